This design comes from an exercise in tuning for small area on the open sky130 flow, not from production work.
Only simulation tests tie the RTL to the original design; equivalence was not proved.
The runs stand in the order in which they began. Some may have run side by side, so a run need not build on the results above it, and the first need not be the original design.
Some runs may be left out. An edit can pass the tests and still lose a function that they never use.
No activity file was given, so power comes from the tool's default toggle rates.

==> flow/run.sh <==
#!/bin/bash
# synth_recipe.tcl (not shown) runs the flow's synth.tcl, then flattens the netlist and writes it again
# the make line also repeats each setting of config.mk as NAME=value (left out here)
make -C /OpenROAD-flow-scripts/flow DESIGN_CONFIG=/design/flow/config.mk WORK_HOME=/design/flow/orfs CLKGATE_MAP_FILE= SYNTH_SCRIPT=/design/flow/synth_recipe.tcl finish
==> flow/config.mk <==
export PLATFORM = sky130hd
export DESIGN_NAME = parking_management_system
export DESIGN_NICKNAME = parking_management_system
export VERILOG_FILES = /design/flow/design.v
export SDC_FILE = /design/flow/constraint.sdc
export NUM_CORES = 4
export LEC_CHECK = 0
export CAP_MARGIN = 20
export CORE_MARGIN = 2
export CORE_UTILIZATION = 40
export SLEW_MARGIN = 20
==> flow/constraint.sdc <==
create_clock -name core_clock -period 5.0 [get_ports {clk}]
set_input_delay 1.0000 -clock core_clock [delete_from_list [all_inputs] [get_ports {clk}]]
set_output_delay 1.0000 -clock core_clock [all_outputs]
set_load 0.01 [all_outputs]
==> flow/design.v <==
module parking_management_system (
    input wire clk,
    input wire reset,
    input wire car_entered,
    input wire car_exited,
    input wire is_uni_car_entered,
    input wire is_uni_car_exited,
    output reg [9:0] uni_parked_car,
    output reg [9:0] parked_car,
    output reg [9:0] uni_vacated_space,
    output reg [9:0] vacated_space,
    output reg uni_is_vacated_space,
    output reg is_vacated_space
);
    parameter MAX_PARKING_SPACE = 700;
    parameter MAX_UNI_SPACE = 500;
    parameter CLK_FREQ = 1;
    reg [31:0] elapsed_time_cycles;
    reg [9:0] NON_UNI_SPACE;
    reg [3:0] time_threshold;
    always @(posedge clk or posedge reset) begin
        if (reset) begin
            elapsed_time_cycles <= 0;
            time_threshold <= 0;
            uni_parked_car <= 0;
            parked_car <= 0;
            uni_vacated_space <= MAX_UNI_SPACE;
            vacated_space <= 200;
            NON_UNI_SPACE <= 200;
            uni_is_vacated_space <= 1;
            is_vacated_space <= 1;
        end else begin
            if (elapsed_time_cycles <= CLK_FREQ * 300 * 60) begin
                elapsed_time_cycles <= elapsed_time_cycles + 1;
            end
            if (elapsed_time_cycles > CLK_FREQ * 300 * 60) begin
                time_threshold <= 4'd4;  
            end else if (elapsed_time_cycles > CLK_FREQ * 240 * 60) begin
                time_threshold <= 4'd3;  
            end else if (elapsed_time_cycles > CLK_FREQ * 180 * 60) begin
                time_threshold <= 4'd2;  
            end else if (elapsed_time_cycles > CLK_FREQ * 120 * 60) begin
                time_threshold <= 4'd1;  
            end else begin
                time_threshold <= 4'd0;  
            end
            if (car_entered && is_uni_car_entered) begin
                if (uni_parked_car < MAX_UNI_SPACE && uni_parked_car + parked_car < MAX_PARKING_SPACE) begin
                    uni_parked_car <= uni_parked_car + 1;
                    uni_vacated_space <= uni_vacated_space - 1;
                    uni_is_vacated_space <= 1;
                end else begin
                    uni_is_vacated_space <= 0;
                end
                if (parked_car < NON_UNI_SPACE && uni_parked_car + parked_car < MAX_PARKING_SPACE) begin
                    is_vacated_space <= 1;
                end else begin
                    is_vacated_space <= 0;
                end
            end else if (car_exited && is_uni_car_exited) begin
                if (uni_parked_car > 0) begin
                    uni_parked_car <= uni_parked_car - 1;
                    uni_vacated_space <= uni_vacated_space + 1;
                    uni_is_vacated_space <= 1;
                end
            end else if (car_entered && !is_uni_car_entered) begin
                if (time_threshold == 4'd0) begin
                    NON_UNI_SPACE <= 200;
                end else if (time_threshold == 4'd1) begin
                    NON_UNI_SPACE <= 250;
                end else if (time_threshold == 4'd2) begin
                    NON_UNI_SPACE <= 300;
                end else if (time_threshold == 4'd3) begin
                    NON_UNI_SPACE <= 350;
                end else if (time_threshold == 4'd4) begin
                    NON_UNI_SPACE <= 500;
                end
                if (parked_car + uni_parked_car < MAX_PARKING_SPACE && parked_car < NON_UNI_SPACE) begin
                    parked_car <= parked_car + 1;
                    vacated_space <= vacated_space - 1;
                    if (uni_parked_car < MAX_UNI_SPACE && uni_parked_car + parked_car < MAX_PARKING_SPACE) begin
                        uni_is_vacated_space <= 1;
                    end else begin
                        uni_is_vacated_space <= 0;
                    end
                    if (parked_car < NON_UNI_SPACE && uni_parked_car + parked_car < MAX_PARKING_SPACE) begin
                        is_vacated_space <= 1;
                    end else begin
                        is_vacated_space <= 0;
                    end
                end
            end else if (car_exited && !is_uni_car_exited) begin
                if (parked_car > 0) begin
                    parked_car <= parked_car - 1;
                    vacated_space <= vacated_space + 1;
                    is_vacated_space <= 1;
                end
            end
        end
    end
endmodule
==> reports/summary.txt, run 1 <==
Share of layout cells above drive strength 1 = 0.132
Max-slew violation count = 0
Yosys reg bits = 84
Final ANT Viol Nets = 0
Slew HR = 0.306
Syn Area/Cell = 10.3 um^2
Final instance area = 0.00627 mm^2
Sum Neg Setup Slack = 0 ns
Clock transition at path regs = 0.07 ns
Vias in the first global route = 3892
Critical Path RT = 5.23 ns
CTS root buf = clkbuf_16
Routed WL = 11100 um
Arrival @ worst endpoint = 3.85 ns
Hold WS = 0.377 ns
Initial Utilization = 0.409
R2R Setup Slk = 1.38 ns
Leading cell type in the layout, fill and taps excluded = dfrtp_1
Largest net degree at the start of global routing = 61
Worst vdd ir = 0.347 mV
Grt ovf = 0
PwrDens = 670 mW/mm^2
Hold Vio Cnt, Final = 0
Port Buffers = 47
Critical-path maximum fanout = 18
Async set-reset flop share out of synthesis = 1.00
CTS tree = built
Outcome = no timing/DRC/antenna violations
Die width = 120 um
DRC viols = 0
Post-CTS setup buffers = 0
Clk_skew = 0.00902 ns
GP Congestion = 0.866
Clock latency (worst-skew pair) = 0.35 ns
Die Area = 0.0144 mm^2
Cell Area, Synth = 0.00539 mm^2
Vias = 3881
Yosys warning count = 1
Initial antenna violation count = 0
Global-route wire length before repair = 19000 um
Hold Crit Endpoint = elapsed_time_cycles[17]
RSZ-0062 raised after global routing = false
DP Area = 0.00596 mm^2
Clock Path Buffers = 2
Ports = 48
Ys flop type = dfrtp_1
Crit path time final = 3.62 ns
Most frequent cells in the layout = dfrtp_1 (70), ha_1 (50), clkdlybuf4s50_1 (47), xnor2_1 (36), nor2_1 (30)
Reg2reg end = parked_car[8]
Synth Instances = 526
Die H = 120 um
Cts bufs inserted = 9
Routed len/inst = 15.0 um
Crit start category = register
Critical Path Sink Type = register
Antenna Cells = 0
Leakage = 0.00282 uW
Worst hold start = elapsed_time_cycles[17]
Reg2reg start = uni_parked_car[3]
Post-cts resize count = 0
Total Routing Usage GR = 0.165
Max_cap viols = 0
Setup Viol. Count Final = 0
Crit share post-route = 0.723
Worst min-delay path category = register to register
CORE AREA = 0.0132 mm^2
Worst Hold Depth = 0
Sequential-to-total area share from yosys stat = 0.393
Net count, final = 617
Area grow syn2layout = 16.3%
Post-DP HPWL = 7900 um
CP Class = register to register
Post-synth cell types = 61
Hold-fix buffers at CTS = 0
Initial DRC count = 187
Design Power = 4200 uW
FMAX = 277 MHz
FF-to-FF path depth = 9
Std-Cell Rows = 42
Via density per instance = 5.26
DRT Pass-1 Iters = 4
Actual slew at the worst max-slew pin = 1.04 ns
Post-synth EDFFs = 0
H-tree depth = 3
Clk sinks = 84
## worst max path at each step
stage | slack [ns] | startpoint | to | cells after the start
floorplan | 1.33 | is_uni_car_entered | vacated_space[9] | 12
CTS | 1.36 | uni_parked_car[3] | parked_car[8] | 9
global route | 1.15 | uni_parked_car[3] | parked_car[8] | 9
finish | 1.38 | uni_parked_car[3] | parked_car[8] | 9
detailed placement | 1.05 | car_entered | vacated_space[9] | 12
global placement | 1.16 | is_uni_car_entered | vacated_space[9] | 12
## kinds of logic (layout without fill, tap and decap cells)
logic type / count (synthesis) / in the layout / share of synthesized area
buf+inv: 60 / 96 / 0.0482
compound gates: 115 / 115 / 0.147
fa+ha+maj: 54 / 54 / 0.131
xor+xnor: 55 / 55 / 0.0893
simple gates: 124 / 124 / 0.117
mux: 34 / 34 / 0.0752
flops: 84 / 84 / 0.393
## layout make-up
class / count / area [um^2]
Multi-Input combinational cell: 382 / 3010
Sequential cell: 84 / 2120
Timing Repair Buffer: 51 / 500
Fill cell: 1220 / 6920
Inverter: 29 / 111
Clock buffer: 9 / 225
Tap cell: 176 / 220
Clock inverter: 7 / 81.3
## power breakdown
part | switching [uW] | internal [uW] | total [uW]
logic | 1100 | 1210 | 2310
clock network | 297 | 394 | 691
registers | 285 | 911 | 1200
total | 1680 | 2520 | 4200
## synth_stat cells, drive strengths merged, types with 2 or more instances
cell / number / area (um^2)
a211oi: 4 / 35.0
nor4: 11 / 68.8
dfstp: 14 / 368
o41ai: 3 / 26.3
o311ai: 2 / 17.5
xnor2: 36 / 315
xor2: 19 / 166
nor2b: 3 / 18.8
o22a: 3 / 26.3
and3: 5 / 31.3
o21bai: 4 / 33.8
dfrtp: 70 / 1750
o21a: 3 / 22.5
a22o: 2 / 17.5
or3: 3 / 18.8
or4: 3 / 22.5
or2: 4 / 25.0
fa: 4 / 80.1
nor3: 8 / 40.0
nand4: 5 / 31.3
o21ai: 26 / 130
clkbuf: 28 / 105
mux2: 31 / 375
inv: 29 / 109
o32ai: 2 / 25.0
ha: 50 / 626
nand2: 28 / 105
nand2b: 5 / 31.3
a21o: 13 / 97.6
nand3: 12 / 60.1
o211ai: 4 / 35.0
a21oi: 30 / 154
a31oi: 11 / 81.3
nor2: 31 / 124
buf: 3 / 46.3
mux2i: 3 / 30.0
## metrics by stage
stage          setup WS [ns]  utilization  instances
5_1_grt                 1.15        0.476        738
6_report                1.38        0.476        738
2_1_floorplan           1.33            -        526
3_5_place_dp            1.05        0.452        722
3_3_place_gp            1.16        0.452        722
4_1_cts                 1.36        0.475        738
## flip-flops by register name, summed over array words and instances (netlist names)
name / flops
uni_parked_car: 10
uni_is_vacated_space: 1
NON_UNI_SPACE: 7
uni_vacated_space: 10
is_vacated_space: 1
elapsed_time_cycles: 32
time_threshold: 3
parked_car: 10
vacated_space: 10
## worst max-delay path, cell delays in order, from the launching register on
cell	delay [ns]
dfrtp_1	0.46
ha_1	0.38
a211oi_2	0.25
o221ai_2	0.19
a31oi_2	0.28
xnor2_1	0.11
o32ai_2	0.39
a21oi_2	0.16
o21bai_2	0.83
mux2_2	0.42
## routing by layer
layer | up-vias | GRT usage | routed length, um
li1 | 1943 | - | -
met1 | 1872 | 0.215 | 5390
met2 | 57 | 0.258 | 5050
met3 | 9 | 0.0561 | 530
met4 | 0 | 0.0478 | 122
met5 | - | 0 | 0
==> inputs of run 2 (changes only) <==
==> flow/design.v (replaced) <==
module parking_management_system (
    input wire clk,
    input wire reset,
    input wire car_entered,
    input wire car_exited,
    input wire is_uni_car_entered,
    input wire is_uni_car_exited,
    output wire [9:0] uni_parked_car,
    output wire [9:0] parked_car,
    output wire [9:0] uni_vacated_space,
    output wire [9:0] vacated_space,
    output reg uni_is_vacated_space,
    output reg is_vacated_space
);
    reg [8:0] uni_cnt;
    reg [8:0] cnt;
    reg [11:0] lfsr;
    reg [2:0] stage;
    reg [2:0] quota;
    localparam [11:0] LFSR_RESET = 12'b011110001110;
    wire term = lfsr[11:7] == 5'b11100 && lfsr[5:0] == 6'b011101;
    wire fb = lfsr[11] ^ lfsr[5] ^ lfsr[3] ^ lfsr[0];
    wire [11:0] lfsr_next = {lfsr[10:9], lfsr[8] | term, lfsr[7:0], fb};
    wire uni_in   = car_entered & is_uni_car_entered;
    wire uni_out  = car_exited & is_uni_car_exited & ~uni_in;
    wire nuni_in  = car_entered & ~is_uni_car_entered & ~(car_exited & is_uni_car_exited);
    wire nuni_out = ~car_entered & car_exited & ~is_uni_car_exited;
    wire [9:0] total = uni_cnt + cnt;
    wire room = total < 10'd700;
    wire uni_full = uni_cnt == 9'd500;
    reg [8:0] quota_val;
    always @(*) begin
        case (quota)
            3'd2: quota_val = 9'd250;
            3'd3: quota_val = 9'd300;
            3'd4: quota_val = 9'd350;
            3'd5: quota_val = 9'd500;
            default: quota_val = 9'd200;
        endcase
    end
    wire below_quota = cnt < quota_val;
    wire uni_inc = uni_in & ~uni_full & room;
    wire uni_dec = uni_out & (uni_cnt != 9'd0);
    wire inc = nuni_in & room & below_quota;
    wire dec = nuni_out & (cnt != 9'd0);
    wire [9:0] uni_c, c;
    assign uni_c[0] = uni_inc | uni_dec;
    assign c[0] = inc | dec;
    genvar i;
    generate for (i = 0; i < 9; i = i + 1) begin : g
        assign uni_c[i+1] = uni_c[i] & (uni_cnt[i] ^ uni_dec);
        assign c[i+1] = c[i] & (cnt[i] ^ dec);
    end endgenerate
    wire [8:0] uni_tog = uni_c[8:0];
    wire [8:0] tog = c[8:0];
    always @(posedge clk or posedge reset) begin
        if (reset) begin
            uni_cnt <= 9'd0;
            cnt <= 9'd0;
            uni_is_vacated_space <= 1'b1;
            is_vacated_space <= 1'b1;
            lfsr <= LFSR_RESET;
            stage <= 3'd0;
            quota <= 3'd0;
        end else begin
            lfsr <= lfsr_next;
            if (term && stage != 3'd5)
                stage <= stage + 3'd1;
            if (nuni_in)
                quota <= stage;
            uni_cnt <= uni_cnt ^ uni_tog;
            cnt <= cnt ^ tog;
            if (uni_in) begin
                uni_is_vacated_space <= ~uni_full & room;
                is_vacated_space <= below_quota & room;
            end else if (uni_dec) begin
                uni_is_vacated_space <= 1'b1;
            end else if (inc) begin
                uni_is_vacated_space <= ~uni_full;
                is_vacated_space <= 1'b1;
            end else if (dec) begin
                is_vacated_space <= 1'b1;
            end
        end
    end
    assign uni_parked_car = {1'b0, uni_cnt};
    assign parked_car = {1'b0, cnt};
    assign uni_vacated_space = 10'd500 - {1'b0, uni_cnt};
    assign vacated_space = 10'd200 - {1'b0, cnt};
endmodule
==> reports/summary.txt, run 2 <==
Leading cell type in the layout, fill and taps excluded = clkdlybuf4s50_1
Net count, final = 352 (-43%)
Setup ws final = 1.62 ns (+0.239 ns)
Leakage = 0.00134 uW (-52%)
Routing usage on met3 = 0.0362 (-0.0199)
FF-to-FF path depth = 9 (unchanged)
Port Buffers = 45 (-4.3%)
Register area = 962 um^2 (-55%)
Vias = 2176 (-44%)
Critical Path RT = 4.00 ns (-1.23 ns)
Cts bufs inserted = 5 (-4)
Reg2reg end = cnt[4]
Top cells by area, synth = dfrtp_1 (26%), xnor2_1 (9.3%), ha_1 (8.7%)
Die H = 86.8 um (-28%)
Max stage delay on crit path = 0.55 ns (-0.28 ns)
Hold Vio Cnt, Final = 0 (unchanged)
Area of the multi-input gates = 0.00166 mm^2 (-45%)
Most frequent cells in the layout = clkdlybuf4s50_1 (45), xnor2_1 (29), dfrtp_1 (29), nand2_1 (26), nor2_1 (20)
Initial Utilization = 0.408 (-0.000928)
Ys flop type = dfrtp_1
PwrDens = 583 mW/mm^2 (-13%)
GP Congestion = 0.870 (+0.45%)
Largest net degree at the start of global routing = 39 (-36%)
Worst hold start = lfsr[6]
Setup Viol. Count Final = 0 (unchanged)
Clock transition at path regs = 0.08 ns (about the same)
Std-Cell Rows = 30 (-29%)
Met2 usage = 0.251 (-0.00695)
Die width = 86.8 um (-28%)
Grt met1 use = 0.255 (+0.0391)
Ports = 48 (unchanged)
Max-slew violation count = 0 (unchanged)
Largest Register = lfsr
Die Area = 0.00753 mm^2 (-48%)
Post-synth cell types = 57 (-6.6%)
Global-route wire length before repair = 10200 um (-46%)
Crit path time final = 3.38 ns (-0.239 ns)
Clk sinks = 38 (-55%)
Slew HR = 0.511 (+0.206)
Hold Crit Endpoint = lfsr[7]
Post-CTS setup buffers = 0 (unchanged)
Worst min-delay path category = register to register
Post-cts resize count = 0 (unchanged)
Syn Area/Cell = 9.42 um^2 (-8.1%)
Synth Instances = 291 (-45%)
Total Routing Usage GR = 0.171 (+0.00697)
Fillers = 642 (-47%)
Clk_skew = 0.00949 ns (+0.000469 ns)
Routed len/inst = 15.1 um (+0.37%)
CTS root buf = clkbuf_8
Crit-path cells = inv_1 -> ha_1 -> inv_1 -> o21ai_0 -> and2_1 -> nor2_1 -> xnor2_1 -> clkdlybuf4s50_1
Leading area contributor after synthesis = dfrtp_1
Crit start category = register
H-tree depth = 2 (-1)
Hold-fix buffers at CTS = 0 (unchanged)
Worst vdd ir = 0.426 mV (+22%)
Final ANT Viol Nets = 0 (unchanged)
Clock Path Buffers = 2 (unchanged)
Yosys warning count = 1 (unchanged)
FMAX = 296 MHz (+7.1%)
Outcome = no timing/DRC/antenna violations
CP Class = register to primary output
Critical Path Sink Type = primary output
Clock latency (worst-skew pair) = 0.29 ns (-0.06 ns)
Post-synth top area share = 0.265 (-0.0600)
Pre-CTS WS = 1.80 ns (+0.755 ns)
Cell Area, Synth = 0.00274 mm^2 (-49%)
Sequential-to-total area share from yosys stat = 0.351 (-0.0420)
Critical-path maximum fanout = 7 (-11)
Synth top cells by count = dfrtp_1 (29), xnor2_1 (29), nand2_1 (26), nor2_1 (20), ha_1 (19)
DRT Pass-1 Iters = 4 (unchanged)
Routed WL = 6160 um (-45%)
CORE AREA = 0.00672 mm^2 (-49%)
Vias in the first global route = 1999 (-49%)
Reg2reg start = cnt[4]
CTS tree = built
Initial DRC count = 146 (-22%)
Largest register FFs = 12 (-63%)
Crit share post-route = 0.675 (-0.0478)
RSZ-0062 raised after global routing = false
Async set-reset flop share out of synthesis = 1.00 (unchanged)
Slowest cell on the critical path = clkdlybuf4s50_1
Grt ovf = 0 (unchanged)
Arrival @ worst endpoint = 2.38 ns (-1.47 ns)
Area grow syn2layout = 20.9%
Via density per instance = 5.33 (+1.4%)
Busiest grt layer = met1
Max_cap viols = 0 (unchanged)
Share of layout cells above drive strength 1 = 0.110 (-0.0219)
Biggest regs = lfsr x12, cnt x9, uni_cnt x9
Yosys reg bits = 38 (-55%)
Antenna Cells = 0 (unchanged)
Initial antenna violation count = 0 (unchanged)
DRC viols = 0 (unchanged)
Worst Hold Depth = 0 (unchanged)
Post-synth EDFFs = 0 (unchanged)
Sum Neg Setup Slack = 0 ns (unchanged)
Post-DP HPWL = 4640 um (-41%)
Most frequent CP cell = inv_1
Actual slew at the worst max-slew pin = 0.733 ns (-0.308 ns)
R2R Setup Slk = 1.90 ns (+0.52 ns)
## run 2: critical path, delay by kind of cell (launching register included)
family | cells | cell delay (ns)
flip-flops | 1 | 0.47
AO/OA/AOI/OAI | 1 | 0.23
buffers and inverters | 3 | 0.75
adder cells (fa/ha/maj) | 1 | 0.24
XOR/XNOR | 1 | 0.12
AND/OR/NAND/NOR | 2 | 0.27
## run 2: cell families after synthesis
| family | share of synthesized area |
|---|---|
| adders and majority gates | 0.0867 |
| xor gates and xnor gates | 0.141 |
| DFF | 0.351 |
| other | 0.00137 |
| buffers and inverters | 0.0466 |
| and+or+nand+nor | 0.194 |
| AOI/OAI and AO/OA | 0.172 |
| muxes | 0.00821 |
## run 2: final cells by class
class,instances,area share
flip-flops and latches,38,0.290
multi-input cells,225,0.499
well taps,80,0.0302
inverters,10,0.0113
clock buffers,6,0.0249
clock inverters,2,0.00377
repair buffers,47,0.140
## run 2: per-stage QoR
step | utilization | power [uW] | std cells | area [um^2] | hold WS, ns
floorplan | - | 1250 | 292 | 2750 | 0.333
global placement | 0.479 | 1710 | 400 | 3220 | 0.337
detailed placement | 0.479 | 1720 | 400 | 3220 | 0.346
CTS | 0.493 | 1950 | 408 | 3320 | 0.365
global route | 0.493 | 2080 | 408 | 3320 | 0.374
finish | 0.493 | 1930 | 408 | 3320 | 0.360
## run 2: per-layer routing
metal | part of all wire | wire (um) | vias up
li1 | - | - | 1099
met1 | 0.51 | 3120 | 1017
met2 | 0.43 | 2660 | 54
met3 | 0.049 | 302 | 6
met4 | 0.013 | 77 | 0
met5 | 0 | 0 | -
## run 2: worst max path at each step
stage                      from              endpoint  cells after the start
floorplan              quota[1]                cnt[7]                     12
global placement         cnt[4]            uni_cnt[5]                      9
detailed placement  car_entered            uni_cnt[6]                      8
CTS                  uni_cnt[0]  uni_vacated_space[8]                      7
global route             cnt[0]      vacated_space[8]                      8
finish                   cnt[0]      vacated_space[8]                      8
## run 2: power breakdown
part           switching (uW)  leakage, uW  internal (uW)  total [uW]
clock network             111    0.0000472            111         222
logic                     510     0.000826            616        1130
registers                 213     0.000466            371         584
total                     834      0.00134           1100        1930
==> inputs of run 3 (changes only) <==
==> flow/flow/run.sh (new file) <==
#!/bin/bash
# The standard layout (bash standard.sh), with every port buffered by the
# smallest buffer, sky130_fd_sc_hd__buf_1, instead of the one buffer_ports
# picks by default. The make output of the whole flow goes to standard.log
# here; ORFS keeps each step's own log under orfs/logs/.
set -euo pipefail
export BUFFER_PORTS_ARGS="-buffer_cell sky130_fd_sc_hd__buf_1"
bash standard.sh > standard.log 2>&1
==> flow/standard.sh (new file) <==
#!/bin/bash
# synth_recipe.tcl (not shown) runs the flow's synth.tcl, then flattens the netlist and writes it again
# the make line also repeats each setting of config.mk as NAME=value (left out here)
make -C /OpenROAD-flow-scripts/flow DESIGN_CONFIG=/design/flow/config.mk WORK_HOME=/design/flow/orfs CLKGATE_MAP_FILE= SYNTH_SCRIPT=/design/flow/synth_recipe.tcl "${@:-finish}"
removed: flow/run.sh
==> reports/summary.txt, run 3 <==
Biggest regs = lfsr x12, cnt x9, uni_cnt x9
Largest Register = lfsr
Ports = 48 (unchanged)
Crit path time final = 3.08 ns (-0.297 ns)
Worst min-delay path category = register to register
Mux contribution to synthesized area = 0.00822 (unchanged)
Critical Path RT = 5.17 ns (+1.17 ns)
DRT Pass-1 Iters = 4 (unchanged)
Initial Utilization = 0.408 (unchanged)
CP Class = register to register
Leakage = 0.00124 uW (-7.7%)
Area share of fa/ha/maj cells after synthesis = 0.0867 (unchanged)
Syn Area/Cell = 9.42 um^2 (unchanged)
Yosys reg bits = 38 (unchanged)
Top cells by area, synth = dfrtp_1 (26%), xnor2_1 (9.3%), ha_1 (8.7%)
Worst Hold Depth = 0 (unchanged)
Leading area contributor after synthesis = dfrtp_1
Post-synth top area share = 0.265 (unchanged)
Most frequent cells in the layout = buf_1 (45), xnor2_1 (29), dfrtp_1 (29), nand2_1 (26), nor2_1 (20)
Post-cts resize count = 0 (unchanged)
Area of the multi-input gates = 0.00166 mm^2 (+0.45%)
Critical Path Sink Type = register
Die Area = 0.00753 mm^2 (unchanged)
Hold Vio Cnt, Final = 0 (unchanged)
Largest register FFs = 12 (unchanged)
Std-Cell Rows = 30 (unchanged)
Die width = 86.8 um (unchanged)
Largest family of logic cells by synthesized area = simple AND/OR/NAND/NOR gates
Hold-fix buffers at CTS = 0 (unchanged)
Slowest cell on the critical path = a211o_1
Yosys warning count = 1 (unchanged)
Sum Neg Setup Slack = 0 ns (unchanged)
Via density per instance = 5.35 (+0.34%)
Clock latency (worst-skew pair) = 0.29 ns (about the same)
DP Area = 0.00293 mm^2 (-9.0%)
Fillers = 649 (+1.1%)
Crit-path cells = nor2b_1 -> and2_1 -> nor2_1 -> ha_1 -> nor3_1 -> nor2_1 -> a2111oi_0 -> o21bai_1 -> a211o_1 -> a21oi_1 -> a21oi_1 -> xnor2_1
Clk_skew = 0.00711 ns (-0.00239 ns)
Post-CTS setup buffers = 0 (unchanged)
Crit share post-route = 0.616 (-0.0593)
Worst vdd ir = 0.281 mV (-34%)
Actual slew at the worst max-slew pin = 0.718 ns (-0.0147 ns)
FF-to-FF path depth = 12 (+3)
Outcome = no timing/DRC/antenna violations
Routed len/inst = 14.9 um (-1.2%)
Post-synth cell types = 57 (unchanged)
Synth top cells by count = dfrtp_1 (29), xnor2_1 (29), nand2_1 (26), nor2_1 (20), ha_1 (19)
Register area = 962 um^2 (unchanged)
Crit start category = register
FMAX = 325 MHz (+9.6%)
Slew HR = 0.521 (+0.00982)
Max-slew violation count = 0 (unchanged)
Cell Area, Synth = 0.00274 mm^2 (unchanged)
Sequential-to-total area share from yosys stat = 0.351 (unchanged)
Post-synth EDFFs = 0 (unchanged)
CTS root buf = clkbuf_8
Synth Area in XOR/XNOR = 0.141 (unchanged)
Final instance area = 0.00308 mm^2 (-7.2%)
Total Routing Usage GR = 0.170 (-0.00156)
Clk sinks = 38 (unchanged)
Ys flop type = dfrtp_1
Setup Viol. Count Final = 0 (unchanged)
Compound-Gate Fraction of Synth Area = 0.172 (unchanged)
Vias in the first global route = 2059 (+3.0%)
GP Congestion = 0.837 (-3.8%)
Share of layout cells above drive strength 1 = 0.110 (+0.000336)
H-tree depth = 2 (unchanged)
Critical-path maximum fanout = 4 (-3)
Max stage delay on crit path = 0.41 ns (-0.14 ns)
Cts bufs inserted = 5 (unchanged)
Initial DRC count = 104 (-29%)
PwrDens = 582 mW/mm^2 (about the same)
Vias = 2178 (+0.092%)
Clock Path Buffers = 2 (unchanged)
Post-DP HPWL = 4520 um (-2.5%)
Max_cap viols = 0 (unchanged)
Simple-gate share of the synthesized area = 0.194 (unchanged)
Async set-reset flop share out of synthesis = 1.00 (unchanged)
Routed WL = 6060 um (-1.5%)
Initial antenna violation count = 0 (unchanged)
Area grow syn2layout = 12.2%
DRC viols = 0 (unchanged)
Clock transition at path regs = 0.08 ns (about the same)
CTS tree = built
Leading cell type in the layout, fill and taps excluded = buf_1
Antenna Cells = 0 (unchanged)
Global-route wire length before repair = 10100 um (-1.3%)
RSZ-0062 raised after global routing = false
Arrival @ worst endpoint = 3.25 ns (+0.87 ns)
Synth Instances = 291 (unchanged)
Largest net degree at the start of global routing = 39 (unchanged)
Port Buffers = 45 (unchanged)
Net count, final = 351 (-0.28%)
Final ANT Viol Nets = 0 (unchanged)
Die H = 86.8 um (unchanged)
Grt ovf = 0 (unchanged)
CORE AREA = 0.00672 mm^2 (unchanged)
-- run 3: power breakdown --
group,switching [uW],total (uW),internal (uW)
sequential,212,583,371
clock,113,313,200
combinational,510,897,386
total,835,1790,957
-- run 3: worst paths after layout --
check | to | slack, ns | from
setup / recovery | cnt[1] | 1.92 | quota[1]
hold / removal | lfsr[7] | 0.36 | lfsr[6]
setup reg to reg | cnt[1] | 1.92 | quota[1]
hold reg to reg | lfsr[7] | 0.36 | lfsr[6]
max in group asynchronous | lfsr[7] | 3.86 | reset
min in group asynchronous | lfsr[4] | 0.78 | reset
-- run 3: logic make-up (layout without fill, tap and decap cells) --
logic type / Yosys count / after routing
xor+xnor: 44 / 44
flops: 38 / 38
mux: 2 / 2
fa+ha+maj: 19 / 19
other cells: 1 / 2
compound gates: 57 / 57
simple gates: 101 / 101
buf+inv: 29 / 64
-- run 3: area by class of cell --
type	count	area share
clock buffers	5	0.0224
clock inverters	3	0.0224
inverters	10	0.0122
multi-input cells	225	0.540
flip-flops and latches	38	0.313
well taps	80	0.0325
repair buffers	46	0.0573
-- run 3: metal layers --
metal | part of all wire | track usage | wire [um]
met1 | 0.52 | 0.245 | 3140
met2 | 0.44 | 0.264 | 2690
met3 | 0.030 | 0.0295 | 181
met4 | 0.0097 | 0.0426 | 59
met5 | 0 | 0 | 0
-- run 3: through the flow --
stage,utilization,worst slack (ns),std cells,hold WS [ns],power [uW]
floorplan,-,2.27,292,0.333,1250
global placement,0.436,1.83,399,0.337,1470
detailed placement,0.436,1.81,399,0.339,1480
CTS,0.457,1.88,407,0.368,1810
global route,0.458,1.62,407,0.371,1940
finish,0.458,1.92,407,0.363,1790
-- run 3: worst max-delay path: cells and delay by family (launching register included) --
family                     cells  cell delay [ns]
AOI/OAI and AO/OA              5             1.39
DFF                            1             0.37
and+or+nand+nor                5             0.78
adders and majority gates      1             0.28
xor gates and xnor gates       1             0.14
==> inputs of run 4 (changes only) <==
==> flow/flow/run.sh (replaced) <==
#!/bin/bash
# The standard layout (bash standard.sh) with two changes:
#  - every port is buffered by the smallest buffer, sky130_fd_sc_hd__buf_1,
#    instead of the one buffer_ports picks by default;
#  - clock tree synthesis builds the tree from clkbuf_4 cells and adds no
#    dummy load cells.
# The make output of the whole flow goes to standard.log here; ORFS keeps each
# step's own log under orfs/logs/.
set -euo pipefail
export BUFFER_PORTS_ARGS="-buffer_cell sky130_fd_sc_hd__buf_1"
export CTS_ARGS="-sink_clustering_enable -repair_clock_nets -dont_use_dummy_load -buf_list sky130_fd_sc_hd__clkbuf_4"
bash standard.sh > standard.log 2>&1
==> reports/summary.txt, run 4 <==
Clock power share = 0.085 (-0.089)
Clock transition at path regs = 0.12 ns (+0.04 ns)
DR WL met3 = 223 um (+23%)
Synth top cells by count = dfrtp_1 (29), xnor2_1 (29), nand2_1 (26), nor2_1 (20), ha_1 (19)
Hold-fix buffers at CTS = 0 (unchanged)
Clk_skew = 0.0273 ns (+0.0202 ns)
Clock Path Buffers = 2 (unchanged)
PwrDens = 543 mW/mm^2 (-6.8%)
Worst vdd ir = 0.281 mV (about the same)
FMAX = 321 MHz (-1.0%)
Critical Path RT = 5.20 ns (+0.03 ns)
Die H = 86.8 um (unchanged)
Std-Cell Rows = 30 (unchanged)
Crit share post-route = 0.622 (+0.00643)
Leading cell type in the layout, fill and taps excluded = buf_1
Max_cap viols = 0 (unchanged)
Yosys warning count = 1 (unchanged)
Syn Area/Cell = 9.42 um^2 (unchanged)
CORE AREA = 0.00672 mm^2 (unchanged)
Post-synth EDFFs = 0 (unchanged)
H-tree depth = 2 (unchanged)
Largest net degree at the start of global routing = 39 (unchanged)
Cts bufs inserted = 5 (unchanged)
Max-slew violation count = 0 (unchanged)
Async set-reset flop share out of synthesis = 1.00 (unchanged)
CTS root buf = clkbuf_4
Biggest regs = lfsr x12, cnt x9, uni_cnt x9
Most frequent CP cell = nor2_1
Initial Utilization = 0.408 (unchanged)
Most frequent cells in the layout = buf_1 (45), xnor2_1 (29), dfrtp_1 (29), nand2_1 (26), nor2_1 (20)
CTS tree = built
Via density per instance = 5.34 (-0.14%)
Post-synth cell types = 57 (unchanged)
Largest Register = lfsr
Post-cts resize count = 0 (unchanged)
Die width = 86.8 um (unchanged)
Cell Area, Synth = 0.00274 mm^2 (unchanged)
Met2 routed WL = 2640 um (-1.7%)
Vias in the first global route = 2040 (-0.92%)
Grt ovf = 0 (unchanged)
Leakage = 0.00119 uW (-3.7%)
Final instance area = 0.00298 mm^2 (-3.3%)
Initial antenna violation count = 0 (unchanged)
Metal-1 WL = 3060 um (-2.4%)
Leading area contributor after synthesis = dfrtp_1
Final ANT Viol Nets = 0 (unchanged)
Outcome = no timing/DRC/antenna violations
Switch share = 0.502 (+0.0362)
Critical Path Sink Type = register
Crit start category = register
Worst min-delay path category = register to register
Setup ws final = 1.89 ns (-0.0321 ns)
Slowest cell on the critical path = a211o_1
Post-DP HPWL = 4520 um (unchanged)
Synth Instances = 291 (unchanged)
Setup Viol. Count Final = 0 (unchanged)
Register area = 962 um^2 (unchanged)
Hold Vio Cnt, Final = 0 (unchanged)
Vias = 2159 (-0.87%)
Crit-path cells = nor2b_1 -> and2_1 -> nor2_1 -> ha_1 -> nor3_1 -> nor2_1 -> a2111oi_0 -> o21bai_1 -> a211o_1 -> a211oi_4 -> o211ai_1 -> xnor2_1
Seq pwr share = 0.360 (+0.035)
Combinational Power Share = 0.555 (+0.055)
Share of layout cells above drive strength 1 = 0.102 (-0.00824)
Top sig layer = met4
Global-route wire length before repair = 9940 um (-1.2%)
Post-CTS setup buffers = 0 (unchanged)
NetSw = 811 uW (-2.9%)
GP Congestion = 0.837 (unchanged)
DRT Pass-1 Iters = 5 (+1)
Hold WS = 0.369 ns (+0.00601 ns)
Clk sinks = 38 (unchanged)
Sum Neg Setup Slack = 0 ns (unchanged)
Max stage delay on crit path = 0.41 ns (about the same)
Critical-path maximum fanout = 4 (unchanged)
Initial DRC count = 83 (-20%)
Area of the multi-input gates = 0.00166 mm^2 (unchanged)
Arrival @ worst endpoint = 3.31 ns (+0.06 ns)
Die Area = 0.00753 mm^2 (unchanged)
Net count, final = 351 (unchanged)
Ys flop type = dfrtp_1
Pre-CTS WS = 1.81 ns (unchanged)
Total Routing Usage GR = 0.168 (-0.00213)
Routed WL = 5980 um (-1.5%)
DRC viols = 0 (unchanged)
Antenna Cells = 0 (unchanged)
Crit path time final = 3.11 ns (+0.0321 ns)
CP Class = register to register
Yosys reg bits = 38 (unchanged)
Sequential-to-total area share from yosys stat = 0.351 (unchanged)
Actual slew at the worst max-slew pin = 0.715 ns (-0.00283 ns)
Top cells by area, synth = dfrtp_1 (26%), xnor2_1 (9.3%), ha_1 (8.7%)
DP Area = 0.00293 mm^2 (unchanged)
Fillers = 662 (+2.0%)
Routed len/inst = 14.8 um (-0.72%)
RSZ-0062 raised after global routing = false
Ports = 48 (unchanged)
Area grow syn2layout = 8.58%
Largest register FFs = 12 (unchanged)
Slew HR = 0.523 (+0.00189)
P_int = 804 uW (-16%)
Post-synth top area share = 0.265 (unchanged)
Port Buffers = 45 (unchanged)
Clock latency (worst-skew pair) = 0.35 ns (+0.06 ns)
-- run 4: path summary, 6_finish.rpt --
check                                end  depth (start not counted)      from  slack, ns
worst max-delay path              cnt[7]                         12  quota[1]       1.89
worst min-delay path            lfsr[10]                          0   lfsr[9]       0.37
worst max register to register    cnt[7]                         12  quota[1]       1.89
worst min register to register  lfsr[10]                          0   lfsr[9]       0.37
max in group asynchronous        lfsr[7]                          3     reset       3.90
min in group asynchronous        lfsr[4]                          3     reset       0.71
-- run 4: critical path: cells and delay by family (launching register included) --
| family | cells | cell delay [ns] |
|---|---|---|
| compound gates | 5 | 1.38 |
| xor+xnor | 1 | 0.14 |
| fa+ha+maj | 1 | 0.28 |
| flops | 1 | 0.39 |
| simple gates | 5 | 0.79 |
-- run 4: layout make-up --
class	instances	area share
multi-input cells	225	0.559
clock buffers	5	0.0126
flip-flops and latches	38	0.323
inverters	10	0.0126
repair buffers	46	0.0593
well taps	80	0.0336
-- run 4: kinds of logic (layout without fill, tap and decap cells) --
| kind of cell | after synthesis | count (layout) | share of synthesized area |
|---|---|---|---|
| xor+xnor | 44 | 44 | 0.141 |
| other cells | 1 | 2 | 0.00137 |
| fa+ha+maj | 19 | 19 | 0.0867 |
| compound gates | 57 | 57 | 0.172 |
| simple gates | 101 | 101 | 0.194 |
| buf+inv | 29 | 61 | 0.0466 |
| flops | 38 | 38 | 0.351 |
| mux | 2 | 2 | 0.00821 |
-- run 4: metal layers --
metal,track usage,up-vias
met2,0.257,53
met4,0.0554,0
met3,0.0210,4
met1,0.244,1011
met5,0,-
li1,-,1091
-- run 4: through the flow --
stage | total power (uW) | std cells | utilization
2_1_floorplan | 1250 | 292 | -
6_report | 1620 | 404 | 0.443
3_3_place_gp | 1470 | 399 | 0.436
3_5_place_dp | 1480 | 399 | 0.436
5_1_grt | 1760 | 404 | 0.443
4_1_cts | 1630 | 404 | 0.442
-- run 4: power groups by stage --
stage | Clock [uW] | Sequential [uW] | Combinational (uW)
final | 137 | 582 | 896
after global routing | 158 | 603 | 999
after CTS | 145 | 583 | 902
after detailed placement | 0 | 589 | 894
after global placement | 0 | 583 | 889
after floorplan | 0 | 471 | 779
==> inputs of run 5 (changes only) <==
--- a/flow/design.v
+++ b/flow/design.v
@@ -25,34 +25,44 @@
     wire uni_out  = car_exited & is_uni_car_exited & ~uni_in;
     wire nuni_in  = car_entered & ~is_uni_car_entered & ~(car_exited & is_uni_car_exited);
     wire nuni_out = ~car_entered & car_exited & ~is_uni_car_exited;
-    wire [9:0] total = uni_cnt + cnt;
-    wire room = total < 10'd700;
-    wire uni_full = uni_cnt == 9'd500;
-    reg [8:0] quota_val;
+    wire [9:0] ua = {1'b0, uni_cnt};
+    wire [9:0] pa = {1'b0, cnt};
+    localparam [9:0] K = 10'd700;
+    wire [9:0] cin;
+    assign cin[0] = 1'b0;
+    genvar j;
+    generate for (j = 1; j < 10; j = j + 1) begin : gk
+        assign cin[j] = K[j-1] ? (ua[j-1] & pa[j-1]) : (ua[j-1] | pa[j-1]);
+    end endgenerate
+    wire room = ~&(ua ^ pa ^ K ^ ~cin);
+    wire uni_full = &{uni_cnt[8:4], uni_cnt[2]};
+    reg at_quota;
     always @(*) begin
         case (quota)
-            3'd2: quota_val = 9'd250;
-            3'd3: quota_val = 9'd300;
-            3'd4: quota_val = 9'd350;
-            3'd5: quota_val = 9'd500;
-            default: quota_val = 9'd200;
+            3'd2: at_quota = &{cnt[7:3], cnt[1]};                    
+            3'd3: at_quota = &{cnt[8], cnt[5], cnt[3:2]};            
+            3'd4: at_quota = &{cnt[8], cnt[6], cnt[4:1]};            
+            3'd5: at_quota = &{cnt[8:4], cnt[2]};                    
+            default: at_quota = &{cnt[7:6], cnt[3]};                 
         endcase
     end
-    wire below_quota = cnt < quota_val;
+    wire below_quota = ~at_quota;
     wire uni_inc = uni_in & ~uni_full & room;
     wire uni_dec = uni_out & (uni_cnt != 9'd0);
     wire inc = nuni_in & room & below_quota;
     wire dec = nuni_out & (cnt != 9'd0);
-    wire [9:0] uni_c, c;
-    assign uni_c[0] = uni_inc | uni_dec;
-    assign c[0] = inc | dec;
+    wire [9:0] uni_up, uni_dn, up, dn;
+    assign uni_up[0] = uni_inc;
+    assign uni_dn[0] = uni_dec;
+    assign up[0] = inc;
+    assign dn[0] = dec;
     genvar i;
     generate for (i = 0; i < 9; i = i + 1) begin : g
-        assign uni_c[i+1] = uni_c[i] & (uni_cnt[i] ^ uni_dec);
-        assign c[i+1] = c[i] & (cnt[i] ^ dec);
+        assign uni_up[i+1] = uni_up[i] & uni_cnt[i];
+        assign uni_dn[i+1] = uni_dn[i] & ~uni_cnt[i];
+        assign up[i+1] = up[i] & cnt[i];
+        assign dn[i+1] = dn[i] & ~cnt[i];
     end endgenerate
-    wire [8:0] uni_tog = uni_c[8:0];
-    wire [8:0] tog = c[8:0];
     always @(posedge clk or posedge reset) begin
         if (reset) begin
             uni_cnt <= 9'd0;
@@ -68,8 +78,8 @@
                 stage <= stage + 3'd1;
             if (nuni_in)
                 quota <= stage;
-            uni_cnt <= uni_cnt ^ uni_tog;
-            cnt <= cnt ^ tog;
+            uni_cnt <= uni_cnt ^ uni_up[8:0] ^ uni_dn[8:0];
+            cnt <= cnt ^ up[8:0] ^ dn[8:0];
             if (uni_in) begin
                 uni_is_vacated_space <= ~uni_full & room;
                 is_vacated_space <= below_quota & room;
@@ -83,8 +93,17 @@
             end
         end
     end
-    assign uni_parked_car = {1'b0, uni_cnt};
-    assign parked_car = {1'b0, cnt};
-    assign uni_vacated_space = 10'd500 - {1'b0, uni_cnt};
-    assign vacated_space = 10'd200 - {1'b0, cnt};
+    localparam [9:0] UVK = 10'd500;
+    localparam [9:0] VK = 10'd200;
+    wire [10:0] ub, pb;
+    assign ub[0] = 1'b0;
+    assign pb[0] = 1'b0;
+    generate for (i = 0; i < 10; i = i + 1) begin : s
+        assign uni_vacated_space[i] = UVK[i] ^ ua[i] ^ ub[i];
+        assign ub[i+1] = UVK[i] ? (ua[i] & ub[i]) : (ua[i] | ub[i]);
+        assign vacated_space[i] = VK[i] ^ pa[i] ^ pb[i];
+        assign pb[i+1] = VK[i] ? (pa[i] & pb[i]) : (pa[i] | pb[i]);
+    end endgenerate
+    assign uni_parked_car = ua;
+    assign parked_car = pa;
 endmodule
==> flow/flow/run.sh (replaced) <==
#!/bin/bash
# The standard layout (bash standard.sh) with these changes:
#  - every port is buffered by the smallest buffer, sky130_fd_sc_hd__buf_1,
#    instead of the one buffer_ports picks by default;
#  - after the floorplan, flow/post_floorplan.tcl gives every combinational
#    cell its smallest drive strength (timing repair later sizes up
#    whatever needs it);
#  - clock tree synthesis builds the tree from clkbuf_4 cells and adds no
#    dummy load cells.
# The make output of the whole flow goes to standard.log here; ORFS keeps each
# step's own log under orfs/logs/.
set -euo pipefail
here=$(pwd)
export BUFFER_PORTS_ARGS="-buffer_cell sky130_fd_sc_hd__buf_1"
export CTS_ARGS="-sink_clustering_enable -repair_clock_nets -dont_use_dummy_load -buf_list sky130_fd_sc_hd__clkbuf_4"
export POST_FLOORPLAN_TCL="$here/flow/post_floorplan.tcl"
bash standard.sh > standard.log 2>&1
==> flow/flow/post_floorplan.tcl (new file) <==
# Give every combinational cell the smallest-area drive strength of its
# function (same cell name but for the _N suffix). Registers keep their cells.
set db [ord::get_db]
set block [ord::get_db_block]
set swapped 0
foreach inst [$block getInsts] {
  set m [$inst getMaster]
  set name [$m getName]
  if { [$m isSequential] } { continue }
  if { ![regexp {^(sky130_fd_sc_hd__[a-z0-9]+)_([0-9]+)$} $name -> base drv] } { continue }
  if { [string match "*tap*" $base] || [string match "*fill*" $base] || [string match "*decap*" $base] || [string match "*conb*" $base] } { continue }
  set best $name
  set best_area [expr { [$m getWidth] * [$m getHeight] }]
  foreach d {0 1 2 3 4 6 8 12 16} {
    set c [$db findMaster ${base}_$d]
    if { $c == "NULL" || $c == "" } { continue }
    set a [expr { [$c getWidth] * [$c getHeight] }]
    if { $a < $best_area } { set best ${base}_$d; set best_area $a }
  }
  if { $best != $name } {
    replace_cell [get_cells [$inst getName]] [get_lib_cells */$best]
    incr swapped
  }
}
puts "post_floorplan: gave $swapped cells a smaller drive strength"
==> reports/summary.txt, run 5 <==
DRC viols = 0 (unchanged)
Cts bufs inserted = 5 (unchanged)
RSZ-0062 raised after global routing = false
Worst vdd ir = 0.216 mV (-23%)
Arrival @ worst endpoint = 2.69 ns (-0.62 ns)
Synth top cells by count = ha_1 (43), inv_1 (31), dfrtp_1 (29), nand2_1 (18), xnor2_1 (17)
Initial antenna violation count = 0 (unchanged)
Seq pwr share = 0.365 (+0.005)
Die H = 81.3 um (-6.4%)
Post-cts resize count = 0 (unchanged)
PwrDens = 550 mW/mm^2 (+1.3%)
Largest Register = lfsr
CTS root buf = clkbuf_4
Sum Neg Setup Slack = 0 ns (unchanged)
Post-Place Cells = 343 (-14%)
CORE AREA = 0.00585 mm^2 (-13%)
Leakage = 0.00132 uW (+11%)
Ports = 48 (unchanged)
Leading area contributor after synthesis = dfrtp_1
Top cells by area, synth = dfrtp_1 (30%), ha_1 (23%), dfstp_2 (9.9%)
Post-CTS setup buffers = 0 (unchanged)
Cell Area, Synth = 0.00239 mm^2 (-13%)
Compound-Gate Fraction of Synth Area = 0.0398 (-0.132)
Synth Area in XOR/XNOR = 0.121 (-0.0195)
Net count, final = 324 (-7.7%)
Post-synth top area share = 0.304 (+0.0393)
Most frequent cell after synthesis = ha_1
Simple-gate share of the synthesized area = 0.144 (-0.0499)
Final instance area = 0.00264 mm^2 (-11%)
Max_cap viols = 0 (unchanged)
Async set-reset flop share out of synthesis = 1.00 (unchanged)
Via density per instance = 4.88 (-8.6%)
Largest register FFs = 12 (unchanged)
Crit path time final = 3.69 ns (+0.574 ns)
Actual slew at the worst max-slew pin = 0.620 ns (-0.0957 ns)
Final ANT Viol Nets = 0 (unchanged)
Post-synth cell types = 36 (-37%)
Mux contribution to synthesized area = 0.00419 (-0.00402)
Post-synth EDFFs = 0 (unchanged)
Clock latency (worst-skew pair) = 0.35 ns (about the same)
Combinational Power Share = 0.537 (-0.018)
P_int = 761 uW (-5.3%)
Clk sinks = 38 (unchanged)
Initial DRC count = 61 (-27%)
Setup Viol. Count Final = 0 (unchanged)
DRT Pass-1 Iters = 4 (-1)
Largest family of logic cells by synthesized area = adder cells
Total Routing Usage GR = 0.155 (-0.0130)
Ys flop type = dfrtp_1
Largest net degree at the start of global routing = 39 (unchanged)
Hold WS = 0.369 ns (+0.0000990 ns)
Hold Vio Cnt, Final = 0 (unchanged)
Yosys reg bits = 38 (unchanged)
Die width = 81.3 um (-6.4%)
FMAX = 271 MHz (-16%)
Port Buffers = 45 (unchanged)
Crit share post-route = 0.737 (+0.115)
Global-route wire length before repair = 7580 um (-24%)
Outcome = no timing/DRC/antenna violations
NetSw = 691 uW (-15%)
Fillers = 579 (-13%)
Critical Path Sink Type = primary output
Synth Instances = 225 (-23%)
Top sig layer = met4
Area share of fa/ha/maj cells after synthesis = 0.225 (+0.139)
Vias in the first global route = 1601 (-22%)
Routed WL = 4570 um (-24%)
Area grow syn2layout = 10.6%
Critical Path RT = 4.00 ns (-1.20 ns)
CP Class = register to primary output
Routed len/inst = 13.1 um (-11%)
GP Congestion = 0.802 (-4.2%)
Slew HR = 0.582 (+0.0584)
Switch share = 0.476 (-0.0263)
Syn Area/Cell = 10.6 um^2 (+13%)
Yosys warning count = 1 (unchanged)
Sequential-to-total area share from yosys stat = 0.403 (+0.0521)
Grt ovf = 0 (unchanged)
Clk_skew = 0.0107 ns (-0.0165 ns)
Die Area = 0.00660 mm^2 (-12%)
Critical-path maximum fanout = 6 (+2)
Hold-fix buffers at CTS = 0 (unchanged)
H-tree depth = 2 (unchanged)
Leading cell type in the layout, fill and taps excluded = buf_1
Clock transition at path regs = 0.11 ns (about the same)
Initial Utilization = 0.408 (about the same)
Post-Layout Cell Count = 348 (-14%)
CTS tree = built
Std-Cell Rows = 28 (-6.7%)
Post-DP HPWL = 3590 um (-20%)
Antenna Cells = 0 (unchanged)
Most frequent cells in the layout = buf_1 (45), ha_1 (43), inv_1 (31), dfrtp_1 (29), nand2_1 (18)
Max-slew violation count = 0 (unchanged)
Worst min-delay path category = register to register
Vias = 1699 (-21%)
Met2 routed WL = 2060 um (-22%)
Clock Path Buffers = 2 (unchanged)
DP Area = 0.00260 mm^2 (-11%)
DR WL met3 = 271 um (+22%)
Clock power share = 0.098 (+0.013)
Metal-1 WL = 2160 um (-30%)
Biggest regs = lfsr x12, cnt x9, uni_cnt x9
Design Power = 1450 uW (-10%)
Crit start category = register
Share of layout cells above drive strength 1 = 0.0586 (-0.0432)
==> run 5: cell types whose count changed after synthesis, sizes merged, moves of 10 or more <==
cell | previous run | this run
ha | 19 | 43
inv | 10 | 31
xnor2 | 29 | 17
clkbuf | 11 | 0
nor2 | 20 | 10
==> run 5: layer usage <==
| metal | vias up | GRT usage |
|---|---|---|
| met2 | 39 | 0.246 |
| met5 | - | 0 |
| met1 | 794 | 0.196 |
| li1 | 858 | - |
| met3 | 8 | 0.0478 |
| met4 | 0 | 0.0610 |
==> run 5: stage by stage <==
step	setup slack, ns	util
floorplan	1.68	-
global placement	1.44	0.445
global route	1.09	0.451
detailed placement	1.40	0.445
finish	1.31	0.451
CTS	1.24	0.451
==> run 5: path summary, 6_finish.rpt <==
check / slack (ns) / endpoint / start / cells after the start
worst max-delay path: 1.31 / uni_vacated_space[8] / uni_cnt[0] / 14
worst min-delay path: 0.37 / lfsr[7] / lfsr[6] / 0
worst max register to register: 1.41 / cnt[8] / cnt[6] / 16
worst min register to register: 0.37 / lfsr[7] / lfsr[6] / 0
max in group asynchronous: 3.92 / lfsr[9] / reset / 3
min in group asynchronous: 0.71 / uni_cnt[1] / reset / 3
==> run 5: kinds of logic (layout without fill, tap and decap cells) <==
| logic type | count (synthesis) | after routing |
|---|---|---|
| and+or+nand+nor | 62 | 62 |
| adders and majority gates | 43 | 43 |
| DFF | 38 | 38 |
| buffers and inverters | 35 | 82 |
| xor gates and xnor gates | 33 | 33 |
| AOI/OAI and AO/OA | 12 | 12 |
| other | 1 | 2 |
| muxes | 1 | 1 |
==> run 5: power by group through the flow <==
stage | Sequential, uW | Clock [uW] | Combinational [uW]
floorplan | 536 | 0 | 551
global placement | 535 | 0 | 782
detailed placement | 538 | 0 | 791
CTS | 533 | 151 | 797
global route | 554 | 163 | 898
finish | 530 | 142 | 780
==> run 5: layout make-up <==
cell class | instances | area, um^2 | share of cell area
Tap cell | 75 | 93.8 | 0.0355
Sequential cell | 38 | 962 | 0.364
Timing Repair Buffer | 46 | 176 | 0.0668
Clock buffer | 5 | 37.5 | 0.0142
Inverter | 31 | 116 | 0.0441
Multi-Input combinational cell | 153 | 1250 | 0.475
==> run 5: worst max-delay path, cell delays in order, from the launching register on <==
cell     delay, ns
dfrtp_1       0.45
inv_1         0.12
ha_1          0.18
inv_1         0.05
ha_1          0.16
inv_1         0.05
ha_1          0.13
inv_1         0.04
ha_1          0.17
ha_1          0.18
ha_1          0.18
ha_1          0.18
ha_1          0.26
inv_1         0.05
buf_1         0.14
==> inputs of run 6 (changes only) <==
--- a/flow/flow/run.sh
+++ b/flow/flow/run.sh
@@ -2,7 +2,8 @@
 # The standard layout (bash standard.sh) with these changes:
 #  - every port is buffered by the smallest buffer, sky130_fd_sc_hd__buf_1,
 #    instead of the one buffer_ports picks by default;
-#  - after the floorplan, flow/post_floorplan.tcl gives every combinational
+#  - after the floorplan, flow/post_floorplan.tcl re-maps the combinational
+#    logic for area (OpenROAD's restructure) and gives every combinational
 #    cell its smallest drive strength (timing repair later sizes up
 #    whatever needs it);
 #  - clock tree synthesis builds the tree from clkbuf_4 cells and adds no
--- a/flow/flow/post_floorplan.tcl
+++ b/flow/flow/post_floorplan.tcl
@@ -1,5 +1,18 @@
-# Give every combinational cell the smallest-area drive strength of its
-# function (same cell name but for the _N suffix). Registers keep their cells.
+# Area recovery after the floorplan, on the standard synthesis's netlist:
+#  1. restructure (OpenROAD's rmp, through ABC) re-maps the combinational
+#     logic between registers for area. Registers are left as they are.
+#  2. every combinational cell gets the smallest-area drive strength of its
+#     function (same cell name but for the _N suffix); timing repair later
+#     sizes up whatever needs it.
+set lib [lindex $::env(LIB_FILES) 0]
+set rs_dir $::env(RESULTS_DIR)/restructure
+file mkdir $rs_dir
+report_design_area
+restructure -liberty_file $lib -target area \
+  -tielo_port sky130_fd_sc_hd__conb_1/LO -tiehi_port sky130_fd_sc_hd__conb_1/HI \
+  -work_dir $rs_dir
+report_design_area
+
 set db [ord::get_db]
 set block [ord::get_db_block]
 set swapped 0
@@ -23,3 +36,4 @@
   }
 }
 puts "post_floorplan: gave $swapped cells a smaller drive strength"
+report_design_area
==> reports/summary.txt, run 6 <==
Leakage = 0.000911 uW (-31%)
H-tree depth = 2 (unchanged)
Global-route wire length before repair = 8340 um (+10%)
Critical-path maximum fanout = 8 (+2)
Port Buffers = 45 (unchanged)
FMAX = 290 MHz (+6.9%)
DRT Pass-1 Iters = 4 (unchanged)
Via density per instance = 5.10 (+4.6%)
Std-Cell Rows = 28 (unchanged)
Met2 routed WL = 2180 um (+5.7%)
Slowest cell on the critical path = dfrtp_1
PwrDens = 527 mW/mm^2 (-4.1%)
Share of layout cells above drive strength 1 = 0.0472 (-0.0114)
Ys flop type = dfrtp_1
Antenna Cells = 0 (unchanged)
Vias = 2006 (+18%)
Die width = 81.3 um (unchanged)
Die Area = 0.00660 mm^2 (unchanged)
Setup ws final = 1.55 ns (+0.238 ns)
Net count, final = 326 (+0.62%)
Clk sinks = 38 (unchanged)
Pre-CTS WS = 1.46 ns (+0.0581 ns)
Clk_skew = 0.0294 ns (+0.0187 ns)
CP Buf/Inv Count = 3 (-3)
Largest register FFs = 12 (unchanged)
Post-layout util = 0.410 (-0.0411)
Clock Path Buffers = 2 (unchanged)
Max_cap viols = 0 (unchanged)
Ports = 48 (unchanged)
Most frequent CP cell = nor2_1
Largest net degree at the start of global routing = 39 (unchanged)
Syn Area/Cell = 10.6 um^2 (unchanged)
GP Congestion = 0.873 (+8.9%)
Arrival @ worst endpoint = 3.64 ns (+0.95 ns)
Worst vdd ir = 0.193 mV (-11%)
Metal-1 WL = 2590 um (+20%)
Leading area contributor after synthesis = dfrtp_1
Initial DRC count = 109 (+79%)
DRC viols = 0 (unchanged)
CTS tree = built
Initial antenna violation count = 0 (unchanged)
Sequential-to-total area share from yosys stat = 0.403 (unchanged)
Clock latency (worst-skew pair) = 0.34 ns (about the same)
Critical Path Sink Type = register
Post-synth top area share = 0.304 (unchanged)
Slew HR = 0.434 (-0.148)
Cts bufs inserted = 5 (unchanged)
Most frequent cells in the layout = clkinv_1 (47), buf_1 (45), nor2_1 (45), nand2_1 (31), dfrtp_1 (29)
Crit path time final = 3.45 ns (-0.238 ns)
Crit share post-route = 0.690 (-0.0476)
Clock transition at path regs = 0.09 ns (-0.02 ns)
CP Class = register to register
Leading cell type in the layout, fill and taps excluded = clkinv_1
Post-DP HPWL = 3990 um (+11%)
Post-synth cell types = 36 (unchanged)
Crit-path cells = clkinv_1 -> nor2_1 -> a21oi_1 -> nand2_1 -> o21ai_0 -> o211ai_1 -> nor4_1 -> a41o_1 -> or3_1 -> nor2_1 -> nand2_1 -> nor2_1 -> clkinv_1 -> nor2_1 -> clkinv_1 -> nor2_1 -> nand2_1 -> a22oi_1 -> o22ai_1
Largest Register = lfsr
Max-slew violation count = 0 (unchanged)
Hold Vio Cnt, Final = 0 (unchanged)
Post-CTS setup buffers = 0 (unchanged)
Final ANT Viol Nets = 0 (unchanged)
Outcome = no timing/DRC/antenna violations
CORE AREA = 0.00585 mm^2 (unchanged)
Setup Viol. Count Final = 0 (unchanged)
Synth top cells by count = ha_1 (43), inv_1 (31), dfrtp_1 (29), nand2_1 (18), xnor2_1 (17)
Hold-fix buffers at CTS = 0 (unchanged)
Crit path max-delay family = simple AND/OR/NAND/NOR gates
Top cells by area, synth = dfrtp_1 (30%), ha_1 (23%), dfstp_2 (9.9%)
Yosys warning count = 1 (unchanged)
Most frequent cell after synthesis = ha_1
Routed WL = 5100 um (+12%)
Worst min-delay path category = register to register
Post-synth EDFFs = 0 (unchanged)
DR WL met3 = 278 um (+2.6%)
Area grow syn2layout = 0.576%
Total Routing Usage GR = 0.164 (+0.00961)
Sum Neg Setup Slack = 0 ns (unchanged)
Vias in the first global route = 1726 (+7.8%)
Die H = 81.3 um (unchanged)
Max stage delay on crit path = 0.49 ns (+0.04 ns)
Routed len/inst = 13.0 um (-1.1%)
Cell Area, Synth = 0.00239 mm^2 (unchanged)
Async set-reset flop share out of synthesis = 1.00 (unchanged)
Crit start category = register
Post-cts resize count = 0 (unchanged)
CTS root buf = clkbuf_4
Actual slew at the worst max-slew pin = 0.839 ns (+0.219 ns)
Top sig layer = met4
Initial Utilization = 0.408 (unchanged)
Grt ovf = 0 (unchanged)
Yosys reg bits = 38 (unchanged)
Biggest regs = lfsr x12, cnt x9, uni_cnt x9
Synth Instances = 225 (unchanged)
RSZ-0062 raised after global routing = false
Critical Path RT = 5.19 ns (+1.19 ns)
## run 6: cell counts after synthesis
No cell type changed its count.
## run 6: worst paths after layout
path                       startpoint         end  slack (ns)  depth (start not counted)
hold / removal                lfsr[7]     lfsr[8]        0.37                          0
setup reg to reg               cnt[3]  uni_cnt[7]        1.55                         19
max in group asynchronous       reset     lfsr[8]        3.90                          3
min in group asynchronous       reset    stage[2]        0.71                          3
hold reg to reg               lfsr[7]     lfsr[8]        0.37                          0
setup / recovery               cnt[3]  uni_cnt[7]        1.55                         19
## run 6: routing by layer
| metal | GRT usage | up-vias |
|---|---|---|
| li1 | - | 1039 |
| met3 | 0.0311 | 5 |
| met2 | 0.237 | 47 |
| met1 | 0.251 | 915 |
| met5 | 0 | - |
| met4 | 0.0407 | 0 |
## run 6: kinds of logic after synthesis
family / Yosys count / synth area share
AO/OA/AOI/OAI: 12 / 0.0398
multiplexers: 1 / 0.00419
AND/OR/NAND/NOR: 62 / 0.144
buffers and inverters: 35 / 0.0613
other: 1 / 0.00157
XOR/XNOR: 33 / 0.121
adder cells (fa/ha/maj): 43 / 0.225
flip-flops: 38 / 0.403
## run 6: area by class of cell
class	count	area, um^2
Clock buffer	5	37.5
Fill cell	623	3450
Inverter	47	176
Multi-Input combinational cell	182	955
Sequential cell	38	962
Tap cell	75	93.8
Timing Repair Buffer	46	176
## run 6: worst register-to-register path: stages (launching register included)
cell,delay [ns]
dfrtp_1,0.49
clkinv_1,0.22
nor2_1,0.22
a21oi_1,0.07
nand2_1,0.06
o21ai_0,0.09
o211ai_1,0.11
nor4_1,0.10
a41o_1,0.25
or3_1,0.38
nor2_1,0.19
nand2_1,0.12
nor2_1,0.16
clkinv_1,0.10
nor2_1,0.14
clkinv_1,0.09
nor2_1,0.14
nand2_1,0.11
a22oi_1,0.18
o22ai_1,0.09
## run 6: report_power, final
| part | internal, uW | leakage (uW) | switching [uW] |
|---|---|---|---|
| sequential | 373 | 0.000465 | 125 |
| combinational | 215 | 0.000423 | 416 |
| clock | 47.1 | 0.0000230 | 89.6 |
## run 6: stage by stage
step / instances / area (um^2) / hold slack [ns] / power [uW]
global placement: 388 / 2360 / 0.337 / 1130
floorplan: 226 / 2390 / 0.333 / 1090
global route: 393 / 2400 / 0.380 / 1400
finish: 393 / 2400 / 0.374 / 1270
CTS: 393 / 2400 / 0.377 / 1280
detailed placement: 388 / 2360 / 0.339 / 1140
==> inputs of run 7 (changes only) <==
--- a/flow/design.v
+++ b/flow/design.v
@@ -27,25 +27,20 @@
     wire nuni_out = ~car_entered & car_exited & ~is_uni_car_exited;
     wire [9:0] ua = {1'b0, uni_cnt};
     wire [9:0] pa = {1'b0, cnt};
+    genvar i;
     localparam [9:0] K = 10'd700;
     wire [9:0] cin;
     assign cin[0] = 1'b0;
-    genvar j;
-    generate for (j = 1; j < 10; j = j + 1) begin : gk
-        assign cin[j] = K[j-1] ? (ua[j-1] & pa[j-1]) : (ua[j-1] | pa[j-1]);
+    generate for (i = 1; i < 10; i = i + 1) begin : gk
+        assign cin[i] = K[i-1] ? (ua[i-1] & pa[i-1]) : (ua[i-1] | pa[i-1]);
     end endgenerate
     wire room = ~&(ua ^ pa ^ K ^ ~cin);
     wire uni_full = &{uni_cnt[8:4], uni_cnt[2]};
-    reg at_quota;
-    always @(*) begin
-        case (quota)
-            3'd2: at_quota = &{cnt[7:3], cnt[1]};                    
-            3'd3: at_quota = &{cnt[8], cnt[5], cnt[3:2]};            
-            3'd4: at_quota = &{cnt[8], cnt[6], cnt[4:1]};            
-            3'd5: at_quota = &{cnt[8:4], cnt[2]};                    
-            default: at_quota = &{cnt[7:6], cnt[3]};                 
-        endcase
-    end
+    wire at_quota = (~quota[2] & ~quota[1] & (&{cnt[7:6], cnt[3]}))             
+                  | (~quota[2] & quota[1] & (&{cnt[7:3], cnt[1]}))              
+                  | (quota[2] & quota[1] & quota[0] & (&{cnt[8], cnt[5], cnt[3:2]}))   
+                  | (quota[2] & quota[1] & ~quota[0] & (&{cnt[8], cnt[6], cnt[4:1]}))  
+                  | (quota[2] & ~quota[1] & (&{cnt[8:4], cnt[2]}));             
     wire below_quota = ~at_quota;
     wire uni_inc = uni_in & ~uni_full & room;
     wire uni_dec = uni_out & (uni_cnt != 9'd0);
@@ -56,13 +51,14 @@
     assign uni_dn[0] = uni_dec;
     assign up[0] = inc;
     assign dn[0] = dec;
-    genvar i;
     generate for (i = 0; i < 9; i = i + 1) begin : g
         assign uni_up[i+1] = uni_up[i] & uni_cnt[i];
         assign uni_dn[i+1] = uni_dn[i] & ~uni_cnt[i];
         assign up[i+1] = up[i] & cnt[i];
         assign dn[i+1] = dn[i] & ~cnt[i];
     end endgenerate
+    wire [8:0] uni_next = uni_cnt ^ (uni_up[8:0] | uni_dn[8:0]);
+    wire [8:0] next = cnt ^ (up[8:0] | dn[8:0]);
     always @(posedge clk or posedge reset) begin
         if (reset) begin
             uni_cnt <= 9'd0;
@@ -74,22 +70,20 @@
             quota <= 3'd0;
         end else begin
             lfsr <= lfsr_next;
-            if (term && stage != 3'd5)
-                stage <= stage + 3'd1;
+            if (term && stage != 3'b100)
+                stage <= {stage[1:0], ~stage[2]};
             if (nuni_in)
                 quota <= stage;
-            uni_cnt <= uni_cnt ^ uni_up[8:0] ^ uni_dn[8:0];
-            cnt <= cnt ^ up[8:0] ^ dn[8:0];
-            if (uni_in) begin
+            uni_cnt <= uni_next;
+            cnt <= next;
+            if (uni_in | inc) begin
                 uni_is_vacated_space <= ~uni_full & room;
                 is_vacated_space <= below_quota & room;
-            end else if (uni_dec) begin
-                uni_is_vacated_space <= 1'b1;
-            end else if (inc) begin
-                uni_is_vacated_space <= ~uni_full;
-                is_vacated_space <= 1'b1;
-            end else if (dec) begin
-                is_vacated_space <= 1'b1;
+            end else begin
+                if (uni_dec)
+                    uni_is_vacated_space <= 1'b1;
+                if (dec)
+                    is_vacated_space <= 1'b1;
             end
         end
     end
--- a/flow/flow/run.sh
+++ b/flow/flow/run.sh
@@ -13,6 +13,6 @@
 set -euo pipefail
 here=$(pwd)
 export BUFFER_PORTS_ARGS="-buffer_cell sky130_fd_sc_hd__buf_1"
-export CTS_ARGS="-sink_clustering_enable -repair_clock_nets -dont_use_dummy_load -buf_list sky130_fd_sc_hd__clkbuf_4"
+export CTS_ARGS="-sink_clustering_enable -repair_clock_nets -dont_use_dummy_load -buf_list sky130_fd_sc_hd__clkbuf_8 -sink_clustering_size 50 -sink_clustering_max_diameter 500"
 export POST_FLOORPLAN_TCL="$here/flow/post_floorplan.tcl"
 bash standard.sh > standard.log 2>&1
==> reports/summary.txt, run 7 <==
Outcome = no timing/DRC/antenna violations
Routed WL = 5230 um (+2.6%)
Global-route wire length before repair = 8920 um (+6.9%)
Max-slew violation count = 0 (unchanged)
Hold Vio Cnt, Final = 0 (unchanged)
CORE AREA = 0.00551 mm^2 (-5.9%)
Max_cap viols = 0 (unchanged)
Area grow syn2layout = 5.02%
Ports = 48 (unchanged)
Crit path time final = 3.68 ns (+0.234 ns)
Setup Viol. Count Final = 0 (unchanged)
Top cells by area, synth = dfrtp_1 (32%), ha_1 (14%), dfstp_2 (10%)
Worst min-delay path category = register to register
Final ANT Viol Nets = 0 (unchanged)
Post-DP HPWL = 4000 um (about the same)
Most frequent cell after synthesis = inv_1
Synth top cells by count = inv_1 (34), dfrtp_1 (29), ha_1 (25), nand2_1 (19), xnor2_1 (18)
Net count, final = 303 (-7.1%)
Cts bufs inserted = 5 (unchanged)
Antenna Cells = 0 (unchanged)
Design Power = 1480 uW (+17%)
Leakage = 0.000886 uW (-2.6%)
Biggest regs = lfsr x12, cnt x9, uni_cnt x9
Port Buffers = 45 (unchanged)
Cell Area, Synth = 0.00229 mm^2 (-4.0%)
Via density per instance = 5.29 (+3.7%)
DRC viols = 0 (unchanged)
Grt ovf = 0 (unchanged)
CTS tree = built
Clk sinks = 38 (unchanged)
Vias = 1943 (-3.1%)
Largest register FFs = 12 (unchanged)
Async set-reset flop share out of synthesis = 1.00 (unchanged)
Leading cell type in the layout, fill and taps excluded = buf_1
Critical Path RT = 4.00 ns (-1.19 ns)
Yosys reg bits = 38 (unchanged)
Clk_skew = 0.0118 ns (-0.0177 ns)
Hold-fix buffers at CTS = 0 (unchanged)
Critical-path maximum fanout = 8 (unchanged)
Share of layout cells above drive strength 1 = 0.0508 (+0.00368)
Total Routing Usage GR = 0.183 (+0.0185)
Initial DRC count = 149 (+37%)
Synth Instances = 229 (+1.8%)
Clock transition at path regs = 0.07 ns (-0.02 ns)
Clock latency (worst-skew pair) = 0.29 ns (-0.05 ns)
Crit start category = register
Crit share post-route = 0.736 (+0.0468)
Post-CTS setup buffers = 0 (unchanged)
Routed len/inst = 14.3 um (+9.9%)
DRT Pass-1 Iters = 4 (unchanged)
Critical Path Sink Type = primary output
Pre-CTS WS = 1.62 ns (+0.163 ns)
Initial Utilization = 0.416 (+0.00800)
GP Congestion = 0.868 (-0.61%)
Syn Area/Cell = 10.0 um^2 (-5.7%)
Sum Neg Setup Slack = 0 ns (unchanged)
H-tree depth = 2 (unchanged)
CTS root buf = clkbuf_8
Largest net degree at the start of global routing = 39 (unchanged)
Worst vdd ir = 0.283 mV (+47%)
Setup ws final = 1.32 ns (-0.234 ns)
FF-to-FF path depth = 13 (-6)
Die H = 79.7 um (-1.9%)
RSZ-0062 raised after global routing = false
CP Class = register to primary output
PwrDens = 616 mW/mm^2 (+17%)
Worst Hold Depth = 0 (unchanged)
Post-cts resize count = 0 (unchanged)
Die width = 79.7 um (-1.9%)
Largest Register = lfsr
Arrival @ worst endpoint = 2.68 ns (-0.96 ns)
Vias in the first global route = 1835 (+6.3%)
FMAX = 272 MHz (-6.4%)
Sequential-to-total area share from yosys stat = 0.420 (+0.0169)
Fillers = 543 (-13%)
Yosys warning count = 1 (unchanged)
Post-synth cell types = 47 (+31%)
Post-synth EDFFs = 0 (unchanged)
Die Area = 0.00635 mm^2 (-3.8%)
Initial antenna violation count = 0 (unchanged)
Leading area contributor after synthesis = dfrtp_1
Clock Path Buffers = 2 (unchanged)
Ys flop type = dfrtp_1
Post-synth top area share = 0.317 (+0.0128)
Std-Cell Rows = 27 (-3.6%)
Most frequent cells in the layout = buf_1 (45), clkinv_1 (44), nor2_1 (35), dfrtp_1 (29), o22ai_1 (16)
[run 7: cell types whose count changed in the layout (fill, tap and decap cells not counted), sizes merged, moves of 4 or more]
cell   delta
nand3     +4
o32ai     +5
nand2    -19
o21ai    -11
xnor2    +12
nor2     -10
[run 7: cell type report]
type                    count  area, um^2  share of cell area
clock buffers               5        68.8              0.0286
inverters                  44         165              0.0686
repair buffers             46         176              0.0733
flip-flops and latches     38         962               0.400
multi-input cells         162         943               0.392
well taps                  72        90.1              0.0374
[run 7: logic make-up after synthesis]
family	count (synthesis)	share of synthesized area
and+or+nand+nor	61	0.139
AOI/OAI and AO/OA	31	0.0994
other	1	0.00164
adders and majority gates	25	0.137
buffers and inverters	41	0.0792
DFF	38	0.420
xor gates and xnor gates	29	0.111
muxes	3	0.0137
[run 7: critical path: stages (launching register included)]
cell and delay, ns:
dfrtp_1 0.49, clkinv_1 0.28, nor2_1 0.20, nor2_1 0.08, nor2_1 0.14, clkinv_1 0.10, nor2_1 0.13, clkinv_1 0.10
nor2_1 0.16, clkinv_1 0.12, nor2_1 0.15, clkinv_1 0.12, o22ai_1 0.16, buf_1 0.17
[run 7: worst paths after layout]
| check | startpoint | to | slack [ns] |
|---|---|---|---|
| max reg2reg | cnt[3] | uni_cnt[7] | 1.52 |
| max | uni_cnt[2] | uni_vacated_space[8] | 1.32 |
| min reg2reg | lfsr[6] | lfsr[7] | 0.36 |
| min in group asynchronous | reset | cnt[6] | 0.77 |
| max in group asynchronous | reset | lfsr[10] | 3.85 |
| min | lfsr[6] | lfsr[7] | 0.36 |
[run 7: per-layer routing]
metal	routed length, um	up-vias	GRT usage
met2	2170	77	0.258
met1	2580	886	0.273
li1	-	971	-
met3	392	9	0.0430
met5	0	-	0
met4	85	0	0.0621
[run 7: where the power goes]
| group | leakage (uW) | internal [uW] | total [uW] | switching [uW] |
|---|---|---|---|---|
| clock | 0.0000359 | 89.8 | 186 | 96.6 |
| sequential | 0.000453 | 379 | 525 | 145 |
| combinational | 0.000398 | 286 | 771 | 485 |
[run 7: per-stage QoR]
step | hold WS, ns | instances | cell area [um^2] | util
after global routing | 0.375 | 367 | 2410 | 0.437
after CTS | 0.362 | 367 | 2410 | 0.437
final | 0.360 | 367 | 2410 | 0.437
after global placement | 0.333 | 362 | 2340 | 0.424
after floorplan | 0.333 | 230 | 2290 | -
after detailed placement | 0.343 | 362 | 2340 | 0.424
==> inputs of run 8 (changes only) <==
--- a/flow/flow/run.sh
+++ b/flow/flow/run.sh
@@ -13,6 +13,6 @@
 set -euo pipefail
 here=$(pwd)
 export BUFFER_PORTS_ARGS="-buffer_cell sky130_fd_sc_hd__buf_1"
-export CTS_ARGS="-sink_clustering_enable -repair_clock_nets -dont_use_dummy_load -buf_list sky130_fd_sc_hd__clkbuf_8 -sink_clustering_size 50 -sink_clustering_max_diameter 500"
+export CTS_ARGS="-sink_clustering_enable -repair_clock_nets -dont_use_dummy_load -buf_list sky130_fd_sc_hd__clkbuf_4"
 export POST_FLOORPLAN_TCL="$here/flow/post_floorplan.tcl"
 bash standard.sh > standard.log 2>&1
--- a/flow/flow/post_floorplan.tcl
+++ b/flow/flow/post_floorplan.tcl
@@ -1,6 +1,7 @@
 # Area recovery after the floorplan, on the standard synthesis's netlist:
 #  1. restructure (OpenROAD's rmp, through ABC) re-maps the combinational
 #     logic between registers for area. Registers are left as they are.
+#     Cells it leaves driving nothing are then removed.
 #  2. every combinational cell gets the smallest-area drive strength of its
 #     function (same cell name but for the _N suffix); timing repair later
 #     sizes up whatever needs it.
@@ -11,6 +12,8 @@
 restructure -liberty_file $lib -target area \
   -tielo_port sky130_fd_sc_hd__conb_1/LO -tiehi_port sky130_fd_sc_hd__conb_1/HI \
   -work_dir $rs_dir
+# restructure can leave tie cells that drive nothing
+eliminate_dead_logic
 report_design_area
 
 set db [ord::get_db]
==> reports/summary.txt, run 8 <==
Die H = 79.7 um (unchanged)
Post-layout util = 0.430 (-0.00704)
Cell Area, Synth = 0.00229 mm^2 (unchanged)
Hold-fix buffers at CTS = 0 (unchanged)
Critical Path Sink Type = primary output
Synth top cells by count = inv_1 (34), dfrtp_1 (29), ha_1 (25), nand2_1 (19), xnor2_1 (18)
Clock latency (worst-skew pair) = 0.34 ns (+0.05 ns)
Net count, final = 301 (-0.66%)
CTS tree = built
Worst min-delay path category = register to register
Grt ovf = 0 (unchanged)
Clk_skew = 0.00992 ns (-0.00186 ns)
CTS root buf = clkbuf_4
Hold Vio Cnt, Final = 0 (unchanged)
Post-synth EDFFs = 0 (unchanged)
Crit share post-route = 0.746 (+0.00979)
CP Class = register to primary output
Max-slew violation count = 0 (unchanged)
Biggest regs = lfsr x12, cnt x9, uni_cnt x9
Max_cap viols = 0 (unchanged)
Leakage = 0.000867 uW (-2.2%)
Std-Cell Rows = 27 (unchanged)
Largest Register = lfsr
Actual slew at the worst max-slew pin = 0.521 ns
PwrDens = 605 mW/mm^2 (-1.8%)
Routed WL = 5150 um (-1.6%)
Leading cell type in the layout, fill and taps excluded = buf_1
DRC viols = 0 (unchanged)
Crit path time final = 3.73 ns (+0.0489 ns)
Initial DRC count = 153 (+2.7%)
Ys flop type = dfrtp_1
Area of the multi-input gates = 936 um^2 (-0.80%)
Post-CTS setup buffers = 0 (unchanged)
H-tree depth = 2 (unchanged)
Largest net degree at the start of global routing = 39 (unchanged)
Crit start category = register
Initial antenna violation count = 0 (unchanged)
Top cells by area, synth = dfrtp_1 (32%), ha_1 (14%), dfstp_2 (10%)
Via density per instance = 5.26 (-0.64%)
Post-cts resize count = 0 (unchanged)
CORE AREA = 0.00551 mm^2 (unchanged)
Clock transition at path regs = 0.11 ns (+0.04 ns)
Post-synth top area share = 0.317 (unchanged)
Syn Area/Cell = 10.0 um^2 (unchanged)
Yosys warning count = 1 (unchanged)
Post-synth cell types = 47 (unchanged)
Clk sinks = 38 (unchanged)
Arrival @ worst endpoint = 2.73 ns (+0.05 ns)
Antenna Cells = 0 (unchanged)
RSZ-0062 raised after global routing = false
Most frequent cells in the layout = buf_1 (45), clkinv_1 (44), nor2_1 (35), dfrtp_1 (29), o22ai_1 (16)
Clock Path Buffers = 2 (unchanged)
Sum Neg Setup Slack = 0 ns (unchanged)
Synth Instances = 229 (unchanged)
DRT Pass-1 Iters = 4 (unchanged)
Vias = 1920 (-1.2%)
Vias in the first global route = 1683 (-8.3%)
Design Power = 1430 uW (-3.4%)
Cts bufs inserted = 5 (unchanged)
Ports = 48 (unchanged)
Register area = 962 um^2 (unchanged)
Port Buffers = 45 (unchanged)
Sequential-to-total area share from yosys stat = 0.420 (unchanged)
Global-route wire length before repair = 8310 um (-6.9%)
Critical Path RT = 4.00 ns (about the same)
Critical-path maximum fanout = 8 (unchanged)
Initial Utilization = 0.416 (unchanged)
Setup Viol. Count Final = 0 (unchanged)
Total Routing Usage GR = 0.167 (-0.0154)
Async set-reset flop share out of synthesis = 1.00 (unchanged)
GP Congestion = 0.862 (-0.66%)
Routed len/inst = 14.1 um (-1.1%)
Largest register FFs = 12 (unchanged)
Leading area contributor after synthesis = dfrtp_1
Die width = 79.7 um (unchanged)
Die Area = 0.00635 mm^2 (unchanged)
Worst vdd ir = 0.273 mV (-3.6%)
Area grow syn2layout = 3.33%
Share of layout cells above drive strength 1 = 0.0512 (+0.000347)
Hold WS = 0.370 ns (+0.0107 ns)
FMAX = 268 MHz (-1.3%)
Outcome = no timing/DRC/antenna violations
Slew HR = 0.649
Post-DP HPWL = 3860 um (-3.4%)
Most frequent cell after synthesis = inv_1
Yosys reg bits = 38 (unchanged)
Fillers = 563 (+3.7%)
Final ANT Viol Nets = 0 (unchanged)
run 8: cell count changes in the layout (fill, tap and decap cells not counted):
cell      before  now
clkbuf_4       0    5
clkbuf_8       5    0
conb_1         4    2
run 8: worst paths after layout:
| check | from | endpoint | slack, ns | cells after the start |
|---|---|---|---|---|
| setup / recovery | uni_cnt[2] | uni_vacated_space[8] | 1.27 | 13 |
| hold / removal | lfsr[6] | lfsr[7] | 0.37 | 0 |
| setup reg to reg | cnt[3] | uni_cnt[7] | 1.48 | 13 |
| hold reg to reg | lfsr[6] | lfsr[7] | 0.37 | 0 |
| max in group asynchronous | reset | is_vacated_space | 3.92 | 3 |
| min in group asynchronous | reset | cnt[6] | 0.73 | 3 |
run 8: stage by stage:
| stage | instance area (um^2) | setup slack, ns | std cells |
|---|---|---|---|
| 3_3_place_gp | 2330 | 1.69 | 360 |
| 2_1_floorplan | 2290 | 1.80 | 230 |
| 6_report | 2370 | 1.27 | 365 |
| 3_5_place_dp | 2330 | 1.61 | 360 |
| 5_1_grt | 2370 | 0.964 | 365 |
| 4_1_cts | 2370 | 1.30 | 365 |
run 8: report_power, final:
part	switching, uW	internal [uW]
clock network	95.0	47.1
logic	481	286
registers	144	379
total	720	712
run 8: layout make-up:
cell class,instances,share of cell area
clock buffers,5,0.0159
well taps,72,0.0381
multi-input cells,160,0.395
flip-flops and latches,38,0.406
repair buffers,46,0.0745
inverters,44,0.0698
run 8: per-layer routing:
layer  vias up  global-route usage  part of all wire
li1        959                   -                 -
met1       889               0.266              0.53
met2        69               0.230              0.41
met3         3              0.0271             0.051
met4         0              0.0466            0.0060
met5         -                   0                 0
run 8: critical path, cell delays in order, from the launching register on:
cell and delay (ns):
dfrtp_1 0.50, clkinv_1 0.25, nor2_1 0.21, nor2_1 0.09, nor2_1 0.14, clkinv_1 0.10
nor2_1 0.13, clkinv_1 0.09, nor2_1 0.17, clkinv_1 0.11, nor2_1 0.16, clkinv_1 0.12
o22ai_1 0.16, buf_1 0.17
run 8: cells by family (layout without fill, tap and decap cells):
kind of cell | count (synthesis) | count (layout) | synth area share
simple gates | 61 | 73 | 0.139
buf+inv | 41 | 95 | 0.0792
flops | 38 | 38 | 0.420
compound gates | 31 | 69 | 0.0994
xor+xnor | 29 | 16 | 0.111
fa+ha+maj | 25 | 0 | 0.137
mux | 3 | 0 | 0.0137
other cells | 1 | 2 | 0.00164

-- static timing again, ports no longer ideal --
The flow's constraints put no driver on any port. The routed layouts listed below were extracted and timed again, unchanged, in two steps. Step 1 assumes that a clkbuf_16 drives the clock port and a buf_2 every other input. Step 2 also shifts input and output timing later by t, the mid clock arrival at the registers, as if the neighbouring blocks saw the same clock. Slacks: ideal / step 1 / step 2; pairs: ideal / step 1.
run	t, ns	setup slack, ns	worst setup path at the end
run 1	0.387	1.385 / 1.385 / 1.064	input to register
run 2	0.316	1.624 / 1.596 / 1.796	input to register
run 3	0.318	1.920 / 1.920 / 1.920	register to register
run 4	0.357	1.888 / 1.888 / 1.888	register to register
run 5	0.366	1.314 / 1.290 / 1.406	register to register
run 6	0.354	1.552 / 1.552 / 1.420	input to register
run 7	0.308	1.318 / 1.291 / 1.518	register to register
run 8	0.361	1.269 / 1.245 / 1.482	register to register
After both steps every run listed still meets setup and hold. For run 1, which loses most, drivers alone change the setup slack by 0.000 ns; drivers and shift together by -0.321 ns.
